Source: an optimization exercise on an open RTL-to-GDS flow (aim: small area). Production flows keep margins and buffers that such runs may drop. In this exercise RTL edits were held to simulation tests only and were not proved equivalent to the original. The runs stand in the order in which they began. Some may have run side by side, so a run need not build on the results above it, and the first need not be the original design. The series may have gaps, and a smaller design here may also do less where the tests do not look. No activity file was given, so power comes from the tool's default toggle rates.

`flow/run.sh`:
```
#!/bin/bash
# synth_recipe.tcl (not shown) runs the flow's synth.tcl, then flattens the netlist and writes it again
# the make line also repeats each setting of config.mk as NAME=value (left out here)
make -C /OpenROAD-flow-scripts/flow DESIGN_CONFIG=/design/flow/config.mk WORK_HOME=/design/flow/orfs CLKGATE_MAP_FILE= SYNTH_SCRIPT=/design/flow/synth_recipe.tcl finish
```
`flow/constraint.sdc`:
```
create_clock -name core_clock -period 6.0 [get_ports {clk}]
set_input_delay 1.2000 -clock core_clock [delete_from_list [all_inputs] [get_ports {clk}]]
set_output_delay 1.2000 -clock core_clock [all_outputs]
set_load 0.01 [all_outputs]
```
`flow/design.v`:
```
module Lab3CA_toplevel(Dc, write, rs1, rs2, rd, clk, reset, Da, Db);
input [31:0] Dc;
input write, clk, reset;
input [4:0] rs1, rs2, rd;
output wire [31:0] Da, Db;
wire [31:0] X;
wire [31:0] load;
wire [31:0] reg0,reg1,reg2,reg3,reg4,reg5,reg6,reg7,reg8,reg9,reg10,reg11,reg12,reg13,reg14,reg15,reg16,reg17,reg18,reg19,reg20,reg21,reg22,reg23,reg24,reg25,reg26,reg27,reg28,reg29,reg30, reg31;
Decoder start(rd[4:0], X[31:0]);
assign load[0] = X[0] & write;
assign load[1] = X[1] & write;
assign load[2] = X[2] & write;
assign load[3] = X[3] & write;
assign load[4] = X[4] & write;
assign load[5] = X[5] & write;
assign load[6] = X[6] & write;
assign load[7] = X[7] & write;
assign load[8] = X[8] & write;
assign load[9] = X[9] & write;
assign load[10] = X[10] & write;
assign load[11] = X[11] & write;
assign load[12] = X[12] & write;
assign load[13] = X[13] & write;
assign load[14] = X[14] & write;
assign load[15] = X[15] & write;
assign load[16] = X[16] & write;
assign load[17] = X[17] & write;
assign load[18] = X[18] & write;
assign load[19] = X[19] & write;
assign load[20] = X[20] & write;
assign load[21] = X[21] & write;
assign load[22] = X[22] & write;
assign load[23] = X[23] & write;
assign load[24] = X[24] & write;
assign load[25] = X[25] & write;
assign load[26] = X[26] & write;
assign load[27] = X[27] & write;
assign load[28] = X[28] & write;
assign load[29] = X[29] & write;
assign load[30] = X[30] & write;
assign load[31] = X[31] & write;
Register one(Dc[31:0], load[0], clk, reset, reg0);
Register two(Dc[31:0], load[1], clk, reset, reg1);
Register three(Dc[31:0], load[2], clk, reset, reg2);
Register four(Dc[31:0], load[3], clk, reset, reg3);
Register five(Dc[31:0], load[4], clk, reset, reg4);
Register six(Dc[31:0], load[5], clk, reset, reg5);
Register seven(Dc[31:0], load[6], clk, reset, reg6);
Register eight(Dc[31:0], load[7], clk, reset, reg7);
Register nine(Dc[31:0], load[8], clk, reset, reg8);
Register ten(Dc[31:0], load[9], clk, reset, reg9);
Register eleven(Dc[31:0], load[10], clk, reset, reg10);
Register twelve(Dc[31:0], load[11], clk, reset, reg11);
Register thirteen(Dc[31:0], load[12], clk, reset, reg12);
Register fourteen(Dc[31:0], load[13], clk, reset, reg13);
Register fifteen(Dc[31:0], load[14], clk, reset, reg14);
Register sixteen(Dc[31:0], load[15], clk, reset, reg15);
Register seventeen(Dc[31:0], load[16], clk, reset, reg16);
Register eighteen(Dc[31:0], load[17], clk, reset, reg17);
Register nineteen(Dc[31:0], load[18], clk, reset, reg18);
Register twenty(Dc[31:0], load[19], clk, reset, reg19);
Register twentyone(Dc[31:0], load[20], clk, reset, reg20);
Register twentytwo(Dc[31:0], load[21], clk, reset, reg21);
Register twentythree(Dc[31:0], load[22], clk, reset, reg22);
Register twentyfour(Dc[31:0], load[23], clk, reset, reg23);
Register twentyfive(Dc[31:0], load[24], clk, reset, reg24);
Register twentysix(Dc[31:0], load[25], clk, reset, reg25);
Register twentyseven(Dc[31:0], load[26], clk, reset, reg26);
Register twentyeight(Dc[31:0], load[27], clk, reset, reg27);
Register twentynine(Dc[31:0], load[28], clk, reset, reg28);
Register thirty(Dc[31:0], load[29], clk, reset, reg29);
Register thirtyone(Dc[31:0], load[30], clk, reset, reg30);
Register thirtytwo(Dc[31:0], load[31], clk, reset, reg31);
Mux_A A(reg0,reg1,reg2,reg3,reg4,reg5,reg6,reg7,reg8,reg9,
reg10,reg11,reg12,reg13,reg14,reg15,reg16,reg17,reg18,reg19,
reg20,reg21,reg22,reg23,reg24,reg25,reg26,reg27,reg28,reg29,
reg30,reg31,rs1[4:0], Da[31:0]);
Mux_A B(reg0,reg1,reg2,reg3,reg4,reg5,reg6,reg7,reg8,reg9,
reg10,reg11,reg12,reg13,reg14,reg15,reg16,reg17,reg18,reg19,
reg20,reg21,reg22,reg23,reg24,reg25,reg26,reg27,reg28,reg29,
reg30,reg31,rs2[4:0], Db[31:0]);
endmodule
module Register(Din, load, clk, reset, Dout);
input [31:0] Din;
input load, clk, reset;
output reg [31:0] Dout;
always @(posedge clk)
begin
	if (reset == 1)
		Dout[31:0] = 32'b00000000000000000000000000000000;
	else if (reset == 0 & load == 1)
		Dout[31:0] = Din[31:0];
	else
		Dout[31:0] = Dout[31:0];
end
endmodule
module Decoder(select, dout);
input [4:0] select;
output [31:0] dout;
assign dout[0] = ~select[4] & ~select[3] & ~select[2] & ~select[1] & ~select[0];
assign dout[1] = ~select[4] & ~select[3] & ~select[2] & ~select[1] & select[0];
assign dout[2] = ~select[4] & ~select[3] & ~select[2] & select[1] & ~select[0];
assign dout[3] = ~select[4] & ~select[3] & ~select[2] & select[1] & select[0];
assign dout[4] = ~select[4] & ~select[3] & select[2] & ~select[1] & ~select[0];
assign dout[5] = ~select[4] & ~select[3] & select[2] & ~select[1] & select[0];
assign dout[6] = ~select[4] & ~select[3] & select[2] & select[1] & ~select[0];
assign dout[7] = ~select[4] & ~select[3] & select[2] & select[1] & select[0];
assign dout[8] = ~select[4] & select[3] & ~select[2] & ~select[1] & ~select[0];
assign dout[9] = ~select[4] & select[3] & ~select[2] & ~select[1] & select[0];
assign dout[10] = ~select[4] & select[3] & ~select[2] & select[1] & ~select[0];
assign dout[11] = ~select[4] & select[3] & ~select[2] & select[1] & select[0];
assign dout[12] = ~select[4] & select[3] & select[2] & ~select[1] & ~select[0];
assign dout[13] = ~select[4] & select[3] & select[2] & ~select[1] & select[0];
assign dout[14] = ~select[4] & select[3] & select[2] & select[1] & ~select[0];
assign dout[15] = ~select[4] & select[3] & select[2] & select[1] & select[0];
assign dout[16] = select[4] & ~select[3] & ~select[2] & ~select[1] & ~select[0];
assign dout[17] = select[4] & ~select[3] & ~select[2] & ~select[1] & select[0];
assign dout[18] = select[4] & ~select[3] & ~select[2] & select[1] & ~select[0];
assign dout[19] = select[4] & ~select[3] & ~select[2] & select[1] & select[0];
assign dout[20] = select[4] & ~select[3] & select[2] & ~select[1] & ~select[0];
assign dout[21] = select[4] & ~select[3] & select[2] & ~select[1] & select[0];
assign dout[22] = select[4] & ~select[3] & select[2] & select[1] & ~select[0];
assign dout[23] = select[4] & ~select[3] & select[2] & select[1] & select[0];
assign dout[24] = select[4] & select[3] & ~select[2] & ~select[1] & ~select[0];
assign dout[25] = select[4] & select[3] & ~select[2] & ~select[1] & select[0];
assign dout[26] = select[4] & select[3] & ~select[2] & select[1] & ~select[0];
assign dout[27] = select[4] & select[3] & ~select[2] & select[1] & select[0];
assign dout[28] = select[4] & select[3] & select[2] & ~select[1] & ~select[0];
assign dout[29] = select[4] & select[3] & select[2] & ~select[1] & select[0];
assign dout[30] = select[4] & select[3] & select[2] & select[1] & ~select[0];
assign dout[31] = select[4] & select[3] & select[2] & select[1] & select[0];
endmodule 
module Mux_A(reg0,reg1,reg2,reg3,reg4,reg5,reg6,reg7,reg8,reg9,reg10,reg11,reg12,
reg13,reg14,reg15,reg16,reg17,reg18,reg19,reg20,reg21,reg22,reg23,reg24,reg25,reg26,
reg27,reg28,reg29,reg30,reg31,s, Mux_out_A);
input [31:0] reg0,reg1,reg2,reg3,reg4,reg5,reg6,reg7,reg8,reg9,reg10,reg11,reg12,
reg13,reg14,reg15,reg16,reg17,reg18,reg19,reg20,reg21,reg22,reg23,reg24,reg25,reg26,
reg27,reg28,reg29,reg30,reg31;
input [4:0] s;
output reg [31:0] Mux_out_A;
always @(*) begin
	case(s) 
	5'b00000: Mux_out_A = reg0;
	5'b00001: Mux_out_A = reg1;
	5'b00010: Mux_out_A = reg2;
	5'b00011: Mux_out_A = reg3;
	5'b00100: Mux_out_A = reg4;
	5'b00101: Mux_out_A = reg5;
	5'b00110: Mux_out_A = reg6;
	5'b00111: Mux_out_A = reg7;
	5'b01000: Mux_out_A = reg8; 
	5'b01001: Mux_out_A = reg9;
	5'b01010: Mux_out_A = reg10;
	5'b01011: Mux_out_A = reg11;
	5'b01100: Mux_out_A = reg12;
	5'b01101: Mux_out_A = reg13;
	5'b01110: Mux_out_A = reg14;
	5'b01111: Mux_out_A = reg15;
	5'b10000: Mux_out_A = reg16;
	5'b10001: Mux_out_A = reg17;
	5'b10010: Mux_out_A = reg18;
	5'b10011: Mux_out_A = reg19;
	5'b10100: Mux_out_A = reg20;
	5'b10101: Mux_out_A = reg21;
	5'b10110: Mux_out_A = reg22;
	5'b10111: Mux_out_A = reg23;
	5'b11000: Mux_out_A = reg24;
	5'b11001: Mux_out_A = reg25;
	5'b11010: Mux_out_A = reg26;
	5'b11011: Mux_out_A = reg27;
	5'b11100: Mux_out_A = reg28;
	5'b11101: Mux_out_A = reg29;
	5'b11110: Mux_out_A = reg30;
	5'b11111: Mux_out_A = reg31;
	endcase
	end
	endmodule
```
`flow/config.mk`:
```
export PLATFORM = sky130hd
export DESIGN_NAME = Lab3CA_toplevel
export DESIGN_NICKNAME = Lab3CA_toplevel
export VERILOG_FILES = /design/flow/design.v
export SDC_FILE = /design/flow/constraint.sdc
export NUM_CORES = 4
export LEC_CHECK = 0
export CAP_MARGIN = 20
export CORE_MARGIN = 2
export CORE_UTILIZATION = 30
export SETUP_SLACK_MARGIN = 0.3
export SLEW_MARGIN = 20
```
==> metrics.cfg, run 1 <==
[outcome]
status = complete, no violations

[place]
hpwl_mm = 241
portBuffers = 113
gp_congestion = 1.08
postPlaceCellArea_um2 = 55000

[global_routing]
grt_max_degree = 164
grt_overflow = 0
gr-usage-all-layers_pct = 43.5
grt_pass1_wl_mm = 488
antenna_found_initial = 43
grt_pass1_vias = 54200

[synth]
synth_xor_area_share_pct = 0
synthCells = 6643
synth_fa_ha_area_share_pct = 0
synth.top_cell.area_share_pct = 42.2
syn_area_um2 = 48600
ys_types = 68
yosys.area.top_type = dfxtp_1
synth_compound_area_share_pct = 27.5
synth_top_family_by_area = compound AO/OA/AOI/OAI gates
synth_area_leaders = dfxtp_1 (42%), nand2_1 (17%), a21oi_1 (11%)
synthArstFlopShare_pct = 0
synthMuxAreaShare_pct = 1.15
syn_nets = 6693
yosys.area_share.simple_pct = 23.6
synth_most_common_cell = nand2_1
yosysWarnings = 2
avgSynthCellArea_um2 = 7.31
yosys-top-cells-count = nand2_1 (2260), a21oi_1 (1097), dfxtp_1 (1024)
synth-edff-count = 0
ys_ff_latch = 1024
synth_flop_cell = dfxtp_1
yosysSeqAreaShare_pct = 42.2

[clock_network]
cts_buffers = 116
path_clk_slew_ns = 0.07
cts_tree = built
cts_root_buffer = clkbuf_16
cts.sinks = 1024
clock_path_buffers = 3
clk_latency_ns = 0.81
cts_max_level = 3
postCtsHoldBufs = 0

[power_and_ir_drop]
p_per_area_nw_per_um2 = 268
ir_drop_mv = 0.229
leakagePower_nw = 19.3

[die]
io_pins = 114
fp.dieW_um = 406
rows = 147
chipHeight_um = 406
coreArea_um2 = 161000
die-area_um2 = 165000
initial_utilization_pct = 30.2

[detailed_routing]
vias_per_cell = 6.79
ant_nets = 0
routedWlPerCell_um = 41.6
first_pass_iters = 10
drc = 0
dr_total_vias = 61100
drtIter0Drc = 13200
finalWirelength_mm = 374

[timing]
worst_slew_pin_slew_ns = 1.30
slew_viol_final = 0
period_share_pct = 97.7
fin_setup_tns_ns = 0
grt_setup_unrepaired = yes
finalCriticalPeriod_ns = 5.86
max_freq_mhz = 171
slew_headroom_pct = 13.1
fin_skew_ns = 0
setup_viol = 0
hold_viol = 0

[layout]
fin_nets = 6770
drive_above_1_share_pct = 12.9
syn2layout_area_growth_pct = 22.6
final_area_um2 = 59500

[worst_setup_path]
start_kind = input port
path_max_fanout = 11
worstSetupPathType = input port to output port
crit_required_ns = 4.80
cp.arrival_ns = 4.66
endpoint_kind = output port

[flow_run]
maxCapViolCount = 0

[hold_path]
hp-class = flop to flop

[metrics by stage]
step,instances,utilization (%),hold slack [ns],worst slack (ns),power (mW)
2_1_floorplan,6643,-,0.442,1.93,7.42
3_3_place_gp,8731,34.2,0.456,0.00956,8.05
3_5_place_dp,8734,34.2,0.462,0.0252,8.05
4_1_cts,8951,36.8,0.471,0.187,15.8
5_1_grt,8983,37.0,0.486,0.125,16.1
6_report,9004,37.0,0.470,0.140,15.9
[per-layer routing]
metal	track usage, %	vias to the layer above	part of all wire [%]
li1	-	23500	-
met1	55.1	29300	36
met2	59.1	6384	39
met3	17.7	1917	16
met4	30.9	28	8.9
met5	0.327	-	0.053
[cells in the final DEF, fill, tap and decap left out, drive strengths merged, types with 23 or more instances in the layout]
cell type and instances:
nand2 2261, a21oi 1097, dfxtp 1024, a22oi 714, buf 504, nor2 197, clkbuf 161, nand4 101
clkdlybuf4s50 91, a22o 70, a221oi 56, nor3 47, nand3 46, o21ai 38, mux2i 32, clkinv 32
diode 25, nor4 25, a31oi 24, and3 23
[report_power, final]
| part | leakage [nW] | total (mW) | internal, mW | switching [mW] |
|---|---|---|---|---|
| Clock | 2.04 | 7.94 | 4.61 | 3.33 |
| Sequential | 8.25 | 6.86 | 6.83 | 0.0343 |
| Combinational | 9.04 | 1.14 | 0.244 | 0.898 |
[final cells by class]
cell class	instances	area (um2)
Clock buffer	160	3370
Multi-Input combinational cell	4975	26200
Antenna cell	25	62.6
Timing Repair Buffer	596	5940
Sequential cell	1024	20500
Inverter	7	26.3
Clock inverter	57	757
Fill cell	16800	101000
Tap cell	2160	2700
[logic make-up (layout without fill, tap and decap cells)]
| group | count (synthesis) | count (layout) |
|---|---|---|
| simple gates | 2804 | 2804 |
| compound gates | 2118 | 2118 |
| flops | 1024 | 1024 |
| buf+inv | 644 | 820 |
| mux | 53 | 53 |
| other cells | 0 | 25 |
[worst max-delay path, stage by stage]
cell and delay (ns):
buf_2 0.26, or2_2 0.62, nor2_1 1.03, a22oi_1 0.37, nand4_1 0.21, nor2_1 0.05, a31oi_1 0.27, clkdlybuf4s50_1 0.61
[repair_timing]
action | CTS | global route
pin swaps | 1 | 6
endpoints found under the hold margin | 0 | 0
gates cloned | 0 | 1
setup buffers | 0 | 27
endpoints found under the setup margin | 10 | 17
resized for setup | 5 | 10
[final timing paths]
path              cells past startpoint                       startpoint                              end  slack, ns
setup / recovery                      8                           rs1[4]                           Da[25]       0.14
hold / removal                        2        two.Dout[26]$_SDFFE_PP0P_        two.Dout[26]$_SDFFE_PP0P_       0.47
setup reg to reg                      2  twentyfive.Dout[3]$_SDFFE_PP0P_  twentyfive.Dout[3]$_SDFFE_PP0P_       5.06
hold reg to reg                       2        two.Dout[26]$_SDFFE_PP0P_        two.Dout[26]$_SDFFE_PP0P_       0.47
==> run 2, diff against run 1 <==
==> flow/design.v (replaced) <==
module Lab3CA_toplevel(Dc, write, rs1, rs2, rd, clk, reset, Da, Db);
input [31:0] Dc;
input write, clk, reset;
input [4:0] rs1, rs2, rd;
output wire [31:0] Da, Db;
wire [31:0] ld, hd, sa, sb;
wire [31:0] Dz;
wire [1023:0] q;
WrDecode wdec(.rd(rd), .write(write), .reset(reset), .ld(ld), .hd(hd));
DataGate dgate(.Dc(Dc), .reset(reset), .Dz(Dz));
RdDecode adec(.rs(rs1), .sel(sa));
RdDecode bdec(.rs(rs2), .sel(sb));
genvar i, j;
generate
for (i = 0; i < 32; i = i + 1) begin : g
	reg [31:0] r;
	wire [31:0] nx;
	for (j = 0; j < 32; j = j + 1) begin : b
		AndOr22 u(.a1(ld[i]), .a2(Dz[j]), .b1(hd[i]), .b2(r[j]), .y(nx[j]));
	end
	always @(posedge clk)
		r <= nx;
	assign q[32*i +: 32] = r;
end
for (j = 0; j < 32; j = j + 1) begin : m
	wire [31:0] ca, cb;
	for (i = 0; i < 32; i = i + 1) begin : c
		assign ca[i] = q[32*i + j];
	end
	ReadBit ra(.sel(sa), .d(ca), .y(Da[j]));
	ReadBit rb(.sel(sb), .d(ca), .y(Db[j]));
end
endgenerate
endmodule
module WrDecode(rd, write, reset, ld, hd);
input [4:0] rd;
input write, reset;
output [31:0] ld, hd;
genvar i;
generate
for (i = 0; i < 32; i = i + 1) begin : g
	assign ld[i] = write & (rd == i);
	assign hd[i] = ~(ld[i] | reset);
end
endgenerate
endmodule
module DataGate(Dc, reset, Dz);
input [31:0] Dc;
input reset;
output [31:0] Dz;
assign Dz = Dc & {32{~reset}};
endmodule
module RdDecode(rs, sel);
input [4:0] rs;
output [31:0] sel;
genvar i;
generate
for (i = 0; i < 32; i = i + 1) begin : g
	assign sel[i] = (rs == i);
end
endgenerate
endmodule
module AndOr22(a1, a2, b1, b2, y);
input a1, a2, b1, b2;
output y;
assign y = (a1 & a2) | (b1 & b2);
endmodule
module Aoi222(a1, a2, b1, b2, c1, c2, y);
input a1, a2, b1, b2, c1, c2;
output y;
assign y = ~((a1 & a2) | (b1 & b2) | (c1 & c2));
endmodule
module Aoi22(a1, a2, b1, b2, y);
input a1, a2, b1, b2;
output y;
assign y = ~((a1 & a2) | (b1 & b2));
endmodule
module ReadBit(sel, d, y);
input [31:0] sel, d;
output y;
wire [10:0] n;
genvar k;
generate
for (k = 0; k < 10; k = k + 1) begin : t
	Aoi222 u(.a1(sel[3*k]), .a2(d[3*k]), .b1(sel[3*k+1]), .b2(d[3*k+1]),
	         .c1(sel[3*k+2]), .c2(d[3*k+2]), .y(n[k]));
end
endgenerate
Aoi22 u10(.a1(sel[30]), .a2(d[30]), .b1(sel[31]), .b2(d[31]), .y(n[10]));
assign y = ~(&n[3:0]) | ~(&n[7:4]) | ~(&n[10:8]);
endmodule
--- a/flow/config.mk
+++ b/flow/config.mk
@@ -7,6 +7,7 @@
 export LEC_CHECK = 0
 export CAP_MARGIN = 20
 export CORE_MARGIN = 2
-export CORE_UTILIZATION = 30
-export SETUP_SLACK_MARGIN = 0.3
+export CORE_UTILIZATION = 40
+export SETUP_SLACK_MARGIN = 0.1
 export SLEW_MARGIN = 20
+export SYNTH_HIERARCHICAL = 1
==> run 2 against run 1 <==
Compared with the run above: the layout now fails its checks (setup timing); largest power group is now registers; setup slack worse by 0.28 ns; critical path depth unchanged; sequential share of layout area up 7.5 points.
==> metrics.cfg, run 2 <==
[outcome]
status = finished with violations
violations = setup timing

[detailed_routing]
drc = 0
first_pass_iters = 14
routedWlPerCell_um = 40.5
vias_per_cell = 8.08
drtIter0Drc = 10200
ant_nets = 0
dr_total_vias = 40700
finalWirelength_mm = 204

[die]
die-area_um2 = 101000
initial_utilization_pct = 40.2
fp.dieW_um = 318
coreArea_um2 = 98000
chipHeight_um = 318
io_pins = 114
rows = 115

[clock_network]
cts_tree = built
cts_buffers = 106
clock_path_buffers = 3
cts_root_buffer = clkbuf_16
postCtsHoldBufs = 0
clk_latency_ns = 0.67
cts_max_level = 3
cts.sinks = 1024
path_clk_slew_ns = 0.06

[worst_setup_path]
crit_required_ns = 4.80
worstReg2RegStart = g[30].r[1]$_DFF_P_
cp.arrival_ns = 4.94
path_max_fanout = 27
ff2ff_path_depth = 1
endpoint_kind = output port
start_kind = input port
worst_r2r_endpoint = g[30].r[1]$_DFF_P_
r2r_slack_ns = 5.34
worstSetupPathType = input port to output port

[synth]
synthCells = 3238
yosys-top-cells-count = a22o_1 (1024), dfxtp_1 (1024), a222oi_1 (640)
yosys.area.top_type = dfxtp_1
synth_area_leaders = dfxtp_1 (52%), a22o_1 (23%), a222oi_1 (16%)
synth_flop_cell = dfxtp_1
synthMuxAreaShare_pct = 0
synth-edff-count = 0
avgSynthCellArea_um2 = 12.2
yosys.area_share.simple_pct = 6.28
synth_compound_area_share_pct = 41.5
synth_fa_ha_area_share_pct = 0
synth_top_family_by_area = compound AO/OA/AOI/OAI gates
ys_types = 27
yosysSeqAreaShare_pct = 52.0
ys_ff_latch = 1024
synth.top_cell.area_share_pct = 52.0
yosysWarnings = 7
synthArstFlopShare_pct = 0
syn_nets = 3288
syn_area_um2 = 39400
synth_xor_area_share_pct = 0

[flow_run]
maxCapViolCount = 0

[timing]
setup_slack_ns = -0.139
grt_setup_unrepaired = yes
max_freq_mhz = 163
holdWs_ns = 0.497
fin_skew_ns = 0
slew_viol_final = 0
setup_viol = 10
finalCriticalPeriod_ns = 6.14
slew_headroom_pct = 11.8
period_share_pct = 102
worst_slew_pin_slew_ns = 1.32
hold_viol = 0

[global_routing]
antenna_found_initial = 13
grt_max_degree = 36
gr-usage-all-layers_pct = 37.2
grt_pass1_vias = 37500
grt_overflow = 0
grt_pass1_wl_mm = 277

[place]
portBuffers = 113
gp_congestion = 0.922
preCtsSetupSlack_ns = -0.0458
hpwl_mm = 113

[hold_path]
holdPathEnd = g[16].r[28]$_DFF_P_
hp-class = flop to flop
hold_start = g[16].r[28]$_DFF_P_
whs_path_depth = 1

[power_and_ir_drop]
pwr-share-comb_pct = 6.1
p_sw_mw = 3.64
p_per_area_nw_per_um2 = 299
internal_power_mw = 11.0
p_seq_share_pct = 47.2
ir_drop_mv = 0.225
leakagePower_nw = 17.3
p_clk_share_pct = 46.6
switching_share_pct = 24.9

[layout]
drive_above_1_share_pct = 17.0
largest_register_ffs = 1024
syn2layout_area_growth_pct = 24.0
fin_nets = 3705
regArea_um2 = 20500
multi_input_area_um2 = 20100
layout_common_cells = a22o_1 (1024), dfxtp_1 (1024), a222oi_1 (640), buf_4 (173), nand4_1 (129)
top_regs = g.r x1024
regMostFlops = g.r
fill_cells = 8617

## run 2: per-stage QoR
| stage | setup TNS, ns | total power, mW | utilization (%) | std cells | cell area, um2 |
|---|---|---|---|---|---|
| floorplan | 0 | 7.34 | - | 3238 | 39400 |
| global placement | 0 | 7.84 | 45.7 | 4795 | 44700 |
| detailed placement | -0.143 | 7.85 | 45.8 | 4800 | 44800 |
| CTS | 0 | 14.5 | 49.4 | 5001 | 48500 |
| global route | 0 | 14.9 | 49.9 | 5034 | 48800 |
| finish | -0.362 | 14.6 | 49.9 | 5040 | 48900 |
## run 2: how the worst max path moves through the flow
stage	cells past startpoint	slack (ns)	endpoint	startpoint
2_1_floorplan	5	1.03	Da[0]	rs1[0]
3_3_place_gp	8	0.006	Da[1]	rs1[3]
3_5_place_dp	8	-0.05	Da[11]	rs1[3]
4_1_cts	7	0.04	Da[1]	rs1[1]
5_1_grt	9	0.03	Da[14]	rs1[4]
6_report	8	-0.14	Da[1]	rs1[3]
## run 2: critical path: stages
cell             delay [ns]
clkdlybuf4s50_1        0.67
or3b_4                 0.62
nor2_4                 0.94
buf_4                  0.32
a222oi_1               0.10
nand4_1                0.21
or3_1                  0.27
clkdlybuf4s50_1        0.58
## run 2: cells by family (layout without fill, tap and decap cells)
kind of cell	count (synthesis)	in the layout
AO/OA/AOI/OAI	1760	1760
flip-flops	1024	1024
AND/OR/NAND/NOR	432	449
buffers and inverters	22	509
other	0	11
## run 2: power by group through the flow
stage	clock, mW	combinational, mW	sequential (mW)
after floorplan	0	0.309	7.03
after global placement	0	0.803	7.04
after detailed placement	0	0.807	7.04
after CTS	6.79	0.815	6.89
after global routing	7.08	0.878	6.89
final	6.81	0.897	6.89
## run 2: per-module statistics from Yosys (local to each module, per instance)
| module | cells inside | cell area [um2] | flip-flops and latches | copies in the design |
|---|---|---|---|---|
| Lab3CA_toplevel | 1024 | 20500 | 1024 | 1 |
| ReadBit | 4 | 23.8 | 0 | 64 |
| AndOr22 | 1 | 8.76 | 0 | 1024 |
| Aoi222 | 1 | 10.0 | 0 | 640 |
| Aoi22 | 1 | 12.5 | 0 | 64 |
| DataGate | 35 | 223 | 0 | 1 |
| RdDecode | 47 | 221 | 0 | 2 |
| WrDecode | 101 | 546 | 0 | 1 |
## run 2: timing repair
| item | 4_1_cts | 5_1_grt |
|---|---|---|
| resized for setup | 2 | 8 |
| hold endpoints to repair | 0 | 0 |
| buffers inserted | 0 | 9 |
| endpoints found under the setup margin | 25 | 44 |
| pin swaps | 8 | 11 |
| gates cloned | 6 | 11 |
## run 2: layout make-up
cell class | instances | share of cell area, %
repair buffers | 314 | 6.21
multi-input cells | 2209 | 41.2
well taps | 1287 | 3.30
diodes | 11 | 0.0563
clock buffers | 147 | 6.30
clock inverters | 48 | 0.976
flip-flops and latches | 1024 | 42.0
## run 2: metal layers
metal / up-vias / routed length, um / global-route usage, %
li1: 16000 / - / -
met1: 19800 / 73600 / 48.3
met2: 4024 / 80300 / 51.3
met3: 958 / 33300 / 13.1
met4: 4 / 16900 / 25.8
met5: - / 24 / 0.284
==> run 3, diff against run 2 <==
==> flow/design.v (replaced) <==
module Lab3CA_toplevel(Dc, write, rs1, rs2, rd, clk, reset, Da, Db);
input [31:0] Dc;
input write, clk, reset;
input [4:0] rs1, rs2, rd;
output wire [31:0] Da, Db;
wire [31:0] ld, hd, sa, sb;
wire [31:0] ld_n, hd_n, sa_n, sb_n;
wire [31:0] Dz, Dz_n;
wire [1023:0] q;
WrDecode wdec(.rd(rd), .write(write), .reset(reset), .ld_n(ld_n), .hd_n(hd_n));
DataGate dgate(.Dc(Dc), .reset(reset), .Dz_n(Dz_n));
RdDecode adec(.rs(rs1), .sel_n(sa_n));
RdDecode bdec(.rs(rs2), .sel_n(sb_n));
genvar i, j;
generate
for (i = 0; i < 32; i = i + 1) begin : drv
	Inv il(.a(ld_n[i]), .y(ld[i]));
	Inv ih(.a(hd_n[i]), .y(hd[i]));
	Inv id(.a(Dz_n[i]), .y(Dz[i]));
	Inv ia(.a(sa_n[i]), .y(sa[i]));
	Inv ib(.a(sb_n[i]), .y(sb[i]));
end
for (i = 0; i < 32; i = i + 1) begin : g
	reg [31:0] r;
	wire [31:0] nx;
	for (j = 0; j < 32; j = j + 1) begin : b
		AndOr22 u(.a1(ld[i]), .a2(Dz[j]), .b1(hd[i]), .b2(r[j]), .y(nx[j]));
	end
	always @(posedge clk)
		r <= nx;
	assign q[32*i +: 32] = r;
end
for (j = 0; j < 32; j = j + 1) begin : m
	wire [31:0] ca, cb;
	for (i = 0; i < 32; i = i + 1) begin : c
		assign ca[i] = q[32*i + j];
	end
	ReadBit ra(.sel(sa), .d(ca), .y(Da[j]));
	ReadBit rb(.sel(sb), .d(ca), .y(Db[j]));
end
endgenerate
endmodule
module WrDecode(rd, write, reset, ld_n, hd_n);
input [4:0] rd;
input write, reset;
output [31:0] ld_n, hd_n;
genvar i;
generate
for (i = 0; i < 32; i = i + 1) begin : g
	assign ld_n[i] = ~(write & (rd == i));
	assign hd_n[i] = ~ld_n[i] | reset;
end
endgenerate
endmodule
module DataGate(Dc, reset, Dz_n);
input [31:0] Dc;
input reset;
output [31:0] Dz_n;
assign Dz_n = ~(Dc & {32{~reset}});
endmodule
module RdDecode(rs, sel_n);
input [4:0] rs;
output [31:0] sel_n;
genvar i;
generate
for (i = 0; i < 32; i = i + 1) begin : g
	assign sel_n[i] = ~(rs == i);
end
endgenerate
endmodule
module Inv(a, y);
input a;
output y;
assign y = ~a;
endmodule
module AndOr22(a1, a2, b1, b2, y);
input a1, a2, b1, b2;
output y;
assign y = (a1 & a2) | (b1 & b2);
endmodule
module Aoi222(a1, a2, b1, b2, c1, c2, y);
input a1, a2, b1, b2, c1, c2;
output y;
assign y = ~((a1 & a2) | (b1 & b2) | (c1 & c2));
endmodule
module Nand4(a1, a2, a3, a4, y);
input a1, a2, a3, a4;
output y;
assign y = ~(a1 & a2 & a3 & a4);
endmodule
module Nand2(a1, a2, y);
input a1, a2;
output y;
assign y = ~(a1 & a2);
endmodule
module Or4(a1, a2, a3, a4, y);
input a1, a2, a3, a4;
output y;
assign y = a1 | a2 | a3 | a4;
endmodule
module ReadBit(sel, d, y);
input [31:0] sel, d;
output y;
wire [9:0] n;
wire [2:0] p;
wire t;
genvar k;
generate
for (k = 0; k < 10; k = k + 1) begin : t3
	Aoi222 u(.a1(sel[3*k]), .a2(d[3*k]), .b1(sel[3*k+1]), .b2(d[3*k+1]),
	         .c1(sel[3*k+2]), .c2(d[3*k+2]), .y(n[k]));
end
endgenerate
AndOr22 u10(.a1(sel[30]), .a2(d[30]), .b1(sel[31]), .b2(d[31]), .y(t));
Nand4 r0(.a1(n[0]), .a2(n[1]), .a3(n[2]), .a4(n[3]), .y(p[0]));
Nand4 r1(.a1(n[4]), .a2(n[5]), .a3(n[6]), .a4(n[7]), .y(p[1]));
Nand2 r2(.a1(n[8]), .a2(n[9]), .y(p[2]));
Or4 r3(.a1(p[0]), .a2(p[1]), .a3(p[2]), .a4(t), .y(y));
endmodule
==> flow/flow/run.sh (new file) <==
#!/bin/bash
# Standard ORFS layout (standard.sh, standard synthesis unchanged),
# with the port buffers made from the smallest buffer cell.
set -uo pipefail
export BUFFER_PORTS_ARGS="-buffer_cell sky130_fd_sc_hd__buf_1"
bash standard.sh finish > standard_flow.log 2>&1
==> flow/standard.sh (new file) <==
#!/bin/bash
# synth_recipe.tcl (not shown) runs the flow's synth.tcl, then flattens the netlist and writes it again
# the make line also repeats each setting of config.mk as NAME=value (left out here)
make -C /OpenROAD-flow-scripts/flow DESIGN_CONFIG=/design/flow/config.mk WORK_HOME=/design/flow/orfs CLKGATE_MAP_FILE= SYNTH_SCRIPT=/design/flow/synth_recipe.tcl "${@:-finish}"
--- a/flow/config.mk
+++ b/flow/config.mk
@@ -7,7 +7,10 @@
 export LEC_CHECK = 0
 export CAP_MARGIN = 20
 export CORE_MARGIN = 2
-export CORE_UTILIZATION = 40
+export CORE_UTILIZATION = 45
+export CTS_BUF_LIST = sky130_fd_sc_hd__clkbuf_16
+export CTS_CLUSTER_DIAMETER = 100
+export CTS_CLUSTER_SIZE = 24
 export SETUP_SLACK_MARGIN = 0.1
 export SLEW_MARGIN = 20
 export SYNTH_HIERARCHICAL = 1
removed: flow/run.sh
==> run 3 against run 2 <==
Compared with the run above: setup slack improved by 0.26 ns; register-to-register slack about the same; the run now finishes clean; clock power decreased by 45%; count of clock-buffer cells in the layout decreased by 97; die area decreased by 10%; global-route usage increased by 4.2 points; final area decreased by 9.4%; highest routed layer unchanged; sequential power about the same; synthesized area increased by 1.1%; total power decreased by 22%.
==> metrics.cfg, run 3 <==
[synth]
synth_area_leaders = dfxtp_1 (51%), a22o_1 (24%), a222oi_1 (16%)
synth.top_cell.area_share_pct = 51.5
synth_most_common_cell = a22o_1
yosysWarnings = 7
ys_ff_latch = 1024
yosys.area.top_type = dfxtp_1
ys_types = 24
synthCells = 3390
synth_flop_cell = dfxtp_1
synthArstFlopShare_pct = 0
avgSynthCellArea_um2 = 11.7
yosys-top-cells-count = a22o_1 (1088), dfxtp_1 (1024), a222oi_1 (640)
yosysSeqAreaShare_pct = 51.5
syn_area_um2 = 39800
syn_nets = 3440
synth-edff-count = 0

[place]
hpwl_mm = 115
gp_congestion = 0.956
portBuffers = 113
place_inst = 4815
postPlaceCellArea_um2 = 42900

[clock_network]
cts.sinks = 1024
postCtsHoldBufs = 0
clk_latency_ns = 0.63
path_clk_slew_ns = 0.09
cts_resized = 0
cts_root_buffer = clkbuf_16
cts_buffers = 48
cts_max_level = 2
cts_setup_buffers = 0
cts_tree = built
clock_path_buffers = 3

[die]
die-area_um2 = 90900
io_pins = 114
rows = 109
chipHeight_um = 302
fp.dieW_um = 302
coreArea_um2 = 88100
initial_utilization_pct = 45.2

[power_and_ir_drop]
leakagePower_nw = 17.2
p_per_area_nw_per_um2 = 258
ir_drop_mv = 0.256

[worst_setup_path]
crit_required_ns = 4.80
endpoint_kind = output port
worstSetupPathType = input port to output port
cp.arrival_ns = 4.68
r2r_slack_ns = 5.34
path_max_fanout = 21
start_kind = input port

[detailed_routing]
finalWirelength_mm = 198
ant_nets = 0
first_pass_iters = 17
top_layer = met5
vias_per_cell = 8.36
dr_total_vias = 40800
dr_wl_met2_mm = 78.1
routedWlPerCell_um = 40.6
met1_length_mm = 71.9
drc = 0
drtIter0Drc = 9823
wl_met3_mm = 32.4

[timing]
slew_viol_final = 0
worst_slew_pin_slew_ns = 1.18
max_freq_mhz = 170
finalCriticalPeriod_ns = 5.88
setup_viol = 0
fin_skew_ns = 0
period_share_pct = 98.0
slew_headroom_pct = 21.2
grt_setup_unrepaired = no
fin_setup_tns_ns = 0
hold_viol = 0

[layout]
layout_common_cells = a22o_1 (1088), dfxtp_1 (1024), a222oi_1 (640), buf_4 (170), nand2_1 (160)
regMostFlops = g.r
final_cells = 4881
fill_cells = 7885
drive_above_1_share_pct = 7.29
top_regs = g.r x1024
syn2layout_area_growth_pct = 11.2
final_common_cell = a22o_1
final_area_um2 = 44300
fin_nets = 3753
largest_register_ffs = 1024
fin_util_pct = 50.3

[global_routing]
gr-usage-all-layers_pct = 41.4
antenna_found_initial = 16
grt_overflow = 0
grt_pass1_wl_mm = 276
grt_pass1_vias = 38500
grt_max_degree = 34

[flow_run]
maxCapViolCount = 0

[outcome]
status = complete, no violations

[hold_path]
hp-class = flop to flop

==> run 3: cell types whose count changed in the layout (fill, tap and decap cells not counted), moves of 34 or more <==
cell,previous run,this run
clkbuf_16,108,51
nand2_1,3,160
buf_1,0,112
nor2b_2,34,0
inv_1,0,122
a22o_1,1024,1088
nand3_1,66,0
clkdlybuf4s50_1,112,0
nor2_4,105,0
a22oi_2,64,0
or4_1,0,64
or3_1,65,0
==> run 3: final cells by class <==
cell class | instances | area, um2 | share of cell area [%]
Multi-Input combinational cell | 2180 | 18600 | 42.0
Inverter | 160 | 601 | 1.36
Tap cell | 1165 | 1460 | 3.29
Timing Repair Buffer | 289 | 1830 | 4.14
Antenna cell | 10 | 25.0 | 0.0565
Clock buffer | 50 | 1250 | 2.83
Sequential cell | 1024 | 20500 | 46.3
Clock inverter | 3 | 28.8 | 0.0650
==> run 3: report_power, final <==
part / switching (mW) / total (mW) / internal, mW
registers: 0.0423 / 6.88 / 6.84
clock network: 2.27 / 3.76 / 1.50
logic: 0.625 / 0.755 / 0.130
==> run 3: final timing paths <==
path	from	end	depth (start not counted)
hold / removal	g[28].r[14]$_DFF_P_	g[28].r[14]$_DFF_P_	1
hold reg to reg	g[28].r[14]$_DFF_P_	g[28].r[14]$_DFF_P_	1
setup reg to reg	g[9].r[25]$_DFF_P_	g[9].r[25]$_DFF_P_	1
setup / recovery	rs1[3]	Da[22]	9
==> run 3: cells by family after synthesis <==
| logic type | count (synthesis) | synth area share (%) |
|---|---|---|
| buffers and inverters | 186 | 1.88 |
| and+or+nand+nor | 420 | 6.04 |
| AOI/OAI and AO/OA | 1760 | 40.6 |
| DFF | 1024 | 51.5 |
==> run 3: Yosys stat by module (local to each module, per instance), excerpt <==
module           times used  flip-flops and latches  area [um2]  cells
DataGate                  1                       0         215     35
Nand2                    64                       0        3.75      1
Aoi222                  640                       0        10.0      1
AndOr22                1088                       0        8.76      1
RdDecode                  2                       0         236     47
Nand4                   128                       0        6.26      1
Lab3CA_toplevel           1                    1024       20500   1024
Inv                     160                       0        3.75      1
Or4                      64                       0        7.51      1
WrDecode                  1                       0         587     93
==> run 3: metrics by stage <==
stage / total power, mW / worst slack [ns] / hold slack [ns]
floorplan: 7.34 / 1.91 / 0.460
global placement: 7.72 / 0.488 / 0.472
detailed placement: 7.74 / 0.611 / 0.475
CTS: 11.3 / 0.614 / 0.506
global route: 11.6 / 0.156 / 0.518
finish: 11.4 / 0.119 / 0.504
==> run 3: layer usage <==
| layer | up-vias | GRT usage, % |
|---|---|---|
| li1 | 15900 | - |
| met1 | 19900 | 54.6 |
| met2 | 4104 | 56.4 |
| met3 | 891 | 14.2 |
| met4 | 8 | 28.7 |
| met5 | - | 0.317 |
==> run 3: critical path, cell delays in order <==
cell	delay (ns)
buf_1	0.29
nor3b_2	0.19
nand2_1	0.12
clkinv_1	0.89
buf_4	0.59
a222oi_1	0.34
nand4_1	0.19
or4_1	0.68
buf_1	0.18
==> run 4, diff against run 3 <==
--- a/flow/design.v
+++ b/flow/design.v
@@ -3,9 +3,9 @@
 input write, clk, reset;
 input [4:0] rs1, rs2, rd;
 output wire [31:0] Da, Db;
-wire [31:0] ld, hd, sa, sb;
+wire [31:0] ld [0:1], hd [0:1], sa [0:1], sb [0:1], Dz [0:1];
 wire [31:0] ld_n, hd_n, sa_n, sb_n;
-wire [31:0] Dz, Dz_n;
+wire [31:0] Dz_n;
 wire [1023:0] q;
 WrDecode wdec(.rd(rd), .write(write), .reset(reset), .ld_n(ld_n), .hd_n(hd_n));
 DataGate dgate(.Dc(Dc), .reset(reset), .Dz_n(Dz_n));
@@ -14,17 +14,19 @@
 genvar i, j;
 generate
 for (i = 0; i < 32; i = i + 1) begin : drv
-	Inv il(.a(ld_n[i]), .y(ld[i]));
-	Inv ih(.a(hd_n[i]), .y(hd[i]));
-	Inv id(.a(Dz_n[i]), .y(Dz[i]));
-	Inv ia(.a(sa_n[i]), .y(sa[i]));
-	Inv ib(.a(sb_n[i]), .y(sb[i]));
+	for (j = 0; j < 2; j = j + 1) begin : h
+		Inv il(.a(ld_n[i]), .y(ld[j][i]));
+		Inv ih(.a(hd_n[i]), .y(hd[j][i]));
+		Inv id(.a(Dz_n[i]), .y(Dz[j][i]));
+		Inv ia(.a(sa_n[i]), .y(sa[j][i]));
+		Inv ib(.a(sb_n[i]), .y(sb[j][i]));
+	end
 end
 for (i = 0; i < 32; i = i + 1) begin : g
 	reg [31:0] r;
 	wire [31:0] nx;
 	for (j = 0; j < 32; j = j + 1) begin : b
-		AndOr22 u(.a1(ld[i]), .a2(Dz[j]), .b1(hd[i]), .b2(r[j]), .y(nx[j]));
+		AndOr22 u(.a1(ld[j/16][i]), .a2(Dz[i/16][j]), .b1(hd[j/16][i]), .b2(r[j]), .y(nx[j]));
 	end
 	always @(posedge clk)
 		r <= nx;
@@ -35,8 +37,8 @@
 	for (i = 0; i < 32; i = i + 1) begin : c
 		assign ca[i] = q[32*i + j];
 	end
-	ReadBit ra(.sel(sa), .d(ca), .y(Da[j]));
-	ReadBit rb(.sel(sb), .d(ca), .y(Db[j]));
+	ReadBit ra(.sel(sa[j/16]), .d(ca), .y(Da[j]));
+	ReadBit rb(.sel(sb[j/16]), .d(ca), .y(Db[j]));
 end
 endgenerate
 endmodule
==> run 4 against run 3 <==
Compared with the run above: sequential share of layout area is 0.89 points higher; core utilization is 1.2 points lower; critical path type unchanged; sequential cell count stayed put; still clean on timing, DRC and antenna; count of clock-buffer cells in the layout is 1 lower.
==> metrics.cfg, run 4 <==
[global_routing]
grt_pass1_vias = 33800
grt_max_degree = 34
gr-usage-all-layers_pct = 34.0
grt_pass1_wl_mm = 240
antenna_found_initial = 11
grt_overflow = 0

[layout]
syn2layout_area_growth_pct = 7.47
fin_util_pct = 49.0
layout_common_cells = a22o_1 (1088), dfxtp_1 (1024), a222oi_1 (640), inv_1 (320), nand2_1 (160)
largest_register_ffs = 1024
drive_above_1_share_pct = 1.76
top_regs = g.r x1024
final_common_cell = a22o_1
regMostFlops = g.r
fin_nets = 3742

[timing]
fin_skew_ns = 0
max_freq_mhz = 188
finalCriticalPeriod_ns = 5.31
slew_viol_final = 0
hold_viol = 0
slew_headroom_pct = 41.8
period_share_pct = 88.4
setup_viol = 0
grt_setup_unrepaired = no
fin_setup_tns_ns = 0
worst_slew_pin_slew_ns = 0.872

[place]
gp_congestion = 1.05
portBuffers = 113
hpwl_mm = 113

[worst_setup_path]
endpoint_kind = output port
crit_required_ns = 4.80
ff2ff_path_depth = 1
start_kind = input port
path_max_fanout = 16
worstSetupPathType = input port to output port
r2r_slack_ns = 5.27
worstReg2RegStart = g[4].r[29]$_DFF_P_
worst_r2r_endpoint = g[4].r[29]$_DFF_P_
cp.arrival_ns = 4.11

[clock_network]
cts_resized = 0
path_clk_slew_ns = 0.09
cts.sinks = 1024
clock_path_buffers = 3
clk_latency_ns = 0.63
postCtsHoldBufs = 0
cts_buffers = 48
cts_max_level = 2
cts_setup_buffers = 0
cts_tree = built
cts_root_buffer = clkbuf_16

[hold_path]
hold_start = g[28].r[20]$_DFF_P_
whs_path_depth = 1
hp-class = flop to flop
holdPathEnd = g[28].r[20]$_DFF_P_

[synth]
synth-edff-count = 0
syn_area_um2 = 40400
ys_ff_latch = 1024
synthArstFlopShare_pct = 0
avgSynthCellArea_um2 = 11.4
yosys.area.top_type = dfxtp_1
synth.top_cell.area_share_pct = 50.7
syn_nets = 3600
synth_area_leaders = dfxtp_1 (51%), a22o_1 (24%), a222oi_1 (16%)
yosysWarnings = 7
ys_types = 24
synth_flop_cell = dfxtp_1
synthCells = 3550
yosysSeqAreaShare_pct = 50.7
yosys-top-cells-count = a22o_1 (1088), dfxtp_1 (1024), a222oi_1 (640)
synth_most_common_cell = a22o_1

[detailed_routing]
dr_total_vias = 38200
ant_nets = 0
drc = 0
vias_per_cell = 7.86
finalWirelength_mm = 168
routedWlPerCell_um = 34.5
drtIter0Drc = 9524
first_pass_iters = 14

[die]
io_pins = 114
rows = 109
coreArea_um2 = 88600
chipHeight_um = 304
initial_utilization_pct = 45.6
die-area_um2 = 92300
fp.dieW_um = 304

[power_and_ir_drop]
leakagePower_nw = 17.8
ir_drop_mv = 0.252
p_per_area_nw_per_um2 = 257

[outcome]
status = complete, no violations

[flow_run]
maxCapViolCount = 0

==> run 4: cell count changes in the layout (fill, tap and decap cells not counted), moves of 4 or more <==
cell,delta
inv_2,-30
diode_2,-4
inv_1,+198
buf_4,-165
clkinv_1,-9
==> run 4: cell type report <==
type | count | area (um2)
fillers | 8176 | 45200
flip-flops and latches | 1024 | 20500
multi-input cells | 2180 | 18600
well taps | 1165 | 1460
clock buffers | 49 | 1230
inverters | 320 | 1200
repair buffers | 118 | 463
diodes | 6 | 15.0
clock inverters | 1 | 8.76
==> run 4: through the flow <==
step	std cells	hold slack [ns]	setup WS, ns	total power [mW]	instance area [um2]
finish	4863	0.501	0.693	11.2	43500
global route	4858	0.516	0.785	11.5	43400
global placement	4807	0.474	0.949	7.63	42200
detailed placement	4807	0.477	0.910	7.63	42200
floorplan	3550	0.460	2.05	7.35	40400
CTS	4857	0.505	0.906	11.2	43400
==> run 4: per-layer routing <==
layer / wire [um] / vias up / global-route usage (%) / share of wire [%]
met2: 72200 / 2976 / 50.8 / 43
met3: 18800 / 451 / 5.41 / 11
met5: 77 / - / 0 / 0.046
met4: 11200 / 10 / 18.6 / 6.7
li1: - / 15900 / - / -
met1: 65700 / 18900 / 47.0 / 39
==> run 4: worst max path at each step <==
stage / startpoint / end / slack [ns] / cells after the start
2_1_floorplan: rs1[0] / Da[0] / 2.05 / 7
3_3_place_gp: rs2[4] / Db[11] / 0.95 / 8
3_5_place_dp: rs2[3] / Db[11] / 0.91 / 8
4_1_cts: rs2[3] / Db[11] / 0.91 / 8
5_1_grt: rs2[4] / Db[11] / 0.78 / 8
6_report: rs1[4] / Da[11] / 0.69 / 8
==> run 4: cells by family after synthesis <==
family	Yosys count	share of synthesized area, %
buf+inv	346	3.34
flops	1024	50.7
simple gates	420	5.95
compound gates	1760	40.0
==> run 4: modules after synthesis, one instance, submodules excluded, excerpt <==
module | times used | area, um2 | cells inside
AndOr22 | 1088 | 8.76 | 1
Aoi222 | 640 | 10.0 | 1
DataGate | 1 | 215 | 35
Inv | 320 | 3.75 | 1
Lab3CA_toplevel | 1 | 20500 | 1024
Nand2 | 64 | 3.75 | 1
Nand4 | 128 | 6.26 | 1
Or4 | 64 | 7.51 | 1
RdDecode | 2 | 236 | 47
WrDecode | 1 | 587 | 93
==> run 4: power by group <==
group	total [mW]	internal [mW]	leakage, nW	switching [mW]
sequential	6.89	6.84	8.25	0.0431
clock	3.69	1.47	0.608	2.22
combinational	0.611	0.0923	8.90	0.519
total	11.2	8.40	17.8	2.79
==> run 4: critical path: stages <==
cell      delay (ns)
buf_1           0.27
nor3b_2         0.16
nand2_1         0.16
inv_1           0.33
a222oi_1        0.64
nand4_1         0.38
or4_1           0.75
buf_1           0.19
==> run 5, diff against run 4 <==
--- a/flow/design.v
+++ b/flow/design.v
@@ -7,13 +7,16 @@
 wire [31:0] ld_n, hd_n, sa_n, sb_n;
 wire [31:0] Dz_n;
 wire [1023:0] q;
-WrDecode wdec(.rd(rd), .write(write), .reset(reset), .ld_n(ld_n), .hd_n(hd_n));
-DataGate dgate(.Dc(Dc), .reset(reset), .Dz_n(Dz_n));
+wire reset_n;
+Inv irst(.a(reset), .y(reset_n));
+WrDecode wdec(.rd(rd), .write(write), .ld_n(ld_n));
+DataGate dgate(.Dc(Dc), .reset_n(reset_n), .Dz_n(Dz_n));
 RdDecode adec(.rs(rs1), .sel_n(sa_n));
 RdDecode bdec(.rs(rs2), .sel_n(sb_n));
 genvar i, j;
 generate
 for (i = 0; i < 32; i = i + 1) begin : drv
+	Nand2 nh(.a1(ld_n[i]), .a2(reset_n), .y(hd_n[i]));
 	for (j = 0; j < 2; j = j + 1) begin : h
 		Inv il(.a(ld_n[i]), .y(ld[j][i]));
 		Inv ih(.a(hd_n[i]), .y(hd[j][i]));
@@ -42,23 +45,22 @@
 end
 endgenerate
 endmodule
-module WrDecode(rd, write, reset, ld_n, hd_n);
+module WrDecode(rd, write, ld_n);
 input [4:0] rd;
-input write, reset;
-output [31:0] ld_n, hd_n;
+input write;
+output [31:0] ld_n;
 genvar i;
 generate
 for (i = 0; i < 32; i = i + 1) begin : g
 	assign ld_n[i] = ~(write & (rd == i));
-	assign hd_n[i] = ~ld_n[i] | reset;
 end
 endgenerate
 endmodule
-module DataGate(Dc, reset, Dz_n);
+module DataGate(Dc, reset_n, Dz_n);
 input [31:0] Dc;
-input reset;
+input reset_n;
 output [31:0] Dz_n;
-assign Dz_n = ~(Dc & {32{~reset}});
+assign Dz_n = ~(Dc & {32{reset_n}});
 endmodule
 module RdDecode(rs, sel_n);
 input [4:0] rs;
@@ -95,17 +97,16 @@
 output y;
 assign y = ~(a1 & a2);
 endmodule
-module Or4(a1, a2, a3, a4, y);
-input a1, a2, a3, a4;
+module RedTail(p0, p1, n8, n9, s30, d30, s31, d31, y);
+input p0, p1, n8, n9, s30, d30, s31, d31;
 output y;
-assign y = a1 | a2 | a3 | a4;
+assign y = p0 | p1 | ~(n8 & n9) | (s30 & d30) | (s31 & d31);
 endmodule
 module ReadBit(sel, d, y);
 input [31:0] sel, d;
 output y;
 wire [9:0] n;
-wire [2:0] p;
-wire t;
+wire [1:0] p;
 genvar k;
 generate
 for (k = 0; k < 10; k = k + 1) begin : t3
@@ -113,9 +114,8 @@
 	         .c1(sel[3*k+2]), .c2(d[3*k+2]), .y(n[k]));
 end
 endgenerate
-AndOr22 u10(.a1(sel[30]), .a2(d[30]), .b1(sel[31]), .b2(d[31]), .y(t));
 Nand4 r0(.a1(n[0]), .a2(n[1]), .a3(n[2]), .a4(n[3]), .y(p[0]));
 Nand4 r1(.a1(n[4]), .a2(n[5]), .a3(n[6]), .a4(n[7]), .y(p[1]));
-Nand2 r2(.a1(n[8]), .a2(n[9]), .y(p[2]));
-Or4 r3(.a1(p[0]), .a2(p[1]), .a3(p[2]), .a4(t), .y(y));
+RedTail r2(.p0(p[0]), .p1(p[1]), .n8(n[8]), .n9(n[9]), .s30(sel[30]), .d30(d[30]),
+           .s31(sel[31]), .d31(d[31]), .y(y));
 endmodule
==> run 5 against run 4 <==
Compared with the run above: still clean on timing, DRC and antenna; non-clock buffer count up 5; synthesized cell count down 0.37%; setup slack worse by 0.062 ns; largest power group unchanged; highest routed layer unchanged.
==> metrics.cfg, run 5 <==
[detailed_routing]
drc = 0
ant_nets = 0
dr_total_vias = 36500
first_pass_iters = 13
finalWirelength_mm = 154
routedWlPerCell_um = 31.6
top_layer = met5
drtIter0Drc = 8598
vias_per_cell = 7.51
dr_wl_met2_mm = 64.7
wl_met3_mm = 19.3
met1_length_mm = 66.8

[worst_setup_path]
r2r_slack_ns = 5.35
cp.arrival_ns = 4.17
endpoint_kind = output port
worst_r2r_endpoint = g[0].r[5]$_DFF_P_
worstReg2RegStart = g[0].r[5]$_DFF_P_
worstSetupPathType = input port to output port
crit_required_ns = 4.80
path_max_fanout = 16
ff2ff_path_depth = 1
start_kind = input port

[power_and_ir_drop]
p_total_mw = 11.1
ir_drop_mv = 0.231
leakagePower_nw = 17.0
p_per_area_nw_per_um2 = 258

[place]
preCtsSetupSlack_ns = 0.925
portBuffers = 113
hpwl_mm = 107
gp_congestion = 0.974

[layout]
layout_common_cells = a22o_1 (1024), dfxtp_1 (1024), a222oi_1 (640), inv_1 (321), nand4_1 (192)
fin_nets = 3748
antennaDiodeCount = 0
regMostFlops = g.r
syn2layout_area_growth_pct = 7.81
fill_cells = 8038
drive_above_1_share_pct = 2.11
largest_register_ffs = 1024
top_regs = g.r x1024

[timing]
finalCriticalPeriod_ns = 5.37
period_share_pct = 89.5
grt_setup_unrepaired = no
fin_setup_tns_ns = 0
setup_viol = 0
hold_viol = 0
slew_viol_final = 0
setup_slack_ns = 0.631
fin_skew_ns = 0
worst_slew_pin_slew_ns = 1.18
slew_headroom_pct = 20.9
max_freq_mhz = 186

[clock_network]
cts_max_level = 2
clk_latency_ns = 0.62
cts_setup_buffers = 0
cts_buffers = 48
cts_root_buffer = clkbuf_16
cts.sinks = 1024
cts_resized = 0
postCtsHoldBufs = 0
path_clk_slew_ns = 0.10
clock_path_buffers = 3
cts_tree = built

[synth]
yosys-top-cells-count = a22o_1 (1024), dfxtp_1 (1024), a222oi_1 (640)
ys_types = 21
synth_area_leaders = dfxtp_1 (51%), a22o_1 (22%), a222oi_1 (16%)
yosysSeqAreaShare_pct = 51.2
synthCells = 3537
avgSynthCellArea_um2 = 11.3
yosys.area.top_type = dfxtp_1
syn_nets = 3587
yosysWarnings = 7
synth.top_cell.area_share_pct = 51.2
synthArstFlopShare_pct = 0
synth_flop_cell = dfxtp_1
syn_area_um2 = 40000
synth-edff-count = 0
ys_ff_latch = 1024

[die]
io_pins = 114
coreArea_um2 = 88200
rows = 109
fp.dieW_um = 302
chipHeight_um = 302
initial_utilization_pct = 45.3
die-area_um2 = 91300

[hold_path]
whs_path_depth = 1
holdPathEnd = g[22].r[20]$_DFF_P_
hp-class = flop to flop
hold_start = g[22].r[20]$_DFF_P_

[global_routing]
grt_pass1_vias = 32600
gr-usage-all-layers_pct = 31.8
antenna_found_initial = 3
grt_max_degree = 48
grt_overflow = 0
grt_pass1_wl_mm = 223

[flow_run]
maxCapViolCount = 0

[outcome]
status = complete, no violations

-- run 5: cell types whose count changed after synthesis, sizes merged, moves of 14 or more --
| cell | previous run | this run |
|---|---|---|
| a22o | 1088 | 1024 |
| a22oi | 0 | 64 |
| nand4 | 128 | 192 |
| nand2b | 32 | 0 |
| buf | 21 | 7 |
| or4 | 64 | 0 |
| nor2 | 3 | 67 |
| a21o | 32 | 0 |
-- run 5: metrics by stage --
stage,std cells,util [%],hold slack [ns],cell area (um2)
2_1_floorplan,3537,-,0.460,40000
3_5_place_dp,4813,47.5,0.478,41900
5_1_grt,4864,48.9,0.518,43100
6_report,4864,48.9,0.505,43100
3_3_place_gp,4813,47.5,0.473,41900
4_1_cts,4864,48.9,0.505,43100
-- run 5: layout make-up --
| cell class | instances | area, um2 | share of cell area, % |
|---|---|---|---|
| Sequential cell | 1024 | 20500 | 47.5 |
| Tap cell | 1165 | 1460 | 3.38 |
| Inverter | 321 | 1200 | 2.79 |
| Timing Repair Buffer | 123 | 499 | 1.16 |
| Clock inverter | 2 | 12.5 | 0.0290 |
| Multi-Input combinational cell | 2180 | 18200 | 42.3 |
| Clock buffer | 49 | 1230 | 2.84 |
-- run 5: logic make-up (layout without fill, tap and decap cells) --
family                 Yosys count  after routing  share of synthesized area [%]
AOI/OAI and AO/OA             1728           1728                           39.6
DFF                           1024           1024                           51.2
and+or+nand+nor                452            452                           5.94
buffers and inverters          333            495                           3.19
-- run 5: routing by layer --
layer	vias to the layer above	GRT usage (%)
met3	203	8.02
met5	-	0.466
met2	2317	46.8
met1	18200	47.0
met4	8	6.05
li1	15800	-
-- run 5: critical path, cell delays in order --
cell,delay [ns]
buf_1,0.14
nor2b_1,0.91
nand2_1,0.18
inv_1,0.62
a222oi_1,0.28
nand4_1,0.32
nor2_1,0.18
nand4_1,0.14
buf_1,0.18
-- run 5: where the power goes --
part / switching [mW] / internal (mW) / leakage [nW]
sequential: 0.0412 / 6.84 / 8.25
clock: 2.19 / 1.47 / 0.614
combinational: 0.509 / 0.0844 / 8.13
total: 2.74 / 8.39 / 17.0
-- run 5: Yosys stat by module, one instance, submodules excluded, a selection --
| module | area (um2) | flops+latches |
|---|---|---|
| Inv | 3.75 | 0 |
| Aoi222 | 10.0 | 0 |
| Nand4 | 6.26 | 0 |
| WrDecode | 259 | 0 |
| DataGate | 154 | 0 |
| RdDecode | 236 | 0 |
| Lab3CA_toplevel | 20500 | 1024 |
| Nand2 | 3.75 | 0 |
| RedTail | 17.5 | 0 |
-- run 5: how the worst max path moves through the flow --
stage	cells after the start	slack, ns	start	end
2_1_floorplan	8	2.36	rs1[0]	Da[0]
6_report	9	0.63	rs1[1]	Da[21]
3_5_place_dp	10	0.93	rs2[0]	Db[24]
4_1_cts	10	0.92	rs2[0]	Db[24]
3_3_place_gp	9	0.91	rs1[0]	Da[24]
5_1_grt	9	0.71	rs2[1]	Db[31]
==> run 6, diff against run 5 <==
--- a/flow/config.mk
+++ b/flow/config.mk
@@ -8,9 +8,9 @@
 export CAP_MARGIN = 20
 export CORE_MARGIN = 2
 export CORE_UTILIZATION = 45
-export CTS_BUF_LIST = sky130_fd_sc_hd__clkbuf_16
-export CTS_CLUSTER_DIAMETER = 100
-export CTS_CLUSTER_SIZE = 24
+export CTS_BUF_LIST = sky130_fd_sc_hd__clkbuf_8
+export CTS_CLUSTER_DIAMETER = 80
+export CTS_CLUSTER_SIZE = 16
 export SETUP_SLACK_MARGIN = 0.1
 export SLEW_MARGIN = 20
 export SYNTH_HIERARCHICAL = 1
==> run 6 against run 5 <==
Compared with the run above: critical path type unchanged; non-clock buffer count unchanged; synthesized area unchanged; global-route usage grew 0.18 points; total power decreased by 2.3%; synthesized cell count unchanged; register-to-register slack barely moved; highest routed layer unchanged; largest power group unchanged.
==> metrics.cfg, run 6 <==
[outcome]
status = complete, no violations

[power_and_ir_drop]
ir_drop_mv = 0.206
leakagePower_nw = 16.9
p_per_area_nw_per_um2 = 253
p_total_mw = 10.9

[synth]
avgSynthCellArea_um2 = 11.3
yosysSeqAreaShare_pct = 51.2
syn_area_um2 = 40000
synth-edff-count = 0
ys_types = 21
yosysWarnings = 7
yosys-top-cells-count = a22o_1 (1024), dfxtp_1 (1024), a222oi_1 (640)
synth.top_cell.area_share_pct = 51.2
synthCells = 3537
synth_flop_cell = dfxtp_1
synthArstFlopShare_pct = 0
synth_area_leaders = dfxtp_1 (51%), a22o_1 (22%), a222oi_1 (16%)
ys_ff_latch = 1024
syn_nets = 3587
yosys.area.top_type = dfxtp_1

[clock_network]
clk_latency_ns = 0.73
cts.sinks = 1024
cts_root_buffer = clkbuf_8
clock_path_buffers = 3
cts_tree = built
cts_setup_buffers = 0
cts_resized = 0
path_clk_slew_ns = 0.11
cts_buffers = 73
cts_max_level = 3
postCtsHoldBufs = 0

[worst_setup_path]
cp.arrival_ns = 4.17
cp-startpoint = rs2[0]
start_kind = input port
crit_end = Db[24]
crit_required_ns = 4.80
worst_r2r_endpoint = g[4].r[23]$_DFF_P_
worstReg2RegStart = g[4].r[23]$_DFF_P_
worstSetupPathType = input port to output port
path_max_fanout = 11
ff2ff_path_depth = 1
r2r_slack_ns = 5.34
endpoint_kind = output port

[detailed_routing]
drtIter0Drc = 8500
ant_nets = 0
first_pass_iters = 13
finalWirelength_mm = 155
drc = 0
routedWlPerCell_um = 31.6
vias_per_cell = 7.51
dr_total_vias = 36700

[timing]
slew_viol_final = 0
fin_skew_ns = 0
grt_setup_unrepaired = no
slew_headroom_pct = 18.4
setup_viol = 0
period_share_pct = 89.5
fin_setup_tns_ns = 0
worst_slew_pin_slew_ns = 1.22
setup_slack_ns = 0.632
max_freq_mhz = 186
hold_viol = 0
holdWs_ns = 0.504
finalCriticalPeriod_ns = 5.37

[layout]
final_area_um2 = 43000
syn2layout_area_growth_pct = 7.43
final_cells = 4893
fill_cells = 8079
regMostFlops = g.r
layout_common_cells = a22o_1 (1024), dfxtp_1 (1024), a222oi_1 (640), inv_1 (320), nand4_1 (192)
top_regs = g.r x1024
largest_register_ffs = 1024
fin_nets = 3773
fin_util_pct = 48.7
drive_above_1_share_pct = 2.87

[flow_run]
maxCapViolCount = 0

[die]
fp.dieW_um = 302
io_pins = 114
chipHeight_um = 302
coreArea_um2 = 88200
rows = 109
die-area_um2 = 91300
initial_utilization_pct = 45.3

[global_routing]
gr-usage-all-layers_pct = 32.0
antenna_found_initial = 3
grt_overflow = 0
grt_max_degree = 48
grt_pass1_vias = 32900
grt_pass1_wl_mm = 224

[hold_path]
hp-class = flop to flop

[place]
hpwl_mm = 107
preCtsSetupSlack_ns = 0.925
gp_congestion = 0.974
place_inst = 4813
portBuffers = 113
postPlaceCellArea_um2 = 41900

[run 6: changes by cell type in the layout (fill, tap and decap cells not counted), sizes merged]
| cell | delta |
|---|---|
| clkbuf | +29 |
| inv | -1 |
| diode | +1 |
[run 6: critical path: stages]
cell and delay [ns]:
buf_1 0.18, nor2b_1 0.87, nand2_1 0.21, inv_1 0.53, buf_4 0.29, a222oi_1 0.10
nand4_1 0.24, nor2_1 0.16, nand4_1 0.20, buf_1 0.18
[run 6: worst min path at each step]
stage,start,cells after the start,to,slack (ns)
finish,g[16].r[8]$_DFF_P_,1,g[16].r[8]$_DFF_P_,0.50
global route,g[19].r[2]$_DFF_P_,1,g[19].r[2]$_DFF_P_,0.52
CTS,g[7].r[23]$_DFF_P_,1,g[7].r[23]$_DFF_P_,0.51
detailed placement,g[19].r[7]$_DFF_P_,1,g[19].r[7]$_DFF_P_,0.48
global placement,g[12].r[25]$_DFF_P_,1,g[12].r[25]$_DFF_P_,0.47
floorplan,g[0].r[0]$_DFF_P_,1,g[0].r[0]$_DFF_P_,0.46
[run 6: modules after synthesis, one instance, submodules excluded, a selection]
module | copies in the design | cells inside | cell area, um2
Lab3CA_toplevel | 1 | 1024 | 20500
WrDecode | 1 | 47 | 259
RdDecode | 2 | 47 | 236
DataGate | 1 | 35 | 154
AndOr22 | 1024 | 1 | 8.76
Nand4 | 128 | 1 | 6.26
Inv | 321 | 1 | 3.75
[run 6: area by class of cell]
| class | instances | area [um2] | share of cell area, % |
|---|---|---|---|
| multi-input combinational | 2180 | 18200 | 42.4 |
| tap | 1165 | 1460 | 3.39 |
| sequential | 1024 | 20500 | 47.7 |
| timing repair buffer | 123 | 499 | 1.16 |
| clock buffer | 78 | 1070 | 2.50 |
| inverter | 321 | 1200 | 2.80 |
| antenna | 1 | 2.50 | 0.00582 |
| clock inverter | 1 | 8.76 | 0.0204 |
[run 6: routing by layer]
layer  GRT usage, %  vias up  wire length [um]
met1           46.9    18200             66600
met2           46.5     2457             64600
li1               -    15900                 -
met3           8.69      214             20300
met4           7.17        6              3020
met5          0.466        -                91
[run 6: power by group]
group / total, mW / switching [mW] / leakage, nW / internal (mW)
sequential: 6.88 / 0.0413 / 8.25 / 6.84
clock: 3.40 / 2.23 / 0.565 / 1.17
combinational: 0.593 / 0.509 / 8.13 / 0.0844
[run 6: cell families after synthesis]
group | share of synthesized area, %
AOI/OAI and AO/OA | 39.6
DFF | 51.2
and+or+nand+nor | 5.94
buffers and inverters | 3.19
==> run 7, diff against run 6 <==
==> flow/run.sh (new file) <==
#!/bin/bash
# synth_recipe.tcl (not shown) runs the flow's synth.tcl, then flattens the netlist and writes it again
# the make line also repeats each setting of config.mk as NAME=value (left out here)
make -C /OpenROAD-flow-scripts/flow DESIGN_CONFIG=/design/flow/config.mk WORK_HOME=/design/flow/orfs CLKGATE_MAP_FILE= SYNTH_SCRIPT=/design/flow/synth_recipe.tcl finish
--- a/flow/config.mk
+++ b/flow/config.mk
@@ -8,9 +8,9 @@
 export CAP_MARGIN = 20
 export CORE_MARGIN = 2
 export CORE_UTILIZATION = 45
-export CTS_BUF_LIST = sky130_fd_sc_hd__clkbuf_8
-export CTS_CLUSTER_DIAMETER = 80
-export CTS_CLUSTER_SIZE = 16
-export SETUP_SLACK_MARGIN = 0.1
+export CTS_BUF_LIST = sky130_fd_sc_hd__clkbuf_16
+export CTS_CLUSTER_DIAMETER = 100
+export CTS_CLUSTER_SIZE = 24
+export SETUP_SLACK_MARGIN = 0.3
 export SLEW_MARGIN = 20
 export SYNTH_HIERARCHICAL = 1
removed: flow/flow/run.sh
removed: flow/standard.sh
==> run 7 against run 6 <==
Compared with the run above: still clean; synthesized area did not move; die area unchanged; clock skew unchanged; critical path depth shrank 1; total power is 3.1% higher; count of clock-buffer cells in the layout is 29 lower; non-clock buffer count increased by 47; register-to-register slack lost 0.02 ns; hold slack about the same; sequential share of layout area shrank 1.4 points; clock power up 8.8%.
==> metrics.cfg, run 7 <==
[clock_network]
clk_latency_ns = 0.63
clock_path_buffers = 3
cts_max_level = 2
cts.sinks = 1024
cts_root_buffer = clkbuf_16
cts_buffers = 48
path_clk_slew_ns = 0.09
cts_tree = built

[worst_setup_path]
cp.arrival_ns = 4.59
cpPeakStageDelay_ns = 0.70
crit_required_ns = 4.80
start_kind = input port
crit_chain = clkdlybuf4s50_1, nor3_2, nand2_1, inv_1, a222oi_1, nand4_1, nor2_1, nand4_1, clkdlybuf4s50_1
critical_path.slowest_cell = a222oi_1
endpoint_kind = output port
critPathTopFamily = buffers and inverters
cp_num_buf_inv = 3
worstSetupPathType = input port to output port
path_max_fanout = 13

[die]
initial_utilization_pct = 45.3
coreArea_um2 = 88200
rows = 109
fp.dieW_um = 302
chipHeight_um = 302
io_pins = 114
die-area_um2 = 91300

[timing]
slew_viol_final = 0
worst_slew_pin_slew_ns = 1.24
hold_viol = 0
max_freq_mhz = 173
slew_headroom_pct = 17.0
setup_viol = 0
finalCriticalPeriod_ns = 5.79
setup_slack_ns = 0.205
period_share_pct = 96.6
fin_setup_tns_ns = 0
holdWs_ns = 0.504
grt_setup_unrepaired = yes
fin_skew_ns = 0

[synth]
syn_nets = 3587
ys_ff_latch = 1024
yosys.area.top_type = dfxtp_1
yosysSeqAreaShare_pct = 51.2
yosysWarnings = 7
synth-edff-count = 0
synth_area_leaders = dfxtp_1 (51%), a22o_1 (22%), a222oi_1 (16%)
synth_flop_cell = dfxtp_1
ys_types = 21
avgSynthCellArea_um2 = 11.3
synthArstFlopShare_pct = 0
syn_area_um2 = 40000
synthCells = 3537
synth.top_cell.area_share_pct = 51.2
yosys-top-cells-count = a22o_1 (1024), dfxtp_1 (1024), a222oi_1 (640)

[global_routing]
grt_max_degree = 36
grt_pass1_wl_mm = 226
gr-usage-all-layers_pct = 32.1
grt_overflow = 0
antenna_found_initial = 0
grt_pass1_vias = 33300

[outcome]
status = complete, no violations

[layout]
drive_above_1_share_pct = 3.98
largest_register_ffs = 1024
fin_nets = 3795
fill_cells = 7966
layout_common_cells = a22o_1 (1024), dfxtp_1 (1024), a222oi_1 (640), inv_1 (319), nand4_1 (192)
syn2layout_area_growth_pct = 10.8
regMostFlops = g.r
top_regs = g.r x1024
antennaDiodeCount = 0

[detailed_routing]
dr_total_vias = 36800
first_pass_iters = 14
routedWlPerCell_um = 31.3
drc = 0
vias_per_cell = 7.49
finalWirelength_mm = 154
ant_nets = 0
drtIter0Drc = 8175

[power_and_ir_drop]
ir_drop_mv = 0.255
p_per_area_nw_per_um2 = 253
p_total_mw = 11.2
leakagePower_nw = 17.5

[place]
preCtsSetupSlack_ns = 0.359
hpwl_mm = 108
gp_congestion = 0.965
portBuffers = 113

[hold_path]
hp-class = flop to flop

[flow_run]
maxCapViolCount = 0

run 7: cell counts after synthesis:
No cell type changed its count.
run 7: logic make-up after synthesis:
kind of cell / Yosys count / share of synthesized area, %
and+or+nand+nor: 452 / 5.94
AOI/OAI and AO/OA: 1728 / 39.6
buffers and inverters: 333 / 3.19
DFF: 1024 / 51.2
run 7: layout make-up:
cell class / instances / area [um2] / share of cell area (%)
flip-flops and latches: 1024 / 20500 / 46.3
repair buffers: 170 / 1580 / 3.57
well taps: 1165 / 1460 / 3.29
inverters: 321 / 1210 / 2.74
clock inverters: 3 / 38.8 / 0.0875
multi-input cells: 2180 / 18300 / 41.3
clock buffers: 49 / 1230 / 2.77
run 7: through the flow:
stage / util (%) / instances / cell area (um2)
2_1_floorplan: - / 3537 / 40000
3_3_place_gp: 48.7 / 4858 / 42900
3_5_place_dp: 48.7 / 4858 / 42900
4_1_cts: 50.1 / 4910 / 44200
5_1_grt: 50.2 / 4912 / 44300
6_report: 50.2 / 4912 / 44300
run 7: repair_timing:
item	in CTS	in global routing
endpoints found under the setup margin	0	25
setup buffers	0	2
hold buffers	0	0
endpoints found under the hold margin	0	0
gates resized for setup	0	26
run 7: Yosys stat by module, one instance, submodules excluded, a selection:
module / cell area [um2] / copies in the design / cells
AndOr22: 8.76 / 1024 / 1
Aoi222: 10.0 / 640 / 1
DataGate: 154 / 1 / 35
Inv: 3.75 / 321 / 1
Lab3CA_toplevel: 20500 / 1 / 1024
Nand2: 3.75 / 32 / 1
Nand4: 6.26 / 128 / 1
RdDecode: 236 / 2 / 47
RedTail: 17.5 / 64 / 3
WrDecode: 259 / 1 / 47
run 7: path summary, 6_finish.rpt:
kind              slack (ns)  cells past startpoint                  end           startpoint
hold / removal          0.50                      1  g[22].r[16]$_DFF_P_  g[22].r[16]$_DFF_P_
setup reg to reg        5.32                      1    g[1].r[0]$_DFF_P_    g[1].r[0]$_DFF_P_
hold reg to reg         0.50                      1  g[22].r[16]$_DFF_P_  g[22].r[16]$_DFF_P_
setup / recovery        0.21                      9                Da[9]               rs1[2]
run 7: where the power goes:
group | internal [mW] | leakage, nW | switching [mW]
Clock | 1.51 | 0.627 | 2.19
Sequential | 6.84 | 8.25 | 0.0425
Combinational | 0.118 | 8.66 | 0.507
Total | 8.47 | 17.5 | 2.74
run 7: per-layer routing:
layer	vias up	wire [um]	GRT usage, %
met3	198	18900	7.65
met5	-	0	0
met1	18300	67300	47.9
met4	0	2900	6.15
met2	2331	64800	47.0
li1	15900	-	-

## separate check: timing with driven ports
The flow's constraints put no driver on any port. The routed layouts listed below were extracted and timed again, unchanged, in two steps.
Step 1 sets driving cells, clkbuf_16 on the clock port and buf_2 on the other inputs (assumed; they add their load-dependent delay and slew).
Step 2 adds t to the input delays and takes it off the output delays; t is the mean of the earliest and latest rising clock arrival at the registers after step 1. Input paths then give back, and output paths get back, about the clock's delay inside the block.
Three values: ideal ports, drivers, drivers and shift; two values: the first two.
run | t, ns | setup WS [ns] | worst setup path after step 2 | worst data-port slew with drivers (ns) | cell pins on the clock port's net
run 1 | 0.869 | 0.140 / 0.120 / 0.120 | input to output | 0.15 | 1
run 2 | 0.746 | -0.139 / -0.177 / -0.177 | input to output | 0.18 | 1
run 3 | 0.714 | 0.119 / 0.064 / 0.064 | input to output | 0.13 | 1
run 4 | 0.705 | 0.693 / 0.542 / 0.542 | input to output | 0.16 | 1
run 5 | 0.692 | 0.631 / 0.581 / 0.581 | input to output | 0.05 | 1
run 6 | 0.784 | 0.632 / 0.605 / 0.605 | input to output | 0.05 | 1
run 7 | 0.694 | 0.205 / 0.178 / 0.178 | input to output | 0.05 | 1
For run 4, which loses most, drivers alone change the setup slack by -0.151 ns; drivers and shift together by -0.151 ns.
